What follows belongs to an exercise in optimizing a design on an open flow for small area; a production flow would make more cautious choices.
The RTL was checked by simulation tests, not by an equivalence proof against the original design.
Runs are listed by start time; runs that overlapped did not see each other's results, and the first one shown may already differ from the original design.
Not every run is shown, and edits may drop behaviour that the tests do not exercise.

`run.sh`:
```
#!/bin/bash
# synth_recipe.tcl (not shown) runs the flow's synth.tcl, then flattens the netlist and writes it again
# the make line also repeats each setting of config.mk as NAME=value (left out here)
make -C /OpenROAD-flow-scripts/flow DESIGN_CONFIG=/design/flow/config.mk WORK_HOME=/design/flow/orfs CLKGATE_MAP_FILE= SYNTH_SCRIPT=/design/flow/synth_recipe.tcl finish
```
`config.mk`:
```
export PLATFORM = sky130hd
export DESIGN_NAME = sxp
export DESIGN_NICKNAME = sxp
export VERILOG_FILES = /design/flow/design.v
export SDC_FILE = /design/flow/constraint.sdc
export NUM_CORES = 4
export LEC_CHECK = 0
export CAP_MARGIN = 20
export CORE_MARGIN = 2
export CORE_UTILIZATION = 40
export PLACE_DENSITY = 0.6
export SLEW_MARGIN = 20
```
`constraint.sdc`:
```
create_clock -name core_clock -period 11.5 [get_ports {clk}]
set_input_delay 2.3000 -clock core_clock [delete_from_list [all_inputs] [get_ports {clk}]]
set_output_delay 2.3000 -clock core_clock [all_outputs]
set_load 0.01 [all_outputs]
```
`design.v`:
```
module generic_dpram(
	rclk, rrst, rce, oe, raddr, dout,
	wclk, wrst, wce, we, waddr, di
);
	parameter aw = 5;   
	parameter dw = 16;  
	input           rclk;   
	input           rrst;   
	input           rce;    
	input           oe;	    
	input  [aw-1:0] raddr;  
	output [dw-1:0] dout;   
	input          wclk;   
	input          wrst;   
	input          wce;    
	input          we;     
	input [aw-1:0] waddr;  
	input [dw-1:0] di;     
	reg	[dw-1:0]	mem [(1<<aw)-1:0];	 
	reg	[dw-1:0]	do_reg;             
	assign dout = do_reg;
	always @(posedge rclk)
		if (rce)
          		do_reg <= mem[raddr];
	always @(posedge wclk)
		if (wce && we)
			mem[waddr] <= di;
endmodule
module mem_regf (
		clk,			 
		reset_b,		 
		halt,			 
	   	addra,			 
                a_en,			 
		addrb,			 
                b_en,			 
		addrc,			 
	        dc,			 
		wec,			 
		qra,			 
		qrb);			 
parameter AWIDTH = 4;
parameter DSIZE  = 32;
input clk;
input reset_b;
input halt;
input [AWIDTH-1:0] addra;
input a_en;
input [AWIDTH-1:0] addrb;
input b_en;
input [AWIDTH-1:0] addrc;
input [DSIZE-1:0] dc;
input wec;
output [DSIZE-1:0] qra;
reg [DSIZE-1:0] qra;
output [DSIZE-1:0] qrb;
reg [DSIZE-1:0] qrb;
wire [DSIZE-1:0] qa;				 
wire [DSIZE-1:0] qb;				 
reg mem_a_enable;			 
reg mem_b_enable;			 
reg [DSIZE-1:0] mem_bypass_a_data;		 
reg [DSIZE-1:0] mem_bypass_b_data;		 
reg mem_bypass_a_enable;		 
reg mem_bypass_b_enable;		 
wire bypass_a;				 
wire bypass_b;				 
reg [AWIDTH-1:0] r_addra;		 
reg [AWIDTH-1:0] r_addrb;		 
wire [AWIDTH-1:0] mem_input_a;			 
wire [AWIDTH-1:0] mem_input_b;			 
always @(posedge clk or negedge reset_b)
  begin
    if (!reset_b)
      begin
        r_addra <= 'b 0;
        r_addrb <= 'b 0;
      end
    else
      if (!halt)
        begin
          r_addra <= mem_input_a;
          r_addrb <= mem_input_b;
        end
  end
assign mem_input_a = (halt) ? r_addra : addra;
assign mem_input_b = (halt) ? r_addrb : addrb;
generic_dpram #(AWIDTH,DSIZE) i1_generic_dpram (
  	   	.rclk(clk),
		.rrst(!reset_b),
		.rce(1'b 1),
                .oe(1'b 1),
    		.raddr(mem_input_a),
		.dout(qa),
  		.wclk(clk),
		.wrst(!reset_b),
                .wce(1'b 1),
		.we(wec),
		.waddr(addrc),
		.di(dc));
generic_dpram #(AWIDTH,DSIZE) i2_generic_dpram (
  	   	.rclk(clk),
		.rrst(!reset_b),
		.rce(1'b 1),
                .oe(1'b 1),
    		.raddr(mem_input_b),
		.dout(qb),
  		.wclk(clk),
		.wrst(!reset_b),
                .wce(1'b 1),
		.we(wec),
		.waddr(addrc),
		.di(dc));
assign bypass_a = ((addrc == mem_input_a) && a_en && wec) ? 1'b 1 : 1'b 0;
assign bypass_b = ((addrc == mem_input_b) && b_en && wec) ? 1'b 1 : 1'b 0;
always @(posedge clk or negedge reset_b)
  begin
    if (!reset_b)
      begin
        mem_bypass_a_data <= 'b 0;
        mem_bypass_a_enable <= 'b 0;
      end
    else
      if (!halt)
        begin
          mem_bypass_a_data <= dc;		 
          mem_bypass_a_enable <= bypass_a;	 
        end
  end      
always @(posedge clk or negedge reset_b)
  begin
    if (!reset_b)
      begin
        mem_bypass_b_data <= 'b 0;
        mem_bypass_b_enable <= 'b 0;
      end
    else
      if (!halt) 
        begin
          mem_bypass_b_data <= dc;		 
          mem_bypass_b_enable <= bypass_b;	 
        end
  end      
always @(posedge clk or negedge reset_b)
  begin
    if (!reset_b)
      mem_a_enable <= 1'b 0;
    else
      if (!halt)
        mem_a_enable <= a_en;
  end
always @(posedge clk or negedge reset_b)
  begin
    if (!reset_b)
      mem_b_enable <= 1'b 0;
    else
      if (!halt)
        mem_b_enable <= b_en;
  end
always @(mem_bypass_a_enable or mem_bypass_a_data or mem_a_enable or qa)
  begin
    if (mem_bypass_a_enable)
      qra = mem_bypass_a_data;
    else
      if (mem_a_enable)
        qra = qa;
      else
        qra = {DSIZE{1'b 0}};
  end
always @(mem_bypass_b_enable or mem_bypass_b_data or mem_b_enable or qb)
  begin
    if (mem_bypass_b_enable)
      qrb = mem_bypass_b_data;
    else
      if (mem_b_enable)
        qrb = qb;
      else
        qrb = {DSIZE{1'b 0}};
  end
endmodule
module regf_status (
		clk,		 
                reset_b,	 
		halt,		 
                dest_en,	 
		dest_addr,	 
  		wec,		 
		addrc,		 
                addra,		 
                addrb,		 
		a_en,		 
	        b_en,		 
		flush_pipeline,	 
                safe_switch,	 
                conflict);	 
parameter AWIDTH = 4;
input clk;
input reset_b;
input halt;
input dest_en;
input [AWIDTH-1:0] dest_addr;
input wec;
input [AWIDTH-1:0] addrc;
input [AWIDTH-1:0] addra;
input [AWIDTH-1:0] addrb;
input a_en;
input b_en;
input flush_pipeline;
output conflict;
output safe_switch;
reg [(1<<AWIDTH)-1:0] reg_stat;		 
wire [(1<<AWIDTH)-1:0] d_field;		 
wire [(1<<AWIDTH)-1:0] w_field;		 
reg status_a;
reg status_b;
assign d_field = (dest_en & (!conflict)) << dest_addr;
assign w_field = ~(wec << addrc);
always @(posedge clk or negedge reset_b)
  begin
    if (!reset_b)
      reg_stat <= 'b 0;
    else
      if (flush_pipeline)
        reg_stat <= 'b 0;
      else
        if (!halt)		 
          reg_stat <= (reg_stat & w_field) | d_field;
  end
always @(addrc or addra or wec or a_en or reg_stat)
  begin
    if (((addrc == addra) && wec) || !a_en)
      status_a = 1'b 0;
    else
      status_a = reg_stat[addra];
  end
always @(addrc or addrb or wec or b_en or reg_stat)
  begin
    if (((addrc == addrb) && wec) || !b_en)
      status_b = 1'b 0;
    else
      status_b = reg_stat[addrb];
  end
assign conflict = (status_a | status_b) & !flush_pipeline;
assign safe_switch = !reg_stat;		
endmodule
module alu     (opcode,		 
		a,		 
		b,		 
		cin,		 
		ya,		 
		yb,		 
		cvnz_a,		 
		cvnz_b		 
	       );
input [2:0] opcode;
input [31:0] a;
input [31:0] b;
input cin;
output [31:0] ya;
reg [31:0] ya;
output [31:0] yb;
reg [31:0] yb;
output [3:0] cvnz_a;
output [3:0] cvnz_b;
reg  c_flag_a;		 
reg  v_flag_a;		 
wire n_flag_a;		 
wire z_flag_a;		 
reg  c_flag_b;		 
reg  v_flag_b;		 
wire n_flag_b;		 
wire z_flag_b;		 
assign cvnz_a = {c_flag_a, v_flag_a, n_flag_a, z_flag_a};
assign cvnz_b = {c_flag_b, v_flag_b, n_flag_b, z_flag_b};
wire [31:0] b_se;	 
assign b_se = {{16{b[15]}}, b[15:0]};
always @(opcode or a or b or b_se or cin)
  begin
    ya = 'b 0;
    yb = 'b 0;
    c_flag_a = 'b 0;
    v_flag_a = 'b 0;
    c_flag_b = 'b 0;
    v_flag_b = 'b 0;
    case (opcode)
      3'd 0: begin	 
          ya = a;
          yb = b;
        end
      3'd 1: begin	 
          {c_flag_a, ya} = a + b + cin;
          {c_flag_b, yb} = a + b_se + cin;
	  v_flag_a = (~a[31] && ~b[31] && ya[31]) || (a[31] && b[31] && ~ya[31]);
	  v_flag_b = (~a[31] && ~b_se[31] && yb[31]) || (a[31] && b_se[31] && ~yb[31]);
        end
      3'd 2: begin	 
          ya = a - b - cin;
          yb = a - b_se - cin;
	  if(b + cin > a)
	    c_flag_a = 1'b 1;
	  if(b_se + cin > a)
	    c_flag_b = 1'b 1;
	  v_flag_a = (~a[31] & b[31] & ya[31]) || (a[31] & ~b[31] & ~ya[31]);
	  v_flag_b = (~a[31] & b[31] & yb[31]) || (a[31] & ~b[31] & ~yb[31]);
        end
      3'd 3: begin	 
	  {yb, ya} = a * b;
        end
      3'd 4: begin	 
          ya = a & b;
          yb = a | b;
        end
      3'd 5: begin	 
          ya = a ^ b;
          yb = ~(a ^ b);
        end
      3'd 7: begin	 
          ya = {a[15:0], a[31:16]};
          yb = {b[15:0], b[31:16]};
        end
    endcase
  end
assign n_flag_a = ya[31];
assign z_flag_a = !ya;
assign n_flag_b = yb[31];
assign z_flag_b = !yb;
endmodule
module fetch 
		(clk,			 
		 reset_b,		 
    		 stall,			 
		 set_pc,		 
		 pc_init,		 
		 mem_inst,		 
		 idle,			 
                 jal_req,		 
                 int_srv_num,		 
		 int_jal_req,		 
		 mem_pc,		 
 		 pcn,			 
		 flush_pipeline,	 
    		 inst_vld,		 
		 inst);			 
input clk;
input reset_b;
input stall;
input set_pc;
input [31:0] pc_init;
input [31:0] mem_inst;
input idle;
input jal_req;
input [15:0] int_srv_num;
output [31:0] mem_pc;
output flush_pipeline;
output int_jal_req;
reg int_jal_req;
output inst_vld;
reg inst_vld;
output [31:0] inst;
reg [31:0] inst;
output [31:0] pcn;
reg [31:0] pcn;
reg fetch_rdy;
reg [1:0] pc_reset_cnt;
reg inst_rdy;
reg [31:0] old_pc;
reg [31:0] pc;
reg [31:0] pc_lat;
wire [31:0] stall_pc;
wire pc_incr;
reg idle_lat;		 
always @(posedge clk or negedge reset_b)
  begin
    if (!reset_b)
      begin
        pc_reset_cnt <= 'b 00;
        fetch_rdy <= 'b 0;
      end
    else
      if (&pc_reset_cnt)
        fetch_rdy <= 1'b 1;
      else
        pc_reset_cnt <= pc_reset_cnt + 1'b 1;
  end
assign mem_pc = (set_pc) ? pc_init : stall_pc;
assign stall_pc = (stall) ? old_pc : pc;
always @(posedge clk or negedge reset_b)
  begin
    if (!reset_b)
      old_pc <= 'b 0;
    else
      if (set_pc)
        old_pc <= pc_init;	 
      else
        if (!stall)
          old_pc <= mem_pc;
  end
always @(posedge clk or negedge reset_b)
  begin
    if (!reset_b)
      pc_lat <= 'b 0;
    else 
      pc_lat <= mem_pc;
  end
always @(posedge clk or negedge reset_b)
  begin
    if (!reset_b)
      begin
        pc <= 'b 0;
        inst_rdy <= 1'b 0;
      end
    else
      if (fetch_rdy)
        begin
          inst_rdy <= 1'b 1;
          if (set_pc)
            pc <= pc_init + pc_incr;
          else 
            if (!stall)
              pc <= pc + pc_incr;
        end
  end
assign pc_incr = (idle) ? 1'b 0 : 1'b 1;
always @(posedge clk or negedge reset_b)
  begin
    if (!reset_b)
      idle_lat <= 'b 0;
    else
      if (!stall)
        idle_lat <= idle;
  end
assign flush_pipeline = set_pc;
always @(posedge clk)
  begin
    if (reset_b && fetch_rdy && !flush_pipeline && inst_rdy && !stall)
      int_jal_req <= jal_req;
  end
always @(posedge clk or negedge reset_b)
  begin
    if (!reset_b)
      begin
        inst_vld <= 'b 0;
        inst <= 'b 0;
        pcn <= 'b 0; 
      end
    else
      if (fetch_rdy)
        if (flush_pipeline)
          inst_vld <= 'b 0;
        else
          if (inst_rdy && !stall)
            begin
              inst_vld <= 'b 1;
              if (jal_req)
                inst <= {16'h 581f, int_srv_num};
              else
                if (idle_lat)
                  inst <= 32'h 5800_0000;
                else
                  inst <= mem_inst; 
              if (jal_req)
                pcn <= pc_lat;
              else
                pcn <= pc_lat + 1'b 1; 
            end
  end
endmodule
module int_cont (
		clk,		 
		reset_b,	 
                halt,		 
                int_req,	 
		int_num,	 
                nop_detect,	 
                int_rdy,	 
                idle,		 
                jal_req,	 
		int_srv_req,	 
                int_srv_num);	 
input clk;
input reset_b;
input halt;
input int_req;
input [15:0] int_num;
input nop_detect;
output int_rdy;
output idle;
output int_srv_req;
output jal_req;
output [15:0] int_srv_num;
reg [1:0] state;
reg [1:0] next_state;
reg [1:0] nop_cnt;
reg [15:0] r_int_num;
assign int_rdy = !state;
assign idle = (state == 2'b 01) ? 1'b 1 : 1'b 0;
always @(posedge clk or negedge reset_b)
  begin
    if (!reset_b)
      nop_cnt <= 'b 0;
    else
      if (!idle)
        nop_cnt <= 'b 0;
      else
        if (nop_detect && !halt)
          if (nop_cnt != 2'b 11)
            nop_cnt <= nop_cnt + 1'b 1;
  end
always @(posedge clk or negedge reset_b)
  begin
    if (!reset_b)
      r_int_num <= 'b 0;
    else
      if (int_req) 
        r_int_num <= int_num;
  end 
assign int_srv_num = r_int_num;
assign int_srv_req = |state; 
assign jal_req = (state == 2'b 10) ? 1'b 1 : 1'b 0;
always @(posedge clk or negedge reset_b)
  begin
    if (!reset_b)
      state <= 'b 0;
    else
      if (!halt)
        state <= next_state;
  end
always @(int_req or nop_cnt or state)
  begin
    case (state)
      2'b 00 : if (int_req)
                 next_state = 2'b 01;
               else
                 next_state = 2'b 00;
      2'b 01 : if (&nop_cnt)
                 next_state = 2'b 10;
               else
                 next_state = 2'b 01;
      2'b 10 : next_state = 2'b 00;
      default : next_state = 2'b 00;
    endcase
  end
endmodule
module sxp 
		(clk,
		 reset_b,
		 mem_inst,		 
		 spqa,			 
                 ext_ra,		 
		 ext_rb,		 
		 ext_result,		 
		 ext_cvnz,		 
                 halt,			 
                 int_req,		 
		 int_num,		 
		 int_rdy,		 
		 int_srv_req,		 
                 int_srv_num,		 
		 ext_alu_a,		 
		 ext_alu_b,		 
                 ext_inst,		 
		 ext_inst_vld,		 
		 ext_we,		 
 		 extr_addr,		 
		 extw_data,		 
                 extw_addr,		 
		 spl_addr,		 
		 spw_addr,		 
 		 spw_we,		 
		 spw_data,		 
		 mem_pc);		 
parameter RF_WIDTH = 4;
parameter RF_SIZE  = 16;
input clk;
input reset_b;
input [31:0] mem_inst;
input [31:0] spqa;
input [31:0] ext_ra;
input [31:0] ext_rb;
input [31:0] ext_result;
input [3:0] ext_cvnz;
input halt;
input int_req;
input [15:0] int_num;
output int_rdy;
output int_srv_req;
output [15:0] int_srv_num;
output [31:0] ext_alu_a;
output [31:0] ext_alu_b;
output  ext_we;
reg     ext_we;
output [31:0] extr_addr;
output [31:0] extw_data;
output [31:0] extw_addr;
output [31:0] spl_addr;
output [31:0] spw_addr;
output spw_we;
reg spw_we;
output [31:0] spw_data;
output [31:0] mem_pc;
output [31:0] ext_inst;
output ext_inst_vld;
reg [31:0] spl_addr_3;
reg [31:0] spl_addr_3_wb;
reg [31:0] spl_data_3_wb;
reg spl_we_3_wb;
reg [31:0] spl_data;
wire stall_1_2;			 
reg [31:0] wb_data;		 
reg  set_pc;
wire flush_pipeline;		 
wire stall_fetch;		 
reg wec;			 
wire [31:0] qra;		 
wire [31:0] qrb;		 
wire [3:0] cvnz_a;		 
wire [3:0] cvnz_b;		 
wire [31:0] ya;			 
wire [31:0] yb;			 
wire stall_1;			 
wire [31:0] pcn_1;		 
wire inst_vld_1;		 
wire [31:0] inst_1; 		 
wire [1:0] dest_cfg_1;		 
wire [RF_WIDTH-1:0] dest_addr_1; 
wire [2:0] src_cfg_1;		 
wire [2:0] alu_cfg_1;		 
wire [3:0] wb_cfg_1;		 
wire [RF_WIDTH-1:0] addra_1;	 
wire [RF_WIDTH-1:0] addrb_1;	 
wire [RF_WIDTH-1:0] addrc_1;	 
wire [15:0] imm_1;		 
reg dest_en_1;			 
reg a_en;			 
reg b_en;			 
wire cond_jump_1;		 
wire jz_1;			 
wire jal_1;			 
wire stall_2;			 
reg  inst_vld_2;		 
reg  [1:0] dest_cfg_2;		 
reg  [RF_WIDTH-1:0] dest_addr_2; 
reg  [2:0] src_cfg_2;		 
reg  [2:0] alu_cfg_2;		 
reg  [3:0] wb_cfg_2;		 
reg  [15:0] imm_2;		 
reg  [31:0] pcn_2;		 
reg  [31:0] a_2;		 
reg  [31:0] b_2;		 
reg  cond_jump_2;		 
reg  jz_2;			 
reg  jal_2;			 
reg [31:0] r_qra;		 
wire stall_3;			 
reg  inst_vld_3;		 
reg  [1:0] dest_cfg_3;		 
reg  [RF_WIDTH-1:0] dest_addr_3; 
reg  [2:0] alu_cfg_3;		 
reg  [3:0] wb_cfg_3;		 
reg  [31:0] pcn_3;		 
reg  [31:0] a_3;		 
reg  [31:0] b_3;		 
reg  cond_jump_3;		 
reg  jz_3;			 
reg  jal_3;			 
wire stall_4;			 
reg  inst_vld_4;		 
reg  [1:0] dest_cfg_4;		 
reg  [RF_WIDTH-1:0] dest_addr_4; 
reg  [3:0] wb_cfg_4;		 
reg  [31:0] spqa_4;		 
reg  [31:0] ya_4;		 
reg  [31:0] yb_4;		 
reg  [31:0] ext_result_4;	 
reg  [31:0] pcn_4;		 
reg  [3:0] ext_cvnz_4;		 
reg  [3:0] cvnz_a_4;		 
reg  [3:0] cvnz_b_4;		 
wire [RF_WIDTH-1:0] addrc_wb;	 
reg  cond_jump_4;		 
reg  jz_4;			 
reg  jal_4;			 
wire [31:0] regc_data;		 
assign stall_1 = stall_1_2 || halt;
assign stall_2 = stall_1_2 || halt;
assign stall_3 = halt;
assign stall_4 = halt;
wire idle;
wire jal_req;
wire safe_switch;
wire nop_detect;
wire int_jal_req;
int_cont i_int_cont(
                .clk(clk),                       
                .reset_b(reset_b),               
                .halt(halt),                     
                .int_req(int_req),               
                .int_num(int_num),               
                .nop_detect(nop_detect),         
                .int_rdy(int_rdy),               
                .idle(idle),          		 
                .jal_req(jal_req),               
                .int_srv_req(int_srv_req),       
                .int_srv_num(int_srv_num));      
fetch  	i_fetch (
		 .clk(clk),			 
		 .reset_b(reset_b),		 
    		 .stall(stall_1),		 
		 .set_pc(set_pc),		 
		 .pc_init(wb_data),		 
		 .mem_inst(mem_inst),		 
                 .idle(idle),			 
                 .jal_req(jal_req),		 
                 .int_srv_num(int_srv_num),	 
		 .int_jal_req(int_jal_req),	 
		 .mem_pc(mem_pc),		 
		 .pcn(pcn_1),			 
		 .flush_pipeline(flush_pipeline),	 
    		 .inst_vld(inst_vld_1),		 
		 .inst(inst_1));		 
assign ext_inst = inst_1;
assign ext_inst_vld = inst_vld_1;
assign dest_cfg_1 = inst_1[31:30];
assign src_cfg_1 = inst_1[29:27];
assign alu_cfg_1 = inst_1[26:24];
assign wb_cfg_1 = inst_1[23:20];
assign dest_addr_1 = inst_1[19:16];
assign addra_1 = (src_cfg_1 == 3'b001) ? dest_addr_1 : inst_1[15:12];
assign addrb_1 = inst_1[11:8];
assign imm_1 = inst_1[15:0]; 
assign cond_jump_1 = inst_1[0]; 
assign jz_1 = inst_1[1]; 
assign jal_1 = (!src_cfg_1[0] && !src_cfg_1[2]) ? inst_1[2] : int_jal_req; 
always @(src_cfg_1 or inst_vld_1 or dest_cfg_1)
  begin
    if (inst_vld_1) 
      begin
        dest_en_1 = !dest_cfg_1;		 
        case (src_cfg_1)
          3'b 000 : begin
                      a_en = 1'b 1;
                      b_en = 1'b 1;
                    end  
          3'b 001 : begin
                      a_en = 1'b 1;
                      b_en = 1'b 0;
                    end  
          3'b 010 : begin
                      a_en = 1'b 0;
                      b_en = 1'b 1;
                    end  
          3'b 011 : begin
                      a_en = 1'b 0;
                      b_en = 1'b 0;
                    end  
          3'b 100 : begin
                      a_en = 1'b 1;
                      b_en = 1'b 0;
                    end  
          3'b 101 : begin
                      a_en = 1'b 0;
                      b_en = 1'b 1;
                    end  
          3'b 110 : begin
                      a_en = 1'b 0;
                      b_en = 1'b 0;
                    end  
          3'b 111 : begin
                      a_en = 1'b 0;
                      b_en = 1'b 0;
                    end  
         endcase
      end
    else
      begin
        a_en = 1'b 0;
        b_en = 1'b 0;
        dest_en_1 = 1'b 0;
      end
  end
mem_regf #(4,32) i_regf ( 
	        .clk(clk),			 
		.reset_b(reset_b),		 
		.halt(halt),			 
	   	.addra(addra_1),		 
                .a_en(a_en),			 
		.addrb(addrb_1),		 
                .b_en(b_en),			 
		.addrc(addrc_wb),		 
	        .dc(regc_data),			 
		.wec(wec),			 
		.qra(qra),			 
		.qrb(qrb));			 
regf_status #(4) i_regf_status(
                .clk(clk),            		 
                .reset_b(reset_b),        	 
		.halt(halt),			 
                .dest_en(dest_en_1),        	 
                .dest_addr(dest_addr_1),      	 
                .wec(wec),   	         	 
                .addrc(addrc_wb),          	 
                .addra(addra_1),          	 
                .addrb(addrb_1),          	 
		.a_en(a_en),			 
		.b_en(b_en),			 
		.flush_pipeline(flush_pipeline), 
                .safe_switch(safe_switch),    	 
                .conflict(stall_1_2));    	 
always @(posedge clk or negedge reset_b)
  begin
    if (!reset_b)
      begin
        inst_vld_2 <= 'b 0;
        dest_cfg_2 <= 'b 0;
        dest_addr_2 <= 'b 0;
        src_cfg_2 <= 'b 0;
        alu_cfg_2 <= 'b 0;
        wb_cfg_2 <= 'b 0;
	imm_2 <= 'b 0;
        pcn_2 <= 'b 0;
        cond_jump_2 <= 'b 0;
        jz_2 <= 'b 0; 
        jal_2 <= 'b 0;
      end
    else
      if (flush_pipeline)
        inst_vld_2 <= 'b 0;
      else
        if (!halt)
          begin
            inst_vld_2 <= (stall_1_2) ? 1'b 0 : inst_vld_1; 	 
            if (inst_vld_1 && !stall_1_2)			 
              begin
                dest_cfg_2 <= dest_cfg_1;
                dest_addr_2 <= dest_addr_1;
                src_cfg_2 <= src_cfg_1;
                alu_cfg_2 <= alu_cfg_1;
                wb_cfg_2 <= wb_cfg_1;
                imm_2 <= imm_1;
                pcn_2 <= pcn_1;
                cond_jump_2 <= cond_jump_1 & b_en;	 
                jz_2 <= jz_1; 
 		jal_2 <= jal_1;	
              end
          end
  end
always @(posedge clk or negedge reset_b)
  begin
    if (!reset_b)
      r_qra <= 'b 0;
    else
      if (!halt)
        r_qra <= qra;
  end
assign spl_addr = (halt) ? r_qra : qra;  
assign extr_addr = (halt) ? r_qra : qra;  
always @(src_cfg_2 or qra or qrb or ext_ra or ext_rb or pcn_2 or imm_2)
  begin
    case (src_cfg_2)
      3'b 000 : begin
                  a_2 = qra;
                  b_2 = qrb;
                end
      3'b 001 : begin
                  a_2 = qra;
                  b_2 = {16'b 0, imm_2};
                end
      3'b 010 : begin
                  a_2 = pcn_2;
                  b_2 = qrb;
                end
      3'b 011 : begin
                  a_2 = pcn_2;
                  b_2 = {16'b 0, imm_2};
                end
      3'b 100 : begin
                  a_2 = qra;
                  b_2 = ext_rb;
                end
      3'b 101 : begin
                  a_2 = ext_ra;
                  b_2 = qrb;
                end
      3'b 110 : begin
                  a_2 = ext_ra;
                  b_2 = {16'b 0, imm_2};
                end
      3'b 111 : begin
                  a_2 = ext_ra;
                  b_2 = ext_rb;
                end
    endcase
  end
always @(posedge clk or negedge reset_b)
  begin
    if (!reset_b)
      begin
        inst_vld_3 <= 'b 0;
        a_3 <= 'b 0;
        b_3 <= 'b 0;
        dest_cfg_3 <= 'b 0;
        dest_addr_3 <= 'b 0;
        alu_cfg_3 <= 'b 0;
        wb_cfg_3 <= 'b 0;
	pcn_3 <= 'b 0;
        cond_jump_3 <= 'b 0;
        jz_3 <= 'b 0; 
	jal_3 <= 'b 0;
	spl_addr_3 <= 'b 0;
	spl_addr_3_wb <= 'b 0;
	spl_data_3_wb <= 'b 0;
        spl_we_3_wb <= 'b 0;
      end
    else
      if (flush_pipeline)		 
        inst_vld_3 <= 'b 0;
      else
        if (!stall_3)
          begin
            inst_vld_3 <= inst_vld_2;
            if (inst_vld_2)		 
              begin
                a_3 <= a_2;
                b_3 <= b_2;
                dest_cfg_3 <= dest_cfg_2;
                dest_addr_3 <= dest_addr_2;
                alu_cfg_3 <= alu_cfg_2;
                wb_cfg_3 <= wb_cfg_2;
		pcn_3 <= pcn_2;
                cond_jump_3 <= cond_jump_2;
                jz_3 <= jz_2; 
		jal_3 <= jal_2;
	        spl_addr_3 <= spl_addr;
	        spl_addr_3_wb <= spw_addr;
	        spl_data_3_wb <= spw_data;
		spl_we_3_wb <= spw_we;
              end          
          end
  end
assign ext_alu_a = a_3;			 
assign ext_alu_b = b_3;			 
alu      i_alu ( 
		.opcode(alu_cfg_3),	 
		.a(a_3),		 
		.b(b_3),		 
		.cin(1'b 0),		 
		.ya(ya),		 
		.yb(yb),		 
		.cvnz_a(cvnz_a),	 
		.cvnz_b(cvnz_b)		 
	        );
always @(spqa or spw_we or spl_addr_3 or spw_addr or spw_data or spl_we_3_wb or spl_addr_3_wb or spl_data_3_wb)
  begin
    if ((spl_addr_3 == spw_addr) && spw_we)
      spl_data = spw_data;
    else
      if ((spl_addr_3 == spl_addr_3_wb) && spl_we_3_wb)
        spl_data = spl_data_3_wb;
      else
        spl_data = spqa;
  end 
always @(posedge clk or negedge reset_b)
  begin
    if (!reset_b)
      begin
        ext_result_4 <= 'b 0;
        ext_cvnz_4 <= 'b 0;
	spqa_4 <= 'b 0;
        ya_4 <= 'b 0;
        cvnz_a_4 <= 'b 0;
        yb_4 <= 'b 0; 
        cvnz_b_4 <= 'b 0;
        inst_vld_4 <= 'b 0;
        wb_cfg_4 <= 'b 0;
        dest_addr_4 <= 'b 0;
        dest_cfg_4 <= 'b 0;
	pcn_4 <= 'b 0;
	cond_jump_4 <= 'b 0;
        jz_4 <= 'b 0; 
	jal_4 <= 'b 0;
      end
    else
      if (flush_pipeline)			 
        inst_vld_4 <= 'b 0;
      else
        if (!stall_4)
          begin
            inst_vld_4 <= inst_vld_3;
            if (inst_vld_3)			 
              begin
                ext_result_4 <= ext_result;
                ext_cvnz_4 <= ext_cvnz;
	        spqa_4 <= spl_data;
                ya_4 <= ya;
                cvnz_a_4 <= cvnz_a;
                yb_4 <= yb;		
                cvnz_b_4 <= cvnz_b;
                inst_vld_4 <= inst_vld_3;
                wb_cfg_4 <= wb_cfg_3;
                dest_addr_4 <= dest_addr_3;
                dest_cfg_4 <= dest_cfg_3;
		pcn_4 <= pcn_3;
	        cond_jump_4 <= cond_jump_3;
                jz_4 <= jz_3; 
		jal_4 <= jal_3;
              end
          end
  end
always @(wb_cfg_4 or ya_4 or cvnz_a_4 or yb_4 or cvnz_b_4 or spqa_4 or ext_cvnz_4 or ext_result_4)
  begin
    case (wb_cfg_4) 
      4'b 0000 : wb_data = ya_4;
      4'b 0001 : wb_data = yb_4;
      4'b 0010 : wb_data = spqa_4;
      4'b 0011 : wb_data = ext_result_4;
      4'b 0100 : wb_data = { {31{1'b 0}} , cvnz_a_4[0]}; 	 
      4'b 0101 : wb_data = { {31{1'b 0}} , cvnz_a_4[1]}; 	 
      4'b 0110 : wb_data = { {31{1'b 0}} , cvnz_a_4[2]}; 	 
      4'b 0111 : wb_data = { {31{1'b 0}} , cvnz_a_4[3]}; 	 
      4'b 1000 : wb_data = { {31{1'b 0}} , cvnz_b_4[0]}; 	 
      4'b 1001 : wb_data = { {31{1'b 0}} , cvnz_b_4[1]}; 	 
      4'b 1010 : wb_data = { {31{1'b 0}} , cvnz_b_4[2]}; 	 
      4'b 1011 : wb_data = { {31{1'b 0}} , cvnz_b_4[3]}; 	 
      4'b 1100 : wb_data = { {31{1'b 0}} , ext_cvnz_4[0]}; 	 
      4'b 1101 : wb_data = { {31{1'b 0}} , ext_cvnz_4[1]}; 	 
      4'b 1110 : wb_data = { {31{1'b 0}} , ext_cvnz_4[2]}; 	 
      4'b 1111 : wb_data = { {31{1'b 0}} , ext_cvnz_4[3]}; 	 
    endcase
  end
always @(dest_cfg_4 or inst_vld_4 or cond_jump_4 or yb_4 or jz_4 or jal_4 or wb_data or pcn_4)
  begin
    if (inst_vld_4)
      case (dest_cfg_4)
        2'b 00 : {wec, set_pc, spw_we, ext_we} = 4'b 1000;
        2'b 01 : begin
                   {spw_we, ext_we} = 2'b 00;
                   if (wb_data == pcn_4)
                     {wec, set_pc} = 2'b 00; 	 
                   else
                     if (cond_jump_4)
                       if (yb_4[0]^jz_4)	 
                         begin
                           wec = jal_4;
                           set_pc = 1'b 1;
                         end
                       else			 
                         {wec, set_pc} = 2'b 00; 
                     else 			 
                       begin
                         wec = jal_4;
                         set_pc = 1'b 1;
                       end
                 end
        2'b 10 : {wec, set_pc, spw_we, ext_we} = 4'b 0010;
        2'b 11 : {wec, set_pc, spw_we, ext_we} = 4'b 0001;
        default: {wec, set_pc, spw_we, ext_we} = 4'b 0000;
      endcase
    else 
      {wec, set_pc, spw_we, ext_we} = 4'b 0000;
  end
  assign regc_data = (wec && set_pc) ? pcn_4 : wb_data;		 
  assign addrc_wb = dest_addr_4;				 
  assign nop_detect = inst_vld_4 & ~(wec | set_pc | spw_we | ext_we);	 
  assign extw_data = wb_data;					 
  assign extw_addr = yb_4;
  assign spw_addr = yb_4;					 
  assign spw_data = wb_data;					 
endmodule
```
==> run_results.csv, run 1 <==
group,metric,value,unit
critical_path,crit_required,12.19,ns
sta,slew_violations,0,
routing,dr.pass1.iters,8,
hold_path,worstHoldStart,"pcn_3[25]$_DFFE_PN0P_",
sta,max_freq,95.0,MHz
critical_path,r2r_setup_slack,0.98,ns
die,core,0.255,mm²
routing,wl_per_cell,34.0,µm
global_route,grt_use_total,35.7,%
clock_network,numCtsBuffers,144,
routing,drc,0,
clock_network,root_buffer,"clkbuf_16",
synth,synthesis.nets,11500,
die,io_pins,525,
synth,ys.flop_type,"dfrtp_1",
run,max_cap_viol_count,0,
synth,ys_warn_count,7,
synth,synth_seq_cells,1316,
critical_path,slowest_delay,0.98,ns
final_layout,top_register,"i_regf.i2_generic_dpram.mem",
die,rows,185,
clock_network,cts_max_level,4,
final_layout,nNetsFinal,11700,
routing,num_vias,84800,
synth,yosysMostFrequentCell,"nand2_1",
routing,m1WireLength,172,mm
placement,io_buffer_count,524,
sta,finalSetupViolCount,0,
sta,fin_crit,10.52,ns
sta,hold_viol,0,
synth,yosys.area.top_type_share,18.0,%
routing,route.met2.wl,212,mm
final_layout,fin_cells,13800,
critical_path,endpoint_kind,"flip-flop",
placement,place_inst,13500,
synth,ys_top_cells_by_area,"dfrtp_1 (18%), fa_1 (18%), edfxtp_1 (15%)",
critical_path,crit_fanout,16,
die,die_w,510,µm
clock_network,clkSinkCount,1316,
routing,first_iter_violations,10100,
clock_network,clockBufferDepth,3,
clock_network,clk_pin_slew,0.06,ns
sta,worst_pin_slew,1.33,ns
synth,synth-edff-count,513,
synth,synthesis.area,0.103,mm²
synth,postSynthAreaPerCell,10.3,µm²
critical_path,cpMaxStageDelayCell,"dfrtp_1",
hold_path,hp-class,"flip-flop to flip-flop",
critical_path,r2r_start,"b_3[10]$_DFFE_PN0P_",
critical_path,start_kind,"flip-flop",
clock_network,cts_resized,0,
global_route,first_global_vias,85900,
sta,setup_tns,0,ns
sta,fin_worst_skew,0.0623,ns
global_route,grt_pass1_wl,653,mm
clock_network,cts_tree,"yes",
die,initial_core_util,40.3,%
routing,detail_route.vias_per_cell,6.16,
sta,max_slew_margin,10.5,%
synth,async_reset_ff_share,56.2,%
global_route,grt_max_degree,138,
routing,routed_wl,468,mm
routing,top_layer,"met5",
die,die_h,510,µm
synth,synth.distinct_cells,95,
clock_network,clk_latency,0.85,ns
synth,yosysTopAreaCell,"dfrtp_1",
clock_network,post_cts_buffers,0,
synth,syn_inst,10000,
final_layout,area.growth.synth_to_final,13.9,%
critical_path,crit_type,"flip-flop to flip-flop",
final_layout,largest_reg_flops,512,
sta,fin_crit_sh,91.5,%
global_route,grt_overflow,0,
die,die_area,0.261,mm²
global_route,antenna_found_initial,45,
final_layout,layout-drive-gt1-share,13.3,%
routing,met3_length,44.9,mm
routing,ant_nets,0,
placement,dp_hpwl,343,mm
critical_path,critPathArrivalTime,11.21,ns
critical_path,startpoint,"b_3[10]$_DFFE_PN0P_",
synth,synth_commonest_cells,"nand2_1 (1438), inv_1 (1044), fa_1 (897)",
critical_path,path_common_cell,"fa_1",
clock_network,ctsHoldBuffers,0,
placement,place.gp.congestion,1.05,
sta,rsz0062_at_grt,"no",
run_status,status,"complete, no violations",
synth,ys_seq_area_share,34.3,%
==> critical path: cells and delay by family (launching register included) <==
kind	cells	cell delay (ns)
adders and majority gates	9	4.28
AOI/OAI and AO/OA	6	2.33
and+or+nand+nor	6	1.44
buffers and inverters	6	1.15
DFF	1	0.98
muxes	1	0.15
==> area by class of cell <==
| type | count | area (µm²) |
|---|---|---|
| Clock buffer | 205 | 4130 |
| Fill cell | 23800 | 138000 |
| Clock inverter | 60 | 773 |
| Sequential cell | 1316 | 35200 |
| Multi-Input combinational cell | 6864 | 60500 |
| Inverter | 1064 | 4000 |
| Antenna cell | 19 | 47.5 |
| Timing Repair Buffer | 873 | 8020 |
| Tap cell | 3366 | 4210 |
==> cells by family (layout without fill, tap and decap cells) <==
kind of cell / count (synthesis) / in the layout / share of synthesized area, %
xor+xnor: 193 / 193 / 1.65
fa+ha+maj: 1297 / 1297 / 22.4
flops: 1316 / 1316 / 34.3
simple gates: 2934 / 2934 / 12.2
mux: 812 / 812 / 11.9
other cells: 0 / 19 / 0
compound gates: 1628 / 1628 / 10.5
buf+inv: 1823 / 2202 / 7.13
==> cells in the final DEF (no fill, tap or decap), types with 365 or more instances in the layout <==
| master | instances |
|---|---|
| ha_1 | 400 |
| nand2_1 | 1432 |
| edfxtp_1 | 513 |
| a21oi_1 | 365 |
| o21ai_0 | 388 |
| mux2_2 | 385 |
| inv_1 | 1025 |
| nor2_1 | 857 |
| fa_1 | 897 |
| clkdlybuf4s50_1 | 522 |
| dfrtp_1 | 733 |
==> layer usage <==
metal / global-route usage, % / up-vias
li1: - / 34600
met1: 44.1 / 43800
met2: 55.5 / 5091
met3: 8.03 / 1276
met4: 24.8 / 24
met5: 0 / -
==> worst paths after layout <==
check,cells past startpoint,to
setup / recovery,28,cvnz_b_4[0]$_DFFE_PN0P_
hold / removal,2,pcn_4[25]$_DFFE_PN0P_
setup reg to reg,28,cvnz_b_4[0]$_DFFE_PN0P_
hold reg to reg,2,pcn_4[25]$_DFFE_PN0P_
max in group asynchronous,3,b_3[30]$_DFFE_PN0P_
min in group asynchronous,1,ext_result_4[18]$_DFFE_PN0P_
==> stage by stage <==
| stage | instance area, µm² | hold WS (ns) | setup WS [ns] | utilization (%) |
|---|---|---|---|---|
| detailed placement | 112000 | 0.450 | 1.21 | 43.9 |
| floorplan | 103000 | 0.433 | 2.67 | - |
| finish | 117000 | 0.467 | 0.978 | 45.9 |
| global route | 117000 | 0.479 | 0.794 | 45.9 |
| global placement | 112000 | 0.446 | 1.30 | 43.9 |
| CTS | 117000 | 0.464 | 1.12 | 45.8 |
Power of run 1 is left out: the tool's default activity adds up to more than one toggle a clock period on the data nets, which glitch-free logic cannot reach.
==> run 2: changes to the inputs <==
--- a/design.v
+++ b/design.v
@@ -264,15 +264,21 @@
 output [3:0] cvnz_b;
-reg  c_flag_a;		 
-reg  v_flag_a;		 
-wire n_flag_a;		 
-wire z_flag_a;		 
-reg  c_flag_b;		 
-reg  v_flag_b;		 
-wire n_flag_b;		 
-wire z_flag_b;		 
-assign cvnz_a = {c_flag_a, v_flag_a, n_flag_a, z_flag_a};
-assign cvnz_b = {c_flag_b, v_flag_b, n_flag_b, z_flag_b};
-wire [31:0] b_se;	 
-assign b_se = {{16{b[15]}}, b[15:0]};
-always @(opcode or a or b or b_se or cin)
+reg  c_flag_a;
+reg  v_flag_a;
+reg  c_flag_b;
+reg  v_flag_b;
+wire sub = opcode[1];				 
+wire [31:0] bx = b ^ {32{sub}};
+wire [16:0] lo = {1'b 0, a[15:0]} + {1'b 0, bx[15:0]} + sub;
+wire [16:0] hi_a = {1'b 0, a[31:16]} + {1'b 0, bx[31:16]} + lo[16];
+wire e = b[15] ^ sub;
+wire [16:0] hi_b = {1'b 0, a[31:16]} + {1'b 0, {16{e}}} + lo[16];
+wire [31:0] s_a = {hi_a[15:0], lo[15:0]};
+wire [31:0] s_b = {hi_b[15:0], lo[15:0]};
+wire co_a = hi_a[16] ^ sub;
+wire co_b = hi_b[16] ^ sub;
+wire vb_bit = sub ? ~b[31] : b[15];
+wire ov_a = (~a[31] & ~bx[31] & s_a[31]) | (a[31] & bx[31] & ~s_a[31]);
+wire ov_b = (~a[31] & ~vb_bit & s_b[31]) | (a[31] & vb_bit & ~s_b[31]);
+wire [63:0] p = a * b;
+always @(*)
   begin
@@ -285,3 +291,3 @@
     case (opcode)
-      3'd 0: begin	 
+      3'd 0: begin
           ya = a;
@@ -289,22 +295,15 @@
         end
-      3'd 1: begin	 
-          {c_flag_a, ya} = a + b + cin;
-          {c_flag_b, yb} = a + b_se + cin;
-	  v_flag_a = (~a[31] && ~b[31] && ya[31]) || (a[31] && b[31] && ~ya[31]);
-	  v_flag_b = (~a[31] && ~b_se[31] && yb[31]) || (a[31] && b_se[31] && ~yb[31]);
+      3'd 1, 3'd 2: begin
+          ya = s_a;
+          yb = s_b;
+          c_flag_a = co_a;
+          c_flag_b = co_b;
+          v_flag_a = ov_a;
+          v_flag_b = ov_b;
         end
-      3'd 2: begin	 
-          ya = a - b - cin;
-          yb = a - b_se - cin;
-	  if(b + cin > a)
-	    c_flag_a = 1'b 1;
-	  if(b_se + cin > a)
-	    c_flag_b = 1'b 1;
-	  v_flag_a = (~a[31] & b[31] & ya[31]) || (a[31] & ~b[31] & ~ya[31]);
-	  v_flag_b = (~a[31] & b[31] & yb[31]) || (a[31] & ~b[31] & ~yb[31]);
+      3'd 3: begin
+          ya = p[31:0];
+          yb = p[63:32];
         end
-      3'd 3: begin	 
-	  {yb, ya} = a * b;
-        end
-      3'd 4: begin	 
+      3'd 4: begin
           ya = a & b;
@@ -312,3 +311,3 @@
         end
-      3'd 5: begin	 
+      3'd 5: begin
           ya = a ^ b;
@@ -316,3 +315,3 @@
         end
-      3'd 7: begin	 
+      3'd 7: begin
           ya = {a[15:0], a[31:16]};
@@ -320,8 +319,7 @@
         end
+      default: ;
     endcase
   end
-assign n_flag_a = ya[31];
-assign z_flag_a = !ya;
-assign n_flag_b = yb[31];
-assign z_flag_b = !yb;
+assign cvnz_a = {c_flag_a, v_flag_a, ya[31], ~|ya};
+assign cvnz_b = {c_flag_b, v_flag_b, yb[31], ~|yb};
 endmodule
@@ -365,8 +363,7 @@
 reg inst_rdy;
-reg [31:0] old_pc;
-reg [31:0] pc;
 reg [31:0] pc_lat;
-wire [31:0] stall_pc;
-wire pc_incr;
-reg idle_lat;		 
+reg pc_d;
+wire [31:0] pc_lat_p1 = pc_lat + 1'b 1;
+wire [31:0] pc = (pc_d) ? pc_lat_p1 : pc_lat;
+reg idle_lat;
 always @(posedge clk or negedge reset_b)
@@ -384,15 +381,3 @@
   end
-assign mem_pc = (set_pc) ? pc_init : stall_pc;
-assign stall_pc = (stall) ? old_pc : pc;
-always @(posedge clk or negedge reset_b)
-  begin
-    if (!reset_b)
-      old_pc <= 'b 0;
-    else
-      if (set_pc)
-        old_pc <= pc_init;	 
-      else
-        if (!stall)
-          old_pc <= mem_pc;
-  end
+assign mem_pc = (set_pc) ? pc_init : ((stall) ? pc_lat : pc);
 always @(posedge clk or negedge reset_b)
@@ -401,3 +386,3 @@
       pc_lat <= 'b 0;
-    else 
+    else
       pc_lat <= mem_pc;
@@ -408,3 +393,3 @@
       begin
-        pc <= 'b 0;
+        pc_d <= 1'b 0;
         inst_rdy <= 1'b 0;
@@ -412,13 +397,9 @@
     else
-      if (fetch_rdy)
-        begin
+      begin
+        if (fetch_rdy)
           inst_rdy <= 1'b 1;
-          if (set_pc)
-            pc <= pc_init + pc_incr;
-          else 
-            if (!stall)
-              pc <= pc + pc_incr;
-        end
+        if (set_pc || !stall)
+          pc_d <= fetch_rdy & !idle;
+      end
   end
-assign pc_incr = (idle) ? 1'b 0 : 1'b 1;
 always @(posedge clk or negedge reset_b)
@@ -463,3 +444,3 @@
               else
-                pcn <= pc_lat + 1'b 1; 
+                pcn <= pc_lat_p1; 
             end
@@ -603,5 +584,4 @@
 reg [31:0] spl_addr_3;
-reg [31:0] spl_addr_3_wb;
 reg [31:0] spl_data_3_wb;
-reg spl_we_3_wb;
+reg spl_hit_3_wb;		 
 reg [31:0] spl_data;
@@ -609,2 +589,3 @@
 reg [31:0] wb_data;		 
+reg [31:0] wb_sel_3;		 
 reg  set_pc;
@@ -669,11 +650,4 @@
 reg  [RF_WIDTH-1:0] dest_addr_4; 
-reg  [3:0] wb_cfg_4;		 
-reg  [31:0] spqa_4;		 
-reg  [31:0] ya_4;		 
 reg  [31:0] yb_4;		 
-reg  [31:0] ext_result_4;	 
 reg  [31:0] pcn_4;		 
-reg  [3:0] ext_cvnz_4;		 
-reg  [3:0] cvnz_a_4;		 
-reg  [3:0] cvnz_b_4;		 
 wire [RF_WIDTH-1:0] addrc_wb;	 
@@ -909,5 +883,4 @@
 	spl_addr_3 <= 'b 0;
-	spl_addr_3_wb <= 'b 0;
 	spl_data_3_wb <= 'b 0;
-        spl_we_3_wb <= 'b 0;
+        spl_hit_3_wb <= 'b 0;
       end
@@ -933,5 +906,4 @@
 	        spl_addr_3 <= spl_addr;
-	        spl_addr_3_wb <= spw_addr;
 	        spl_data_3_wb <= spw_data;
-		spl_we_3_wb <= spw_we;
+		spl_hit_3_wb <= (spl_addr == spw_addr) && spw_we;
               end          
@@ -951,3 +923,3 @@
 	        );
-always @(spqa or spw_we or spl_addr_3 or spw_addr or spw_data or spl_we_3_wb or spl_addr_3_wb or spl_data_3_wb)
+always @(*)
   begin
@@ -956,3 +928,3 @@
     else
-      if ((spl_addr_3 == spl_addr_3_wb) && spl_we_3_wb)
+      if (spl_hit_3_wb)
         spl_data = spl_data_3_wb;
@@ -961,2 +933,23 @@
   end 
+always @(*)
+  begin
+    case (wb_cfg_3) 
+      4'b 0000 : wb_sel_3 = ya;
+      4'b 0001 : wb_sel_3 = yb;
+      4'b 0010 : wb_sel_3 = spl_data;
+      4'b 0011 : wb_sel_3 = ext_result;
+      4'b 0100 : wb_sel_3 = { {31{1'b 0}} , cvnz_a[0]}; 	 
+      4'b 0101 : wb_sel_3 = { {31{1'b 0}} , cvnz_a[1]}; 	 
+      4'b 0110 : wb_sel_3 = { {31{1'b 0}} , cvnz_a[2]}; 	 
+      4'b 0111 : wb_sel_3 = { {31{1'b 0}} , cvnz_a[3]}; 	 
+      4'b 1000 : wb_sel_3 = { {31{1'b 0}} , cvnz_b[0]}; 	 
+      4'b 1001 : wb_sel_3 = { {31{1'b 0}} , cvnz_b[1]}; 	 
+      4'b 1010 : wb_sel_3 = { {31{1'b 0}} , cvnz_b[2]}; 	 
+      4'b 1011 : wb_sel_3 = { {31{1'b 0}} , cvnz_b[3]}; 	 
+      4'b 1100 : wb_sel_3 = { {31{1'b 0}} , ext_cvnz[0]}; 	 
+      4'b 1101 : wb_sel_3 = { {31{1'b 0}} , ext_cvnz[1]}; 	 
+      4'b 1110 : wb_sel_3 = { {31{1'b 0}} , ext_cvnz[2]}; 	 
+      4'b 1111 : wb_sel_3 = { {31{1'b 0}} , ext_cvnz[3]}; 	 
+    endcase
+  end
 always @(posedge clk or negedge reset_b)
@@ -965,11 +958,5 @@
       begin
-        ext_result_4 <= 'b 0;
-        ext_cvnz_4 <= 'b 0;
-	spqa_4 <= 'b 0;
-        ya_4 <= 'b 0;
-        cvnz_a_4 <= 'b 0;
+        wb_data <= 'b 0;
         yb_4 <= 'b 0; 
-        cvnz_b_4 <= 'b 0;
         inst_vld_4 <= 'b 0;
-        wb_cfg_4 <= 'b 0;
         dest_addr_4 <= 'b 0;
@@ -990,11 +977,4 @@
               begin
-                ext_result_4 <= ext_result;
-                ext_cvnz_4 <= ext_cvnz;
-	        spqa_4 <= spl_data;
-                ya_4 <= ya;
-                cvnz_a_4 <= cvnz_a;
+                wb_data <= wb_sel_3;
                 yb_4 <= yb;		
-                cvnz_b_4 <= cvnz_b;
-                inst_vld_4 <= inst_vld_3;
-                wb_cfg_4 <= wb_cfg_3;
                 dest_addr_4 <= dest_addr_3;
@@ -1008,24 +988,3 @@
   end
-always @(wb_cfg_4 or ya_4 or cvnz_a_4 or yb_4 or cvnz_b_4 or spqa_4 or ext_cvnz_4 or ext_result_4)
-  begin
-    case (wb_cfg_4) 
-      4'b 0000 : wb_data = ya_4;
-      4'b 0001 : wb_data = yb_4;
-      4'b 0010 : wb_data = spqa_4;
-      4'b 0011 : wb_data = ext_result_4;
-      4'b 0100 : wb_data = { {31{1'b 0}} , cvnz_a_4[0]}; 	 
-      4'b 0101 : wb_data = { {31{1'b 0}} , cvnz_a_4[1]}; 	 
-      4'b 0110 : wb_data = { {31{1'b 0}} , cvnz_a_4[2]}; 	 
-      4'b 0111 : wb_data = { {31{1'b 0}} , cvnz_a_4[3]}; 	 
-      4'b 1000 : wb_data = { {31{1'b 0}} , cvnz_b_4[0]}; 	 
-      4'b 1001 : wb_data = { {31{1'b 0}} , cvnz_b_4[1]}; 	 
-      4'b 1010 : wb_data = { {31{1'b 0}} , cvnz_b_4[2]}; 	 
-      4'b 1011 : wb_data = { {31{1'b 0}} , cvnz_b_4[3]}; 	 
-      4'b 1100 : wb_data = { {31{1'b 0}} , ext_cvnz_4[0]}; 	 
-      4'b 1101 : wb_data = { {31{1'b 0}} , ext_cvnz_4[1]}; 	 
-      4'b 1110 : wb_data = { {31{1'b 0}} , ext_cvnz_4[2]}; 	 
-      4'b 1111 : wb_data = { {31{1'b 0}} , ext_cvnz_4[3]}; 	 
-    endcase
-  end
-always @(dest_cfg_4 or inst_vld_4 or cond_jump_4 or yb_4 or jz_4 or jal_4 or wb_data or pcn_4)
+always @(*)
   begin
==> run 2 against run 1 <==
Effect of this change: highest routed layer unchanged; critical endpoint is now wb_data[0]$_DFFE_PN0P_; routed wire length shrank 15%; count of clock-buffer cells in the layout shrank 19; final area shrank 11%; non-clock buffer count shrank 67.
==> run_results.csv, run 2 <==
group,metric,value,unit
final_layout,fill_cells,21100,
final_layout,layout_commonest_cell,"nand2_1",
sta,finalSetupViolCount,0,
routing,wl_per_cell,32.8,µm
routing,dr.pass1.iters,8,
critical_path,r2r_end,"wb_data[0]$_DFFE_PN0P_",
synth,yosysTopAreaCell,"fa_1",
critical_path,crit_required,12.21,ns
synth,ys_warn_count,7,
die,rows,175,
clock_network,clk_latency,0.82,ns
routing,ant_nets,0,
final_layout,largest_reg_flops,512,
routing,routed_wl,399,mm
sta,worst_pin_slew,1.24,ns
placement,place.gp.congestion,1.02,
sta,fin_worst_skew,0.0343,ns
clock_network,cts_tree,"yes",
synth,synth_seq_cells,1143,
critical_path,crit_fanout,27,
routing,top_layer,"met5",
synth,yosys.area.top_type_share,19.8,%
placement,io_buffer_count,524,
synth,synth-edff-count,513,
clock_network,post_cts_buffers,0,
sta,slew_violations,0,
final_layout,area.growth.synth_to_final,14.1,%
synth,synth.distinct_cells,106,
global_route,grt_overflow,0,
routing,m1WireLength,142,mm
die,die_w,481,µm
clock_network,clockBufferDepth,3,
critical_path,crit_type,"flip-flop to flip-flop",
synth,ys_top_cells_by_area,"fa_1 (20%), edfxtp_1 (17%), dfrtp_1 (16%)",
sta,rsz0062_at_grt,"no",
routing,drc,0,
routing,met3_length,40.4,mm
critical_path,start_kind,"flip-flop",
sta,hold_viol,0,
global_route,grt_max_degree,174,
critical_path,critPathArrivalTime,11.61,ns
die,core,0.227,mm²
synth,synthesis.area,0.0911,mm²
hold_path,hp-class,"flip-flop to flip-flop",
global_route,grt_use_total,34.3,%
sta,fin_crit,10.90,ns
die,die_area,0.232,mm²
critical_path,r2r_setup_slack,0.60,ns
routing,detail_route.vias_per_cell,5.99,
critical_path,reg2regPathDepth,28,
synth,synthesis.nets,10200,
sta,setup_ws,0.604,ns
routing,route.met2.wl,181,mm
clock_network,ctsHoldBuffers,0,
critical_path,startpoint,"b_3[6]$_DFFE_PN0P_",
clock_network,clkSinkCount,1143,
final_layout,layout-drive-gt1-share,12.4,%
synth,synth_commonest_cells,"nand2_1 (1316), inv_1 (962), fa_1 (901)",
global_route,grt_pass1_wl,559,mm
clock_network,clk_pin_slew,0.07,ns
synth,ys.flop_type,"dfrtp_1",
run_status,status,"complete, no violations",
sta,setup_tns,0,ns
clock_network,numCtsBuffers,132,
global_route,antenna_found_initial,39,
final_layout,final_core_util,45.8,%
synth,postSynthAreaPerCell,10.4,µm²
die,initial_core_util,40.2,%
placement,dp_hpwl,292,mm
routing,first_iter_violations,8592,
die,io_pins,525,
synth,syn_inst,8750,
run,max_cap_viol_count,0,
critical_path,slowest_delay,1.13,ns
clock_network,root_buffer,"clkbuf_16",
sta,max_slew_margin,17.2,%
critical_path,endpoint_kind,"flip-flop",
critical_path,path_common_cell,"fa_1",
die,die_h,481,µm
synth,ys_seq_area_share,33.9,%
global_route,first_global_vias,74500,
final_layout,top_register,"i_regf.i2_generic_dpram.mem",
sta,fin_crit_sh,94.8,%
critical_path,r2r_start,"b_3[6]$_DFFE_PN0P_",
clock_network,cts_resized,0,
placement,pre_cts_ws,0.743,ns
final_layout,nNetsFinal,10500,
sta,max_freq,91.8,MHz
critical_path,cpMaxStageDelayCell,"dfrtp_1",
routing,num_vias,72700,
clock_network,cts_max_level,4,
synth,async_reset_ff_share,49.5,%
final_layout,layout_common_cells,"nand2_1 (1315), inv_1 (952), fa_1 (901), nor2_1 (837), dfrtp_1 (561)",
synth,yosysMostFrequentCell,"nand2_1",
critical_path,crit_end,"wb_data[0]$_DFFE_PN0P_",
==> run 2: cell types whose count changed after synthesis, sizes merged, moves of 72 or more <==
cell / delta
mux2i: -86
xor2: +96
a21oi: -72
o21ai: -161
dfrtp: -173
clkbuf: -83
mux2: -123
inv: -84
nand2: -119
==> run 2: worst min path at each step <==
stage	slack, ns	depth (start not counted)	start	endpoint
final	0.47	1	i_fetch.inst_rdy$_DFFE_PN0P_	i_fetch.inst_rdy$_DFFE_PN0P_
after CTS	0.47	1	i_fetch.inst_rdy$_DFFE_PN0P_	i_fetch.inst_rdy$_DFFE_PN0P_
after detailed placement	0.45	2	dest_addr_2[1]$_DFFE_PN0P_	dest_addr_3[1]$_DFFE_PN0P_
after global routing	0.49	2	pcn_3[2]$_DFFE_PN0P_	pcn_3[2]$_DFFE_PN0P_
after global placement	0.45	2	dest_cfg_2[1]$_DFFE_PN0P_	dest_cfg_3[1]$_DFFE_PN0P_
after floorplan	0.43	2	alu_cfg_2[0]$_DFFE_PN0P_	alu_cfg_3[0]$_DFFE_PN0P_
==> run 2: cells by family after synthesis <==
| family | after synthesis | share of synthesized area [%] |
|---|---|---|
| xor gates and xnor gates | 289 | 2.78 |
| AOI/OAI and AO/OA | 1161 | 8.42 |
| DFF | 1143 | 33.9 |
| adders and majority gates | 1277 | 25.0 |
| buffers and inverters | 1661 | 7.41 |
| and+or+nand+nor | 2637 | 12.2 |
| muxes | 582 | 10.4 |
==> run 2: layout make-up <==
type / count / area [µm²] / area share (%)
Timing Repair Buffer: 806 / 7460 / 7.18
Multi-Input combinational cell: 5946 / 53800 / 51.8
Tap cell: 3009 / 3760 / 3.62
Clock buffer: 186 / 3700 / 3.56
Inverter: 981 / 3690 / 3.55
Sequential cell: 1143 / 30900 / 29.7
Clock inverter: 55 / 634 / 0.610
Antenna cell: 17 / 42.5 / 0.0409
==> run 2: metal layers <==
metal,vias to the layer above,GRT usage (%)
met1,37500,41.1
li1,29700,-
met4,32,24.5
met5,-,0
met2,4221,53.7
met3,1216,8.97
==> run 2: worst max-delay path, delay by kind of cell (launching register included) <==
| kind | cells | cell delay (ns) |
|---|---|---|
| AND/OR/NAND/NOR | 7 | 2.06 |
| flip-flops | 1 | 1.13 |
| AO/OA/AOI/OAI | 4 | 1.99 |
| buffers and inverters | 7 | 1.07 |
| adder cells (fa/ha/maj) | 9 | 4.39 |
| XOR/XNOR | 1 | 0.10 |
==> run 2: per-stage QoR <==
step	instance area, µm²	hold slack [ns]	std cells
after global placement	99500	0.450	11900
after detailed placement	99500	0.452	11900
after floorplan	91100	0.435	8750
after global routing	104000	0.490	12100
final	104000	0.467	12100
after CTS	104000	0.471	12100
Power of run 2 is left out for the same reason.
==> run 3: too many edits to list; what changed since run 2 <==
design.v: 1027 -> 2929 lines; modules unchanged: 6
  alu: edited, 80 -> 81 lines
  mul32: new, 1901 lines, shown in part
==> module alu, changes in run 3 <==
@@ -36,3 +36,4 @@
 wire ov_b = (~a[31] & ~vb_bit & s_b[31]) | (a[31] & vb_bit & ~s_b[31]);
-wire [63:0] p = a * b;
+wire [63:0] p;
+mul32 i_mul (.a(a), .b(b), .p(p));
 always @(*)
==> module mul32 as of run 3, first 49 of 1901 lines <==
module mul32 (a, b, p);
input [31:0] a;
input [31:0] b;
output [63:0] p;
wire [1023:0] pp;
assign pp[31:0] = a & {32{b[0]}};
assign pp[63:32] = a & {32{b[1]}};
assign pp[95:64] = a & {32{b[2]}};
assign pp[127:96] = a & {32{b[3]}};
assign pp[159:128] = a & {32{b[4]}};
assign pp[191:160] = a & {32{b[5]}};
assign pp[223:192] = a & {32{b[6]}};
assign pp[255:224] = a & {32{b[7]}};
assign pp[287:256] = a & {32{b[8]}};
assign pp[319:288] = a & {32{b[9]}};
assign pp[351:320] = a & {32{b[10]}};
assign pp[383:352] = a & {32{b[11]}};
assign pp[415:384] = a & {32{b[12]}};
assign pp[447:416] = a & {32{b[13]}};
assign pp[479:448] = a & {32{b[14]}};
assign pp[511:480] = a & {32{b[15]}};
assign pp[543:512] = a & {32{b[16]}};
assign pp[575:544] = a & {32{b[17]}};
assign pp[607:576] = a & {32{b[18]}};
assign pp[639:608] = a & {32{b[19]}};
assign pp[671:640] = a & {32{b[20]}};
assign pp[703:672] = a & {32{b[21]}};
assign pp[735:704] = a & {32{b[22]}};
assign pp[767:736] = a & {32{b[23]}};
assign pp[799:768] = a & {32{b[24]}};
assign pp[831:800] = a & {32{b[25]}};
assign pp[863:832] = a & {32{b[26]}};
assign pp[895:864] = a & {32{b[27]}};
assign pp[927:896] = a & {32{b[28]}};
assign pp[959:928] = a & {32{b[29]}};
assign pp[991:960] = a & {32{b[30]}};
assign pp[1023:992] = a & {32{b[31]}};
wire t1 = pp[28] ^ pp[59];
wire t2 = pp[28] & pp[59];
wire t3 = pp[29] ^ pp[60] ^ pp[91];
wire t4 = (pp[29] & pp[60]) | (pp[29] & pp[91]) | (pp[60] & pp[91]);
wire t5 = pp[122] ^ pp[153];
wire t6 = pp[122] & pp[153];
wire t7 = pp[30] ^ pp[61] ^ pp[92];
wire t8 = (pp[30] & pp[61]) | (pp[30] & pp[92]) | (pp[61] & pp[92]);
wire t9 = pp[123] ^ pp[154] ^ pp[185];
wire t10 = (pp[123] & pp[154]) | (pp[123] & pp[185]) | (pp[154] & pp[185]);
wire t11 = pp[216] ^ pp[247];
wire t12 = pp[216] & pp[247];
==> run 3 against run 2 <==
Effect of this change: still clean on timing, DRC and antenna; non-clock buffer count down 19; routed wire length grew 3.7%; count of clock-buffer cells in the layout down 29; worst setup slack better by 0.38 ns; register-to-register slack better by 0.38 ns; synthesized cell count shrank 2.1%; worst hold slack gained 0.0020 ns; critical endpoint unchanged; largest cell class unchanged.
==> run_results.csv, run 3 <==
group,metric,value,unit
critical_path,critPathArrivalTime,11.21,ns
clock_network,cts_max_level,3,
synth,ys_top_cells_by_area,"fa_1 (20%), edfxtp_1 (17%), dfrtp_1 (16%)",
final_layout,fill_cells,20800,
sta,hold_viol,0,
final_layout,multi_input_area,0.0519,mm²
routing,detail_route.vias_per_cell,6.11,
clock_network,numCtsBuffers,120,
run,max_cap_viol_count,0,
routing,ant_nets,0,
synth,yosysTopAreaCell,"fa_1",
critical_path,endpoint_kind,"flip-flop",
global_route,grt_max_degree,154,
synth,postSynthAreaPerCell,10.4,µm²
synth,synth_commonest_cells,"nand2_1 (1167), nor2_1 (1004), inv_1 (931)",
placement,place.gp.congestion,1.05,
synth,ys.flop_type,"dfrtp_1",
placement,dp_hpwl,296,mm
synth,synthesis.area,0.0889,mm²
die,core,0.222,mm²
run_status,status,"complete, no violations",
global_route,grt_pass1_wl,570,mm
placement,io_buffer_count,524,
hold_path,hp-class,"flip-flop to flip-flop",
die,initial_core_util,40.1,%
sta,fin_crit_sh,91.5,%
routing,wl_per_cell,34.7,µm
sta,fin_worst_skew,0.0580,ns
routing,m1WireLength,145,mm
global_route,antenna_found_initial,24,
die,die_w,475,µm
synth,synth.distinct_cells,98,
final_layout,largest_reg_flops,512,
global_route,grt_use_total,36.3,%
clock_network,clk_latency,0.80,ns
synth,async_reset_ff_share,49.5,%
final_layout,layout_commonest_cell,"nand2_1",
global_route,first_global_vias,73300,
global_route,grt_overflow,0,
sta,rsz0062_at_grt,"no",
routing,first_iter_violations,8988,
routing,top_layer,"met5",
routing,routed_wl,414,mm
routing,num_vias,72900,
sta,worst_pin_slew,1.30,ns
critical_path,start_kind,"flip-flop",
synth,synth-edff-count,513,
clock_network,ctsHoldBuffers,0,
clock_network,root_buffer,"clkbuf_16",
critical_path,crit_type,"flip-flop to flip-flop",
clock_network,post_cts_buffers,0,
final_layout,layout-drive-gt1-share,12.5,%
clock_network,clockBufferDepth,3,
final_layout,ff_latch_area,0.0309,mm²
synth,synthesis.nets,9863,
routing,met3_length,46.8,mm
die,rows,173,
routing,dr.pass1.iters,8,
synth,syn_inst,8568,
sta,fin_crit,10.52,ns
final_layout,top_register,"i_regf.i2_generic_dpram.mem",
routing,route.met2.wl,187,mm
clock_network,clkSinkCount,1143,
clock_network,clk_pin_slew,0.07,ns
final_layout,nNetsFinal,10100,
routing,drc,0,
critical_path,crit_fanout,13,
final_layout,area.growth.synth_to_final,14.4,%
die,die_area,0.226,mm²
clock_network,cts_resized,0,
clock_network,cts_tree,"yes",
synth,synth_seq_cells,1143,
final_layout,layout_common_cells,"nand2_1 (1166), nor2_1 (985), inv_1 (913), fa_1 (905), dfrtp_1 (562)",
synth,yosys.area.top_type_share,20.4,%
synth,yosysMostFrequentCell,"nand2_1",
sta,max_slew_margin,12.2,%
critical_path,crit_required,12.19,ns
die,die_h,475,µm
sta,setup_tns,0,ns
sta,max_freq,95.1,MHz
sta,finalSetupViolCount,0,
synth,ys_seq_area_share,34.7,%
sta,slew_violations,0,
synth,ys_warn_count,7,
die,io_pins,525,
-- run 3: per-layer routing --
| layer | up-vias | global-route usage (%) |
|---|---|---|
| met5 | - | 0 |
| met1 | 37500 | 43.4 |
| li1 | 29100 | - |
| met3 | 1316 | 10.8 |
| met2 | 4892 | 56.2 |
| met4 | 16 | 25.1 |
-- run 3: worst paths after layout --
kind                                             from                            to  cells past startpoint  slack [ns]
setup / recovery                  b_3[20]$_DFFE_PN0P_        wb_data[0]$_DFFE_PN0P_                     26        0.98
hold / removal             dest_addr_2[1]$_DFFE_PN0P_    dest_addr_3[1]$_DFFE_PN0P_                      2        0.47
setup reg to reg                  b_3[20]$_DFFE_PN0P_        wb_data[0]$_DFFE_PN0P_                     26        0.98
hold reg to reg            dest_addr_2[1]$_DFFE_PN0P_    dest_addr_3[1]$_DFFE_PN0P_                      2        0.47
max in group asynchronous                     reset_b           b_3[17]$_DFFE_PN0P_                      3        7.47
min in group asynchronous                     reset_b  i_fetch.inst[31]$_DFFE_PN0P_                      1        1.54
-- run 3: cells by family (layout without fill, tap and decap cells) --
family                     after synthesis  count (layout)  synth area share [%]
DFF                                   1143            1143                  34.7
xor gates and xnor gates               272             272                  2.68
adders and majority gates             1111            1111                  23.3
buffers and inverters                 1618            1978                  7.32
and+or+nand+nor                       2670            2670                  12.7
AOI/OAI and AO/OA                     1155            1155                  8.46
other                                    0              21                     0
muxes                                  599             599                  10.9
-- run 3: critical path, stage by stage, from the launching register on --
cell and delay, ns:
dfrtp_1 1.16, clkinv_1 0.84, buf_4 0.46, nor2_1 0.18, fa_1 0.47, fa_1 0.55, inv_1 0.05, fa_1 0.60
inv_1 0.09, fa_1 0.52, fa_1 0.40, inv_1 0.09, fa_1 0.42, inv_1 0.09, fa_1 0.44, ha_1 0.61
nand4_1 0.31, nor2_1 0.25, nand2_1 0.10, a211oi_1 0.86, o21ai_1 0.23, a211oi_1 0.44, o311ai_0 0.32, nor4bb_1 0.32
and4_1 0.21, and4_1 0.25, a31o_1 0.16
-- run 3: stage by stage --
step / instances / worst slack (ns) / utilization (%) / instance area, µm² / hold slack, ns
4_1_cts: 11900 / 1.42 / 45.9 / 102000 / 0.472
3_5_place_dp: 11700 / 1.46 / 43.9 / 97300 / 0.456
2_1_floorplan: 8568 / 3.44 / - / 88900 / 0.435
3_3_place_gp: 11700 / 1.30 / 43.9 / 97300 / 0.450
5_1_grt: 11900 / 0.948 / 45.9 / 102000 / 0.490
6_report: 11900 / 0.979 / 45.9 / 102000 / 0.469
-- run 3: final cells by class --
cell class	instances	share of cell area, %
multi-input cells	5807	51.0
repair buffers	787	7.19
well taps	2975	3.66
clock buffers	157	3.32
clock inverters	73	0.943
diodes	21	0.0517
inverters	961	3.55
flip-flops and latches	1143	30.3
Power of run 3 is left out for the same reason.
==> run 4: too many edits to list; what changed since run 3 <==
design.v: 2929 -> 2915 lines; modules unchanged: 5
  generic_dpram: edited, 28 -> 25 lines
  mem_regf: edited, 152 -> 132 lines
  mul32: edited, 1901 -> 1901 lines, shown in part
  mul_fa: new, 9 lines
==> module generic_dpram as of run 4 <==
module generic_dpram(clk, raddra, douta, raddrb, doutb, we, waddr, di);
	parameter aw = 5;   
	parameter dw = 16;  
	input           clk;
	input  [aw-1:0] raddra;
	output [dw-1:0] douta;
	input  [aw-1:0] raddrb;
	output [dw-1:0] doutb;
	input           we;
	input  [aw-1:0] waddr;
	input  [dw-1:0] di;
	reg	[dw-1:0]	mem [(1<<aw)-1:0];	 
	reg	[dw-1:0]	do_rega;
	reg	[dw-1:0]	do_regb;
	assign douta = do_rega;
	assign doutb = do_regb;
	always @(posedge clk)
	  begin
	    do_rega <= mem[raddra];
	    do_regb <= mem[raddrb];
	  end
	always @(posedge clk)
		if (we)
			mem[waddr] <= di;
endmodule
==> module mem_regf as of run 4 <==
module mem_regf (
		clk,			 
		reset_b,		 
		halt,			 
	   	addra,			 
                a_en,			 
		addrb,			 
                b_en,			 
		addrc,			 
	        dc,			 
		wec,			 
		qra,			 
		qrb);			 
parameter AWIDTH = 4;
parameter DSIZE  = 32;
input clk;
input reset_b;
input halt;
input [AWIDTH-1:0] addra;
input a_en;
input [AWIDTH-1:0] addrb;
input b_en;
input [AWIDTH-1:0] addrc;
input [DSIZE-1:0] dc;
input wec;
output [DSIZE-1:0] qra;
reg [DSIZE-1:0] qra;
output [DSIZE-1:0] qrb;
reg [DSIZE-1:0] qrb;
wire [DSIZE-1:0] qa;				 
wire [DSIZE-1:0] qb;				 
reg mem_a_enable;			 
reg mem_b_enable;			 
reg [DSIZE-1:0] mem_bypass_data;		 
reg mem_bypass_a_enable;		 
reg mem_bypass_b_enable;		 
wire bypass_a;				 
wire bypass_b;				 
reg [AWIDTH-1:0] r_addra;		 
reg [AWIDTH-1:0] r_addrb;		 
wire [AWIDTH-1:0] mem_input_a;			 
wire [AWIDTH-1:0] mem_input_b;			 
always @(posedge clk or negedge reset_b)
  begin
    if (!reset_b)
      begin
        r_addra <= 'b 0;
        r_addrb <= 'b 0;
      end
    else
      if (!halt)
        begin
          r_addra <= mem_input_a;
          r_addrb <= mem_input_b;
        end
  end
assign mem_input_a = (halt) ? r_addra : addra;
assign mem_input_b = (halt) ? r_addrb : addrb;
generic_dpram #(AWIDTH,DSIZE) i_generic_dpram (
		.clk(clk),
		.raddra(mem_input_a),
		.douta(qa),
		.raddrb(mem_input_b),
		.doutb(qb),
		.we(wec),
		.waddr(addrc),
		.di(dc));
assign bypass_a = ((addrc == mem_input_a) && a_en && wec) ? 1'b 1 : 1'b 0;
assign bypass_b = ((addrc == mem_input_b) && b_en && wec) ? 1'b 1 : 1'b 0;
always @(posedge clk or negedge reset_b)
  begin
    if (!reset_b)
      begin
        mem_bypass_data <= 'b 0;
        mem_bypass_a_enable <= 'b 0;
      end
    else
      if (!halt)
        begin
          mem_bypass_data <= dc;		 
          mem_bypass_a_enable <= bypass_a;	 
        end
  end      
always @(posedge clk or negedge reset_b)
  begin
    if (!reset_b)
      begin
        mem_bypass_b_enable <= 'b 0;
      end
    else
      if (!halt) 
        begin
          mem_bypass_b_enable <= bypass_b;	 
        end
  end      
always @(posedge clk or negedge reset_b)
  begin
    if (!reset_b)
      mem_a_enable <= 1'b 0;
    else
      if (!halt)
        mem_a_enable <= a_en;
  end
always @(posedge clk or negedge reset_b)
  begin
    if (!reset_b)
      mem_b_enable <= 1'b 0;
    else
      if (!halt)
        mem_b_enable <= b_en;
  end
always @(mem_bypass_a_enable or mem_bypass_data or mem_a_enable or qa)
  begin
    if (mem_bypass_a_enable)
      qra = mem_bypass_data;
    else
      if (mem_a_enable)
        qra = qa;
      else
        qra = {DSIZE{1'b 0}};
  end
always @(mem_bypass_b_enable or mem_bypass_data or mem_b_enable or qb)
  begin
    if (mem_bypass_b_enable)
      qrb = mem_bypass_data;
    else
      if (mem_b_enable)
        qrb = qb;
      else
        qrb = {DSIZE{1'b 0}};
  end
endmodule
==> module mul32 as of run 4, first 47 of 1901 lines <==
module mul32 (a, b, p);
input [31:0] a;
input [31:0] b;
output [63:0] p;
wire [1023:0] ppn;
assign ppn[31:0] = ~(a & {32{b[0]}});
assign ppn[63:32] = ~(a & {32{b[1]}});
assign ppn[95:64] = ~(a & {32{b[2]}});
assign ppn[127:96] = ~(a & {32{b[3]}});
assign ppn[159:128] = ~(a & {32{b[4]}});
assign ppn[191:160] = ~(a & {32{b[5]}});
assign ppn[223:192] = ~(a & {32{b[6]}});
assign ppn[255:224] = ~(a & {32{b[7]}});
assign ppn[287:256] = ~(a & {32{b[8]}});
assign ppn[319:288] = ~(a & {32{b[9]}});
assign ppn[351:320] = ~(a & {32{b[10]}});
assign ppn[383:352] = ~(a & {32{b[11]}});
assign ppn[415:384] = ~(a & {32{b[12]}});
assign ppn[447:416] = ~(a & {32{b[13]}});
assign ppn[479:448] = ~(a & {32{b[14]}});
assign ppn[511:480] = ~(a & {32{b[15]}});
assign ppn[543:512] = ~(a & {32{b[16]}});
assign ppn[575:544] = ~(a & {32{b[17]}});
assign ppn[607:576] = ~(a & {32{b[18]}});
assign ppn[639:608] = ~(a & {32{b[19]}});
assign ppn[671:640] = ~(a & {32{b[20]}});
assign ppn[703:672] = ~(a & {32{b[21]}});
assign ppn[735:704] = ~(a & {32{b[22]}});
assign ppn[767:736] = ~(a & {32{b[23]}});
assign ppn[799:768] = ~(a & {32{b[24]}});
assign ppn[831:800] = ~(a & {32{b[25]}});
assign ppn[863:832] = ~(a & {32{b[26]}});
assign ppn[895:864] = ~(a & {32{b[27]}});
assign ppn[927:896] = ~(a & {32{b[28]}});
assign ppn[959:928] = ~(a & {32{b[29]}});
assign ppn[991:960] = ~(a & {32{b[30]}});
assign ppn[1023:992] = ~(a & {32{b[31]}});
wire n1 = ~(ppn[28] ^ ppn[59]);
wire n2 = ppn[28] | ppn[59];
wire n3, n4;
mul_fa un3 (.a(ppn[29]), .b(ppn[60]), .c(ppn[91]), .s(n3), .co(n4));
wire n5 = ~(ppn[122] ^ ppn[153]);
wire n6 = ppn[122] | ppn[153];
wire n7, n8;
mul_fa un7 (.a(ppn[30]), .b(ppn[61]), .c(ppn[92]), .s(n7), .co(n8));
wire n9, n10;
mul_fa un9 (.a(ppn[123]), .b(ppn[154]), .c(ppn[185]), .s(n9), .co(n10));
==> module mul_fa as of run 4 <==
module mul_fa (a, b, c, s, co);
input a;
input b;
input c;
output s;
output co;
assign s = a ^ b ^ c;
assign co = (a & b) | (a & c) | (b & c);
endmodule
--- a/config.mk
+++ b/config.mk
@@ -9,4 +9,5 @@
 export CORE_MARGIN = 2
-export CORE_UTILIZATION = 40
-export PLACE_DENSITY = 0.6
+export CORE_UTILIZATION = 55
+export PLACE_DENSITY = 0.65
 export SLEW_MARGIN = 20
+export SYNTH_HIERARCHICAL = 1
==> run 4 against run 3 <==
Effect of this change: sequential cell count did not move; via count fell by 8.1%; final cell count fell by 16%; critical path depth rose by 6; worst setup slack improved by 0.086 ns; critical endpoint unchanged; highest routed layer unchanged; routed wire length fell by 18%; still clean; first-iteration DRC count fell by 3.4%; count of clock-buffer cells in the layout rose by 12; sequential share of layout area rose by 1.3 points.
==> run_results.csv, run 4 <==
group,metric,value,unit
run_status,status,"complete, no violations",
critical_path,endpoint_kind,"flip-flop",
final_layout,nNetsFinal,9158,
final_layout,top_register,"i_regf.i_generic_dpram.mem",
placement,pre_cts_ws,1.29,ns
sta,max_slew_margin,19.0,%
critical_path,reg2regPathDepth,32,
global_route,antenna_found_initial,15,
sta,worst_pin_slew,1.20,ns
clock_network,cts_max_level,3,
routing,detail_route.vias_per_cell,6.68,
die,io_pins,525,
routing,ant_nets,0,
final_layout,fin_area,0.0977,mm²
synth,ys_warn_count,13,
sta,max_freq,95.8,MHz
synth,syn_inst,7639,
placement,dp_hpwl,244,mm
final_layout,ff_latch_area,0.0309,mm²
final_layout,multi_input_area,0.0521,mm²
clock_network,clk_pin_slew,0.06,ns
placement,io_buffer_count,524,
routing,wl_per_cell,33.9,µm
die,rows,145,
global_route,grt_max_degree,148,
global_route,grt_pass1_wl,489,mm
critical_path,crit_fanout,31,
sta,rsz0062_at_grt,"no",
clock_network,clockBufferDepth,3,
die,initial_core_util,55.5,%
clock_network,numCtsBuffers,115,
critical_path,crit_type,"flip-flop to flip-flop",
final_layout,fin_cells,10000,
sta,setup_tns,0,ns
clock_network,cts_tree,"yes",
critical_path,critPathTopFamily,"adder cells",
sta,fin_crit,10.44,ns
critical_path,start_kind,"flip-flop",
final_layout,layout_commonest_cell,"nand2_1",
global_route,use_met2,65.3,%
clock_network,clkSinkCount,1143,
placement,place_inst,9799,
routing,num_vias,67000,
synth,postSynthAreaPerCell,11.4,µm²
clock_network,clk_latency,0.77,ns
die,die_h,402,µm
routing,first_iter_violations,8679,
placement,postPlaceCellArea,0.0937,mm²
die,core,0.157,mm²
final_layout,layout_common_cells,"nand2_1 (1621), fa_1 (905), dfrtp_1 (525), clkdlybuf4s50_1 (522), edfxtp_1 (513)",
global_route,top_usage_layer,"met2",
final_layout,layout-drive-gt1-share,13.7,%
sta,finalSetupViolCount,0,
hold_path,worst_hold_path.num_cells,2,
routing,drc,0,
die,die_area,0.161,mm²
global_route,grt_overflow,0,
routing,routed_wl,340,mm
placement,place.gp.congestion,1.06,
clock_network,cts_resized,0,
global_route,grtUsageMet1,54.5,%
critical_path,cp.buffers_inverters,1,
final_layout,area.growth.synth_to_final,12.3,%
run,max_cap_viol_count,0,
global_route,met3_usage,10.7,%
synth,synthesis.area,0.0870,mm²
clock_network,root_buffer,"clkbuf_16",
critical_path,slowest_delay,1.11,ns
sta,setup_ws,1.06,ns
critical_path,critPathArrivalTime,11.11,ns
final_layout,fill_cells,12600,
synth,synthesis.nets,8934,
hold_path,hp-class,"flip-flop to flip-flop",
die,die_w,402,µm
critical_path,path_common_cell,"fa_1",
clock_network,ctsHoldBuffers,0,
clock_network,post_cts_buffers,0,
sta,hold_viol,0,
critical_path,crit_required,12.17,ns
global_route,first_global_vias,68100,
critical_path,crit_cells,32,
global_route,grt_use_total,42.3,%
sta,fin_crit_sh,90.7,%
sta,fin_worst_skew,0.0335,ns
critical_path,cpMaxStageDelayCell,"dfrtp_2",
routing,dr.pass1.iters,6,
sta,slew_violations,0,
final_layout,largest_reg_flops,512,
-- run 4: changes by cell type in the layout (fill, tap and decap cells not counted), moves of 42 or more --
cell	previous run	this run
nand2_1	1166	1621
and2_1	17	82
and3_1	90	14
inv_1	913	329
nor2_1	985	193
a31oi_1	132	31
a22oi_1	88	168
mux2i_1	53	146
buf_4	255	213
a21oi_1	232	147
-- run 4: cell type report --
type	count	share of cell area, %
Antenna cell	8	0.0205
Multi-Input combinational cell	5527	53.3
Sequential cell	1143	31.6
Tap cell	2058	2.64
Inverter	331	1.27
Clock inverter	47	0.540
Clock buffer	169	3.42
Timing Repair Buffer	745	7.15
-- run 4: tightest hold or removal path, cell delays in order, from the launching register on --
cell	delay, ns
dfrtp_1	0.34
nand2_1	0.05
nand2_1	0.05
-- run 4: path summary, 6_finish.rpt --
path,from,to,slack (ns)
max in group asynchronous,reset_b,a_3[20]$_DFFE_PN0P_,7.71
max,b_3[16]$_DFFE_PN0P_,wb_data[0]$_DFFE_PN0P_,1.06
min in group asynchronous,reset_b,i_int_cont.r_int_num[10]$_DFFE_PN0P_,1.56
min,dest_addr_2[2]$_DFFE_PN0P_,dest_addr_3[2]$_DFFE_PN0P_,0.46
min reg2reg,dest_addr_2[2]$_DFFE_PN0P_,dest_addr_3[2]$_DFFE_PN0P_,0.46
max reg2reg,b_3[16]$_DFFE_PN0P_,wb_data[0]$_DFFE_PN0P_,1.06
-- run 4: metal layers --
layer	routed length [µm]	vias up	part of all wire, %
li1	-	26900	-
met2	155000	4641	45
met5	91	-	0.027
met3	39000	1092	11
met1	122000	34300	36
met4	24200	14	7.1
-- run 4: metrics by stage --
step / utilization [%] / hold WS, ns
2_1_floorplan: - / 0.435
3_3_place_gp: 59.8 / 0.450
5_1_grt: 62.3 / 0.489
3_5_place_dp: 59.8 / 0.444
6_report: 62.3 / 0.461
4_1_cts: 62.3 / 0.461
Power of run 4 is left out for the same reason.
==> run 5: changes to the inputs <==
==> flow/run.sh (new file) <==
#!/bin/bash
# Standard layout, except that the port buffers buffer_ports inserts are the
# smallest plain buffer (buf_1) instead of the delay cell it picks by default.
set -euo pipefail
export BUFFER_PORTS_ARGS="-buffer_cell sky130_fd_sc_hd__buf_1"
bash standard.sh > standard.log 2>&1
==> standard.sh (new file) <==
#!/bin/bash
# synth_recipe.tcl (not shown) runs the flow's synth.tcl, then flattens the netlist and writes it again
# the make line also repeats each setting of config.mk as NAME=value (left out here)
make -C /OpenROAD-flow-scripts/flow DESIGN_CONFIG=/design/flow/config.mk WORK_HOME=/design/flow/orfs CLKGATE_MAP_FILE= SYNTH_SCRIPT=/design/flow/synth_recipe.tcl "${@:-finish}"
--- a/config.mk
+++ b/config.mk
@@ -10,2 +10,3 @@
 export CORE_UTILIZATION = 55
+export CTS_BUF_LIST = sky130_fd_sc_hd__clkbuf_4 sky130_fd_sc_hd__clkbuf_8
 export PLACE_DENSITY = 0.65
removed: run.sh
==> run 5 against run 4 <==
Effect of this change: register-to-register slack got worse by 0.30 ns; final cell count rose by 1.2%; global-route usage rose by 0.47 points; non-clock buffer count fell by 8; critical endpoint unchanged; worst hold slack improved by 0.0025 ns; sequential cell count did not move; final area fell by 3.2%; count of clock-buffer cells in the layout rose by 121; critical path depth fell by 1.
==> run_results.csv, run 5 <==
group,metric,value,unit
critical_path,critPathTopFamily,"adder cells",
global_route,grt_pass1_wl,493,mm
sta,max_freq,93.2,MHz
routing,drc,0,
clock_network,post_cts_buffers,0,
routing,dr.pass1.iters,7,
clock_network,clkSinkCount,1143,
sta,worst_pin_slew,1.34,ns
run,max_cap_viol_count,0,
sta,fin_crit_sh,93.3,%
clock_network,root_buffer,"clkbuf_8",
synth,synthesis.area,0.0870,mm²
synth,syn_inst,7639,
critical_path,path_common_cell,"fa_1",
critical_path,cpMaxStageDelayCell,"dfrtp_1",
global_route,first_global_vias,68900,
sta,finalSetupViolCount,0,
sta,slew_violations,0,
die,initial_core_util,55.5,%
sta,setup_tns,0,ns
placement,dp_hpwl,248,mm
routing,detail_route.vias_per_cell,6.64,
global_route,antenna_found_initial,25,
critical_path,crit_type,"flip-flop to flip-flop",
final_layout,fill_cells,13000,
synth,postSynthAreaPerCell,11.4,µm²
routing,wl_per_cell,33.8,µm
routing,routed_wl,343,mm
critical_path,crit_required,12.34,ns
critical_path,crit_fanout,22,
die,rows,145,
clock_network,clockBufferDepth,3,
clock_network,cts_resized,0,
critical_path,critPathArrivalTime,11.57,ns
synth,ys_warn_count,13,
placement,place.gp.congestion,1.03,
final_layout,largest_reg_flops,512,
final_layout,layout-drive-gt1-share,15.4,%
clock_network,clk_latency,0.93,ns
clock_network,ctsHoldBuffers,0,
hold_path,hp-class,"flip-flop to flip-flop",
die,die_h,402,µm
placement,io_buffer_count,524,
routing,ant_nets,0,
run_status,status,"complete, no violations",
final_layout,multi_input_area,0.0521,mm²
die,io_pins,525,
routing,num_vias,67400,
critical_path,slowest_delay,0.99,ns
sta,fin_worst_skew,0.0437,ns
clock_network,cts_max_level,4,
die,die_w,402,µm
synth,synthesis.nets,8934,
clock_network,cts_tree,"yes",
die,die_area,0.161,mm²
global_route,grt_max_degree,196,
global_route,grt_use_total,42.7,%
clock_network,numCtsBuffers,184,
die,core,0.157,mm²
sta,rsz0062_at_grt,"no",
final_layout,layout_commonest_cell,"nand2_1",
sta,hold_viol,0,
final_layout,top_register,"i_regf.i_generic_dpram.mem",
global_route,grt_overflow,0,
final_layout,nNetsFinal,9219,
sta,max_slew_margin,10.4,%
critical_path,endpoint_kind,"flip-flop",
final_layout,ff_latch_area,0.0309,mm²
final_layout,area.growth.synth_to_final,8.64,%
final_layout,layout_common_cells,"nand2_1 (1621), fa_1 (905), buf_1 (522), dfrtp_1 (517), edfxtp_1 (513)",
sta,fin_crit,10.73,ns
routing,first_iter_violations,9153,
critical_path,start_kind,"flip-flop",
critical_path,cp.buffers_inverters,1,
clock_network,clk_pin_slew,0.06,ns
==> run 5: area by class of cell <==
type	count	share of cell area, %
inverter	331	1.31
sequential	1143	32.7
timing repair buffer	737	3.88
tap	2058	2.72
antenna	15	0.0397
clock buffer	290	3.75
multi-input combinational	5527	55.1
clock inverter	52	0.498
==> run 5: per-layer routing <==
layer	GRT usage, %	up-vias	part of all wire, %
met1	55.8	34600	36
met2	64.3	4605	44
met5	0	-	0.032
met3	11.5	1133	12
met4	25.8	10	7.5
li1	-	27100	-
==> run 5: worst min-delay path: stages, from the launching register on <==
cell and delay, ns:
dfrtp_1 0.34, nand2_1 0.05, nand2_1 0.05
==> run 5: final timing paths <==
path	startpoint	endpoint	slack, ns	cells past startpoint
max	a_3[31]$_DFFE_PN0P_	wb_data[0]$_DFFE_PN0P_	0.77	31
min	dest_addr_2[3]$_DFFE_PN0P_	dest_addr_3[3]$_DFFE_PN0P_	0.46	2
max reg2reg	a_3[31]$_DFFE_PN0P_	wb_data[0]$_DFFE_PN0P_	0.77	31
min reg2reg	dest_addr_2[3]$_DFFE_PN0P_	dest_addr_3[3]$_DFFE_PN0P_	0.46	2
max in group asynchronous	reset_b	b_3[6]$_DFFE_PN0P_	7.46	4
min in group asynchronous	reset_b	i_int_cont.state[0]$_DFFE_PN0N_	1.46	1
==> run 5: per-stage QoR <==
stage / setup WS [ns] / hold WS [ns] / cells / util, % / area [µm²]
6_report: 0.768 / 0.463 / 10200 / 60.3 / 94500
3_5_place_dp: 0.882 / 0.456 / 9791 / 57.7 / 90400
5_1_grt: 0.465 / 0.485 / 10100 / 60.3 / 94500
2_1_floorplan: 2.69 / 0.435 / 7639 / - / 87000
3_3_place_gp: 0.935 / 0.447 / 9791 / 57.7 / 90400
4_1_cts: 0.833 / 0.471 / 10100 / 60.2 / 94400
Power of run 5 is left out for the same reason.
==> run 6: changes to the inputs <==
--- a/design.v
+++ b/design.v
@@ -300,4 +300,4 @@
   end
-assign cvnz_a = {c_flag_a, v_flag_a, ya[31], ~|ya};
-assign cvnz_b = {c_flag_b, v_flag_b, yb[31], ~|yb};
+assign cvnz_a = {c_flag_a, v_flag_a, ya[31], 1'b 0};
+assign cvnz_b = {c_flag_b, v_flag_b, yb[31], 1'b 0};
 endmodule
@@ -2476,3 +2476,5 @@
 wire stall_1_2;			 
-reg [31:0] wb_data;		 
+wire [31:0] wb_data;		 
+reg [31:0] wb_word;		 
+reg wb_zf;			 
 reg [31:0] wb_sel_3;		 
@@ -2828,3 +2830,3 @@
       4'b 0011 : wb_sel_3 = ext_result;
-      4'b 0100 : wb_sel_3 = { {31{1'b 0}} , cvnz_a[0]}; 	 
+      4'b 0100 : wb_sel_3 = ya;			 	 
       4'b 0101 : wb_sel_3 = { {31{1'b 0}} , cvnz_a[1]}; 	 
@@ -2832,3 +2834,3 @@
       4'b 0111 : wb_sel_3 = { {31{1'b 0}} , cvnz_a[3]}; 	 
-      4'b 1000 : wb_sel_3 = { {31{1'b 0}} , cvnz_b[0]}; 	 
+      4'b 1000 : wb_sel_3 = yb;			 	 
       4'b 1001 : wb_sel_3 = { {31{1'b 0}} , cvnz_b[1]}; 	 
@@ -2846,3 +2848,4 @@
       begin
-        wb_data <= 'b 0;
+        wb_word <= 'b 0;
+        wb_zf <= 'b 0;
         yb_4 <= 'b 0; 
@@ -2865,3 +2868,4 @@
               begin
-                wb_data <= wb_sel_3;
+                wb_word <= wb_sel_3;
+                wb_zf <= (wb_cfg_3 == 4'b 0100) || (wb_cfg_3 == 4'b 1000);
                 yb_4 <= yb;		
@@ -2876,2 +2880,3 @@
   end
+assign wb_data = (wb_zf) ? { {31{1'b 0}} , ~|wb_word} : wb_word;
 always @(*)
==> flow/run.sh (replaced) <==
#!/bin/bash
# Standard layout, except:
#  - the port buffers buffer_ports inserts are the smallest plain buffer
#    (buf_1) instead of the delay cell it picks by default;
#  - clock tree synthesis clusters up to 16 sinks per leaf buffer, uses
#    clkbuf_8 and inserts no dummy loads.
set -euo pipefail
export BUFFER_PORTS_ARGS="-buffer_cell sky130_fd_sc_hd__buf_1"
export CTS_ARGS="-sink_clustering_enable -repair_clock_nets -sink_clustering_size 16 -sink_clustering_max_diameter 50 -buf_list {sky130_fd_sc_hd__clkbuf_8} -dont_use_dummy_load"
bash standard.sh > standard.log 2>&1
--- a/config.mk
+++ b/config.mk
@@ -10,3 +10,2 @@
 export CORE_UTILIZATION = 55
-export CTS_BUF_LIST = sky130_fd_sc_hd__clkbuf_4 sky130_fd_sc_hd__clkbuf_8
 export PLACE_DENSITY = 0.65
==> run 6 against run 5 <==
Effect of this change: still clean; worst setup slack gained 1.1 ns; area after synthesis rose by 1.0%; sequential cell count is 1 higher; worst hold slack got worse by 0.016 ns; register-to-register slack better by 1.1 ns; non-clock buffer count decreased by 39; highest routed layer unchanged.
==> run_results.csv, run 6 <==
group,metric,value,unit
run_status,status,"complete, no violations",
sta,slew_violations,0,
clock_network,cts_resized,0,
critical_path,slowest_delay,1.14,ns
routing,drc,0,
critical_path,endpoint_kind,"flip-flop",
routing,num_vias,67400,
clock_network,clockBufferDepth,3,
final_layout,fill_cells,13400,
global_route,first_global_vias,68200,
final_layout,area.growth.synth_to_final,5.34,%
critical_path,crit_required,12.25,ns
global_route,grtUsageMet1,53.9,%
placement,io_buffer_count,524,
synth,synthesis.area,0.0879,mm²
global_route,met3_usage,13.1,%
sta,finalSetupViolCount,0,
clock_network,cts_tree,"yes",
clock_network,clkSinkCount,1144,
run,max_cap_viol_count,0,
routing,wl_per_cell,33.5,µm
clock_network,numCtsBuffers,109,
synth,ys_warn_count,13,
critical_path,cpMaxStageDelayCell,"dfrtp_2",
global_route,grt_overflow,0,
synth,syn_inst,7787,
global_route,top_usage_layer,"met2",
synth,synthesis.nets,9082,
routing,detail_route.vias_per_cell,6.72,
sta,fin_crit,9.61,ns
routing,routed_wl,336,mm
sta,rsz0062_at_grt,"no",
routing,first_iter_violations,8676,
sta,fin_worst_skew,0.141,ns
global_route,antenna_found_initial,22,
clock_network,post_cts_buffers,0,
routing,ant_nets,0,
global_route,use_met2,60.5,%
die,initial_core_util,55.4,%
clock_network,clk_pin_slew,0.08,ns
die,die_w,404,µm
die,io_pins,525,
routing,dr.pass1.iters,9,
sta,setup_tns,0,ns
clock_network,ctsHoldBuffers,0,
hold_path,hp-class,"flip-flop to flip-flop",
clock_network,cts_max_level,3,
placement,place.gp.congestion,1.02,
placement,dp_hpwl,245,mm
critical_path,critPathArrivalTime,10.36,ns
global_route,grt_use_total,41.4,%
final_layout,layout-drive-gt1-share,12.9,%
sta,fin_crit_sh,83.6,%
global_route,grt_max_degree,86,
final_layout,top_register,"i_regf.i_generic_dpram.mem",
die,die_area,0.163,mm²
critical_path,start_kind,"flip-flop",
synth,postSynthAreaPerCell,11.3,µm²
sta,max_slew_margin,13.2,%
critical_path,path_common_cell,"fa_1",
sta,worst_pin_slew,1.27,ns
sta,max_freq,104,MHz
sta,hold_viol,0,
final_layout,nNetsFinal,9238,
die,die_h,404,µm
die,rows,146,
die,core,0.159,mm²
clock_network,root_buffer,"clkbuf_8",
critical_path,crit_fanout,39,
final_layout,layout_commonest_cell,"nand2_1",
final_layout,largest_reg_flops,512,
final_layout,layout_common_cells,"nand2_1 (1681), fa_1 (905), buf_1 (521), edfxtp_1 (513), dfrtp_1 (512)",
clock_network,clk_latency,0.93,ns
critical_path,crit_type,"flip-flop to flip-flop",
global_route,grt_pass1_wl,483,mm
run 6: final timing paths:
check                                      start                         end  slack (ns)  depth (start not counted)
setup / recovery              b_3[5]$_DFFE_PN0P_      wb_word[0]$_DFFE_PN0P_        1.89                         30
hold / removal             pcn_3[21]$_DFFE_PN0P_       pcn_4[21]$_DFFE_PN0P_        0.45                          2
setup reg to reg              b_3[5]$_DFFE_PN0P_      wb_word[0]$_DFFE_PN0P_        1.89                         30
hold reg to reg            pcn_3[21]$_DFFE_PN0P_       pcn_4[21]$_DFFE_PN0P_        0.45                          2
max in group asynchronous                reset_b          a_3[7]$_DFFE_PN0P_        7.51                          3
min in group asynchronous                reset_b  spl_addr_3[25]$_DFFE_PN0P_        1.53                          1
run 6: metrics by stage:
stage | utilization, % | worst slack, ns | hold WS (ns) | area (µm²) | std cells
floorplan | - | 3.31 | 0.433 | 87900 | 7787
global placement | 57.4 | 1.97 | 0.440 | 91100 | 9904
detailed placement | 57.4 | 1.97 | 0.446 | 91100 | 9904
CTS | 58.4 | 1.95 | 0.445 | 92600 | 10000
global route | 58.4 | 1.49 | 0.472 | 92600 | 10000
finish | 58.4 | 1.89 | 0.447 | 92600 | 10000
run 6: worst max-delay path: cells and delay by family (launching register included):
family	cells	cell delay, ns
AOI/OAI and AO/OA	15	2.69
adders and majority gates	9	4.51
buffers and inverters	1	0.05
DFF	1	1.14
muxes	1	0.08
and+or+nand+nor	4	0.99
run 6: area by class of cell:
cell class	instances	area (µm²)	area share, %
well taps	2072	2590	2.80
diodes	20	50.0	0.0540
multi-input cells	5667	53000	57.2
flip-flops and latches	1144	30900	33.4
clock buffers	109	1500	1.62
repair buffers	698	3290	3.56
inverters	323	1210	1.31
run 6: metal layers:
layer	vias to the layer above	routed length [µm]
li1	27200	-
met1	34400	122000
met2	4673	145000
met3	1035	43300
met4	16	25000
met5	-	103
Power of run 6 is not shown: the default activity estimate is doubtful for this run.

## port drivers added, routing unchanged
No port has a modelled driver above. Below, the same layouts with a new extraction and two added sets of constraints.
Step 1 sets driving cells, clkbuf_16 on the clock port and buf_2 on the other inputs (assumed; they add their load-dependent delay and slew).
Step 2, shift: input delay + t, output delay - t, t = (earliest + latest rising clock arrival at the registers) / 2. This alone moves slack from input paths to output paths.
Slacks: ideal ports / drivers / drivers and shift; pairs: ideal ports / drivers.
run | t, ns | slack for setup (ns) | hold slack, ns
run 1 | 0.919 | 0.978 / 0.978 / 0.978 | 0.467 / 0.467 / 0.467
run 2 | 0.890 | 0.604 / 0.604 / 0.604 | 0.467 / 0.467 / 0.467
run 3 | 0.846 | 0.979 / 0.979 / 0.979 | 0.469 / 0.469 / 0.469
run 4 | 0.835 | 1.065 / 1.065 / 1.065 | 0.461 / 0.461 / 0.461
run 5 | 0.987 | 0.768 / 0.768 / 0.768 | 0.463 / 0.463 / 0.463
run 6 | 0.950 | 1.889 / 1.883 / 1.889 | 0.447 / 0.447 / 0.447
After both steps every run listed still meets setup and hold.
